From an optimization exercise on the open Yosys and OpenROAD flow, aimed at small area, a short achievable clock period and few clock cycles; shortcuts taken in it are not production practice. In this exercise RTL edits were held to simulation tests only and were not proved equivalent to the original. Runs are listed by start time; runs that overlapped did not see each other's results, and the first one shown may already differ from the original design. The series may have gaps, and a smaller design here may also do less where the tests do not look. Power figures rest on the tool's default switching activity, not on a simulated workload.

--- config.mk ---
export PLATFORM = sky130hd
export DESIGN_NAME = sc_core
export DESIGN_NICKNAME = sc_core
export VERILOG_FILES = /design/flow/design.v
export SDC_FILE = /design/flow/constraint.sdc
export NUM_CORES = 4
export LEC_CHECK = 0
export CAP_MARGIN = 20
export CORE_MARGIN = 2
export CORE_UTILIZATION = 40
export PLACE_DENSITY = 0.6
export SETUP_SLACK_MARGIN = 0.2
export SLEW_MARGIN = 20
--- constraint.sdc ---
create_clock -name core_clock -period 16.0 [get_ports {clk}]
set_input_delay 3.2000 -clock core_clock [delete_from_list [all_inputs] [get_ports {clk}]]
set_output_delay 3.2000 -clock core_clock [all_outputs]
set_load 0.01 [all_outputs]
--- design.v ---
typedef enum {OP, OPIMM, BRANCH, LUI, JAL, JALR, LOAD, STORE, AUIPC, NOP} IType;  
typedef enum {Add, Sub, And, Or, Xor, Slt, Sltu, Sll, Srl, Sra, NoAlu} AluFunc;  
typedef enum {Eq, Neq, Lt, Ltu, Ge, Geu, Dbr} BrFunc;  
`timescale 1ns / 1ps
`default_nettype none
module decode 
  (
    input wire [31:0] instruction_in,
    output logic [3:0] iType_out,
    output logic [3:0] aluFunc_out,
    output logic [2:0] brFunc_out,
    output logic signed [31:0] imm_out,
    output logic signed [4:0] rs1_out,
    output logic signed [4:0] rs2_out,
    output logic [4:0] rd_out
  );
  logic [6:0] opcode;
  logic [2:0] funct3;
  logic [6:0] funct7;
  logic [4:0] rs1;
  logic [4:0] rs2;
  logic [4:0] rd;
  logic signed [31:0] imm;  
  typedef enum {R, I, S, B, U, J, N} inst_types;
  inst_types inst_type;
  assign opcode = instruction_in[6:0];
  always_comb begin
    aluFunc_out = NoAlu;
    iType_out = NOP;
    if (opcode == 7'b0110011) begin  
      inst_type = R;
    end else if (opcode == 7'b0010011) begin  
      inst_type = I;
    end else if (opcode == 7'b0000011) begin  
      inst_type = I;
    end else if (opcode == 7'b0100011) begin  
      inst_type = S;
    end else if (opcode == 7'b1100011) begin  
      inst_type = B;
    end else if (opcode == 7'b1101111) begin  
      inst_type = J;
    end else if (opcode == 7'b1100111) begin  
      inst_type = I;
    end else if (opcode == 7'b0110111) begin  
      inst_type = U;
    end else if (opcode == 7'b0010111) begin  
      inst_type = U;
    end else if (opcode == 7'b1110011) begin  
      inst_type = I;
    end else begin
      inst_type = N;
    end
    if (inst_type == R) begin
     funct3 = instruction_in[14:12];
     funct7 = instruction_in[31:25];
     rs1 = instruction_in[19:15];
     rs2 = instruction_in[24:20];
     rd = instruction_in[11:7];
     imm = 0;
    end else if (inst_type == I) begin
     funct3 = instruction_in[14:12];
     funct7 = 0;
     rs1 = instruction_in[19:15];
     rs2 = 0;
     rd = instruction_in[11:7];
     imm = {20'b0, instruction_in[31:20]};
    end else if (inst_type == S) begin
     funct3 = instruction_in[14:12];
     funct7 = 0;
     rs1 = instruction_in[19:15];
     rs2 = instruction_in[24:20];
     rd = 0;
     imm = {20'b0, instruction_in[31:25], instruction_in[11:7]};
    end else if (inst_type == B) begin
     funct3 = instruction_in[14:12];
     funct7 = 0;
     rs1 = instruction_in[19:15];
     rs2 = instruction_in[24:20];
     rd = 0;
     imm = {19'b0, instruction_in[31], instruction_in[30:25], instruction_in[7], instruction_in[11:8], 1'b0};
    end else if (inst_type == U) begin
     funct3 = 0;
     funct7 = 0;
     rs1 = 0;
     rs2 = 0;
     rd = instruction_in[11:7];
     imm = {instruction_in[31:12], 12'b0};
    end else if (inst_type == J) begin
     funct3 = 0;
     funct7 = 0;
     rs1 = 0;
     rs2 = 0;
     rd = instruction_in[11:7];
     imm = instruction_in[31] == 1'b1 ? {11'b111_1111_1111, instruction_in[31], instruction_in[19:12], instruction_in[20], instruction_in[30:21], 1'b0} : {11'b000_0000_0000, instruction_in[31], instruction_in[19:12], instruction_in[20], instruction_in[30:21], 1'b0};
    end else begin  
      funct3 = 0;
      funct7 = 0;
      rs1 = 0;
      rs2 = 0;
      rd = 0;
      imm = 0;
    end
    imm_out = imm;
    rs1_out = rs1;
    rs2_out = rs2;
    rd_out = rd;
    if (inst_type == R) begin
      iType_out = OP;
      if (funct3 == 4'h0 && funct7 == 8'h00) begin
        aluFunc_out = Add;
      end else if (funct3 == 4'h0 && funct7 == 8'h20) begin
        aluFunc_out = Sub;
      end else if (funct3 == 4'h4 && funct7 == 8'h00) begin
        aluFunc_out = Xor;
      end else if (funct3 == 4'h6 && funct7 == 8'h00) begin
        aluFunc_out = Or;
      end else if (funct3 == 4'h7 && funct7 == 8'h00) begin
        aluFunc_out = And;
      end else if (funct3 == 4'h1 && funct7 == 8'h00) begin
        aluFunc_out = Sll;
      end else if (funct3 == 4'h5 && funct7 == 8'h00) begin
        aluFunc_out = Srl;
      end else if (funct3 == 4'h5 && funct7 == 8'h20) begin
        aluFunc_out = Sra;
      end else if (funct3 == 4'h2 && funct7 == 8'h00) begin
        aluFunc_out = Slt;
      end else if (funct3 == 4'h3 && funct7 == 8'h00) begin
        aluFunc_out = Sltu;
      end
    end else if (inst_type == I) begin
      iType_out = OPIMM;
      if (funct3 == 4'h0) begin
        aluFunc_out = Add;
      end else if (funct3 == 4'h4) begin
        aluFunc_out = Xor;
      end else if (funct3 == 4'h6) begin
        aluFunc_out = Or;
      end else if (funct3 == 4'h7) begin
        aluFunc_out = And;
      end else if (funct3 == 4'h1 && imm[11:5] == 8'h00) begin
        aluFunc_out = Sll;
      end else if (funct3 == 4'h5 && imm[11:5] == 8'h00) begin
        aluFunc_out = Srl;
      end else if (funct3 == 4'h5 && imm[11:5] == 8'h04) begin 
        aluFunc_out = Sra;
      end else if (funct3 == 4'h2) begin
        aluFunc_out = Slt;
      end else if (funct3 == 4'h3) begin
        aluFunc_out = Sltu;
      end
    end else begin
      aluFunc_out = NoAlu;
    end
    if (inst_type == B) begin
      iType_out = BRANCH;
      if (funct3 == 4'h0) begin
        brFunc_out = Eq;
      end else if (funct3 == 4'h1) begin
        brFunc_out = Neq;
      end else if (funct3 == 4'h4) begin
        brFunc_out = Lt;
      end else if (funct3 == 4'h5) begin
        brFunc_out = Ge;
      end else if (funct3 == 4'h6) begin
        brFunc_out = Ltu;
      end else if (funct3 == 4'h7) begin
        brFunc_out = Geu;
      end else begin
        brFunc_out = Dbr;  
      end
    end else begin
      brFunc_out = Dbr;
    end
    if (inst_type == U && opcode == 7'b0110111) begin
      iType_out = LUI;
    end else if (inst_type == J) begin
      iType_out = JAL;
    end else if (inst_type == I && opcode == 7'b1100111) begin
      iType_out = JALR;
    end else if (inst_type == I && opcode == 7'b0000011) begin
      iType_out = LOAD;
    end else if (inst_type == S) begin
      iType_out = STORE;
    end else if (inst_type == U && opcode == 7'b0010111) begin
      iType_out = AUIPC;
    end else if ((inst_type != R) && (inst_type != I) && (inst_type != B)) begin
      iType_out = NOP;
    end
  end
endmodule
`default_nettype wire
`timescale 1ns / 1ps
`default_nettype none
module alu(
    input wire signed [31:0] rval1_in,
    input wire signed [31:0] rval2_in,
    input wire [3:0] aluFunc_in,
    output logic signed [31:0] data_out
);
    logic [31:0] rval1_u, rval2_u;
    assign rval1_u = rval1_in;
    assign rval2_u = rval2_in;
    always_comb begin
        case (aluFunc_in)
            Add : data_out = rval1_in + rval2_in;
            Sub : data_out = rval1_in - rval2_in;
            And : data_out = rval1_in & rval2_in;
            Or  : data_out = rval1_in | rval2_in;
            Xor : data_out = rval1_in ^ rval2_in;
            Slt : data_out = (rval1_in < rval2_in) ? 1 : 0;  
            Sltu : data_out = (rval1_u < rval2_u) ? 1 : 0;
            Sll : data_out = (rval1_in << rval2_in);
            Srl : data_out = (rval1_in >>> rval2_in);  
            Sra : data_out = (rval1_in >> rval2_in);  
            default : data_out = 0;
        endcase
    end
endmodule  
`default_nettype wire
`timescale 1ns / 1ps
`default_nettype none
module branchAlu(
    input wire signed [31:0] rval1_in,
    input wire signed [31:0] rval2_in,
    input wire [2:0] brFunc_in,
    output logic bool_out
);
    logic [31:0] rval1_u, rval2_u;
    assign rval1_u = rval1_in;
    assign rval2_u = rval2_in;
    always_comb begin
        case (brFunc_in)
            Eq: bool_out = (rval1_in == rval2_in);
            Neq: bool_out = (rval1_in != rval2_in);
            Lt:  bool_out = (rval1_in < rval2_in);  
            Ltu: bool_out = (rval1_u < rval2_u);
            Ge:  bool_out = (rval1_in >= rval2_in);  
            Geu: bool_out = (rval1_u >= rval2_u);
            default: bool_out = 0;
        endcase
    end
endmodule  
`default_nettype wire
`timescale 1ns / 1ps
`default_nettype none
module execute(
        input wire [3:0] iType_in,
        input wire [3:0] aluFunc_in,
        input wire [2:0] brFunc_in,
        input wire signed [31:0] imm_in,
        input wire signed [31:0] pc_in,
        input wire signed [31:0] rval1_in,
        input wire signed [31:0] rval2_in,
        output logic signed [31:0] data_out,
        output logic signed [31:0] addr_out,
        output logic signed [31:0] nextPc_out
    );
    logic signed [31:0] alu_rval1, alu_rval2, alu_result;
    logic [31:0] nextPc_default;
    assign nextPc_default = pc_in + 4;
    assign alu_rval1 = rval1_in;
    assign alu_rval2 = (iType_in == OPIMM) ? imm_in : rval2_in;
    logic branch_res;
    always_comb begin
        if (iType_in == OP || iType_in == OPIMM) begin
            data_out = alu_result;
            nextPc_out = nextPc_default;
        end else if (iType_in == BRANCH) begin
            data_out = 0;
            nextPc_out = (branch_res) ? pc_in + imm_in : nextPc_default;
        end else if (iType_in == LUI) begin
            data_out = imm_in;
            nextPc_out = nextPc_default;
        end else if (iType_in == JAL) begin
            data_out = pc_in + 4;
            nextPc_out = pc_in + imm_in;
        end else if (iType_in == JALR) begin
            data_out = pc_in + 4;
            nextPc_out = (rval1_in + imm_in) & ~32'b1;
        end else if (iType_in == STORE) begin
            data_out = rval2_in;
            nextPc_out = nextPc_default;
        end else if (iType_in == AUIPC) begin
            data_out = pc_in + imm_in;
            nextPc_out = nextPc_default;
        end else begin
            data_out = 0;
            nextPc_out = nextPc_default;
        end
    end
    alu my_alu(
        .rval1_in(alu_rval1),
        .rval2_in(alu_rval2),
        .aluFunc_in(aluFunc_in),
        .data_out(alu_result)
    );
    branchAlu my_branchAlu(
    .rval1_in(alu_rval1),
    .rval2_in(alu_rval2),
    .brFunc_in(brFunc_in),
    .bool_out(branch_res)
    );
    assign addr_out = rval1_in + imm_in;
endmodule  
`default_nettype wire
`timescale 1ns / 1ps
`default_nettype none
module register_file
  (
    input wire clk_in,
    input wire pulse_in,
    input wire rst_in,
    input wire [4:0] rs1_in,
    input wire [4:0] rs2_in,
    input wire [4:0] wa_in,  
    input wire we_in,  
    input wire [31:0] wd_in,  
    output logic [31:0] rd1_out,
    output logic [31:0] rd2_out
  );
  logic [31:0] registers [31:0];  
  logic [31:0] a1;
  assign a1 = registers[11];
  always_ff @(posedge clk_in) begin
    if (rst_in) begin
      for(integer i=0; i<32; i=i+1) begin
        registers[i] <= 0;  
      end
    end else if (we_in) begin
      if (pulse_in) begin
        registers[wa_in] <= wd_in;
      end
    end
  end
always_comb begin
  rd1_out = registers[rs1_in];
  rd2_out = registers[rs2_in];
end
endmodule
`default_nettype wire
`timescale 1ns / 1ps
`default_nettype none
module sc_core(
  input wire clk,
  input wire rst,
  output logic [15:0] imem_addr,
  input wire [31:0] imem_rdata,
  output logic [6:0] dmem_addr,
  output logic dmem_we,
  output logic [31:0] dmem_wdata,
  input wire [31:0] dmem_rdata,
  output logic halted
);
  logic sys_rst;
  assign sys_rst = rst;
  logic signed [31:0] pc;
  logic [15:0] effective_pc;
  assign effective_pc = pc[17:2];  
  logic [31:0] inst_fetched;
  assign imem_addr = effective_pc;
  assign inst_fetched = imem_rdata;
  localparam PULSE_PERIOD = 5;
  logic [5:0] counter;
  logic single_cycle_pulse;
  always_ff @(posedge clk) begin
    if (sys_rst) begin
      pc <= 32'h0000_0000;
      counter <= 0;
      single_cycle_pulse <= 0;
    end else begin
      if (inst_fetched != 32'h00000000) begin
        if (counter == PULSE_PERIOD-1) begin
          single_cycle_pulse <= 1;
          counter <= 0;
        end else begin
          single_cycle_pulse <= 0;
          counter <= counter + 1;
        end
        if (single_cycle_pulse) begin
          pc <= nextPc;
        end
      end
    end
  end
  assign halted = (inst_fetched == 32'h00000000) && (pc > 0);
  logic[3:0] iType;
  logic[3:0] aluFunc;
  logic[2:0] brFunc;
  logic signed [31:0] imm;
  logic [4:0] rs1;
  logic [4:0] rs2;
  logic [4:0] rd;
  decode decoder(
    .instruction_in(inst_fetched),
    .iType_out(iType),
    .aluFunc_out(aluFunc),
    .brFunc_out(brFunc),
    .imm_out(imm),
    .rs1_out(rs1),
    .rs2_out(rs2),
    .rd_out(rd)
  );
  logic signed [31:0] rval1, rval2, wd;
  logic [4:0] wa;
  logic we;
  register_file registers(
    .clk_in(clk),
    .pulse_in(single_cycle_pulse),
    .rst_in(sys_rst),
    .rs1_in(rs1),
    .rs2_in(rs2),
    .wa_in(wa),
    .we_in(we),
    .wd_in(wd),
    .rd1_out(rval1),
    .rd2_out(rval2)
  );
  logic signed [31:0] result;
  logic signed [31:0] addr, nextPc;
  execute execute_module(
    .iType_in(iType),
    .aluFunc_in(aluFunc),
    .brFunc_in(brFunc),
    .imm_in(imm),
    .pc_in(pc),
    .rval1_in(rval1),
    .rval2_in(rval2),
    .data_out(result),
    .addr_out(addr),
    .nextPc_out(nextPc)
  );
  logic[31:0] mem_addr;
  logic[15:0] effective_mem_addr;
  logic signed [31:0] mem_output;
  logic writing;
  assign mem_addr = rval1 + imm;
  assign effective_mem_addr = mem_addr[13:2];
  assign writing = (iType == STORE && counter == 3) ? 1 : 0;
  assign dmem_addr = effective_mem_addr[6:0];
  assign dmem_we = writing;
  assign dmem_wdata = result;
  assign mem_output = dmem_rdata;
  assign wd = (iType == LOAD) ? mem_output : result;
  assign wa = rd;
  assign we = (iType != BRANCH) && (iType != STORE) && (rd != 0);
endmodule
`default_nettype wire
--- run.sh ---
#!/bin/bash
# synth_recipe.tcl (not shown) runs the flow's synth.tcl, then flattens the netlist and writes it again
# the make line also repeats each setting of config.mk as NAME=value (left out here)
make -C /OpenROAD-flow-scripts/flow DESIGN_CONFIG=/design/flow/config.mk WORK_HOME=/design/flow/orfs CLKGATE_MAP_FILE= SYNTH_SCRIPT=/design/flow/synth_recipe.tcl finish
==> impl_metrics.tcl, run 1 <==
set metrics [dict create \
    first_pass_iters 12 \
    syn_area_per_cell_um2 9.26 \
    finalHoldViolations 0 \
    rr_endpoint "registers.registers[10][31]$_SDFFCE_PN0P_" \
    final_cell_mix "1,413 x nor2_1, 1,024 x edfxtp_1, 520 x nand2_1" \
    vdd_ir_drop_max_mv 0.0973 \
    grt_antenna_before_repair 45 \
    antenna_left 0 \
    grt_max_degree 122 \
    endpoint "dmem_wdata[31]" \
    fillers 17767 \
    ys_seq_elements 1063 \
    synth-edff-count 1024 \
    drive_above_1_share 0.139 \
    cp.required_ps 12800 \
    port_buffers 122 \
    synthFlopType "edfxtp_1" \
    grt-ovfl-total 0 \
    crit_arrival_ps 12550 \
    fin_tns_setup_ps 0 \
    critical_path_class "in2out" \
    rrSetupSlack_ps 7690 \
    synthDistinctLibCells 117 \
    timing.fmax_mhz 63.5 \
    die_h_um 435 \
    yosysWarnings 6 \
    wl_met1_mm 156 \
    setup_viol 0 \
    leakagePower_uw 0.0287 \
    finalPower_uw 7630 \
    end_kind "output port" \
    reg2reg_depth 26 \
    first_iter_violations 16317 \
    postSynthCellCount 8015 \
    fin_area_um2 83500 \
    finClkSkew_ps 83.0 \
    worst_pin_slew_ps 1350 \
    io_pins 123 \
    grt_usage 0.473 \
    maxCapViolCount 0 \
    fin_crit_sh 0.985 \
    worstSkewPairLatency_ps 840 \
    core_area_um2 185000 \
    cts_buffers 117 \
    rsz0062_at_grt "no" \
    cts_max_path_buffers 3 \
    placed_cell_area_um2 79500 \
    cp-start-kind "primary input" \
    num-nets-final 8199 \
    routed_wl_mm 468 \
    synth_area_um2 74200 \
    power.density_nw_per_um2 91.4 \
    via_per_inst 7.49 \
    cts_max_level 3 \
    initial_core_util 0.402 \
    final_common_cell "nor2_1" \
    grt_pass1_vias 72443 \
    cp_max_fo 18 \
    hp-class "reg2reg" \
    die_area_um2 189000 \
    crit_start "imem_rdata[2]" \
    grt_first_pass_wirelength_mm 621 \
    areaGrowthSynthToFinish_pct 12.5 \
    async_flop_share 0 \
    clkTransAtPathRegs_ps 50 \
    drv_slew 0 \
    holdBufCountCts 0 \
    via_count 79274 \
    gp_congestion 1.06 \
    cts_tree "yes" \
    max_slew_margin 0.0973 \
    dr_wl_met3_mm 72.1 \
    post-dp-hpwl_mm 313 \
    dieWidth_um 435 \
    synth_seq_area_share 0.425 \
    run_status "finished clean" \
    multi_input_area_um2 39300 \
    period_minus_slack_ps 15750 \
    cts.sinks 1063 \
    reg2reg_from "registers.registers[9][5]$_SDFFCE_PN0P_" \
    final-seq-area_um2 31500 \
    dr_wl_met2_mm 188 \
    drc 0 \
    routed.top_layer "met5" \
    wire_per_inst_um 44.2 \
    num_rows 158 \
    root_buffer "clkbuf_16" \
]
-- worst max-delay path, cell delays in order --
cell and delay, ps:
clkdlybuf4s50_1 730, nand4bb_4 690, buf_4 380, or3_2 810
buf_4 330, buf_4 220, o21ai_0 90, nand2_1 150
nor3_1 480, o41a_1 510, ha_1 360, nand2_1 220
nor3b_1 240, o41ai_1 150, a31oi_1 330, o2111ai_1 270
a2111oi_0 790, buf_4 240, nor3_1 70, o211ai_1 280
a311o_1 270, nor4_1 60, o21a_1 210, o41a_1 570
or2_2 360, clkdlybuf4s50_1 490
-- sequential cells by signal (all words and copies together), names as in the netlist --
name,count
pc,32
single_cycle_pulse,1
counter,6
registers.registers,1024
-- power by group --
part	total, µW	leakage (µW)	internal, µW	switching (µW)
logic	1600	0.0160	439	1160
registers	3210	0.0109	3140	71.1
clock network	2810	0.00185	1530	1280
-- metrics by stage --
stage          setup slack (ps)  std cells  hold slack (ps)  utilization
2_1_floorplan              3150       8046              474            -
3_3_place_gp                580      10320              491        0.430
3_5_place_dp                702      10322              503        0.430
4_1_cts                     662      10544              512        0.451
5_1_grt                     228      10557              526        0.451
6_report                    248      10590              510        0.452
-- synthesized netlist by cell type, types with 63 or more instances --
library cell	instances	area, µm²
nand3_1	164	821
ha_1	161	2010
inv_1	186	698
buf_2	220	1100
mux4_2	68	1530
nand2_1	581	2180
edfxtp_1	1024	30700
a221oi_1	219	1920
o211ai_1	108	811
o221ai_1	120	1050
nand2b_1	67	419
mux2_2	116	1310
mux2i_1	295	2950
a21oi_1	424	2120
o22ai_1	157	982
buf_4	63	473
o21ai_0	345	1730
a211oi_1	117	878
clkbuf_1	422	1580
nor2_1	1421	5330
a21o_1	66	495
nor3_1	255	1280
a31oi_1	72	450
-- cells by family after synthesis --
| group | count (synthesis) | synth area share |
|---|---|---|
| AOI/OAI and AO/OA | 2286 | 0.220 |
| xor gates and xnor gates | 102 | 0.0120 |
| adders and majority gates | 165 | 0.0282 |
| buffers and inverters | 977 | 0.0583 |
| DFF | 1063 | 0.425 |
| muxes | 482 | 0.0788 |
| other | 1 | 0.0000505 |
| and+or+nand+nor | 2939 | 0.177 |
-- worst min-delay path by stage --
| stage | depth (start not counted) | startpoint | end |
|---|---|---|---|
| 5_1_grt | 2 | counter[0]$_SDFFE_PP0N_ | counter[0]$_SDFFE_PP0N_ |
| 2_1_floorplan | 2 | counter[0]$_SDFFE_PP0N_ | counter[0]$_SDFFE_PP0N_ |
| 3_3_place_gp | 2 | counter[0]$_SDFFE_PP0N_ | counter[0]$_SDFFE_PP0N_ |
| 4_1_cts | 2 | counter[0]$_SDFFE_PP0N_ | counter[0]$_SDFFE_PP0N_ |
| 3_5_place_dp | 2 | counter[0]$_SDFFE_PP0N_ | counter[0]$_SDFFE_PP0N_ |
| 6_report | 2 | counter[0]$_SDFFE_PP0N_ | counter[0]$_SDFFE_PP0N_ |
-- routing by layer --
metal	vias up	GRT usage
met3	2506	0.181
met5	-	0.0108
met1	38277	0.559
met4	26	0.417
li1	30211	-
met2	8254	0.666
-- cell type report --
cell class | instances | area share
clock buffer | 143 | 0.0362
antenna | 39 | 0.00117
tap | 2480 | 0.0372
multi-input combinational | 6007 | 0.471
inverter | 198 | 0.00895
timing repair buffer | 581 | 0.0580
sequential | 1063 | 0.378
clock inverter | 79 | 0.00968
-- repair_timing --
item	4_1_cts	5_1_grt
buffers inserted	0	6
endpoints found under the setup margin	0	1
gates resized for setup	0	1
Testbench counts, summed over its fixed seeds: cycles 652,835.
==> inputs of run 2 (changes only) <==
==> design.v (replaced) <==
`timescale 1ns / 1ps
`default_nettype none
module register_file
  (
    input wire clk_in,
    input wire rst_in,
    input wire [4:0] rs1_in,
    input wire [4:0] rs2_in,
    input wire [4:0] wa_in,
    input wire we_in,
    input wire [31:0] wd_in,
    output logic [31:0] rd1_out,
    output logic [31:0] rd2_out
  );
  logic [31:0] registers [31:0];
  always_ff @(posedge clk_in) begin
    if (rst_in) begin
      for (integer i = 1; i < 32; i = i + 1) begin
        registers[i] <= 0;
      end
    end else if (we_in && wa_in != 0) begin
      registers[wa_in] <= wd_in;
    end
  end
  always_comb begin
    rd1_out = (rs1_in == 0) ? 32'b0 : registers[rs1_in];
    rd2_out = (rs2_in == 0) ? 32'b0 : registers[rs2_in];
  end
endmodule
`default_nettype wire
`timescale 1ns / 1ps
`default_nettype none
module sc_core(
  input wire clk,
  input wire rst,
  output logic [15:0] imem_addr,
  input wire [31:0] imem_rdata,
  output logic [6:0] dmem_addr,
  output logic dmem_we,
  output logic [31:0] dmem_wdata,
  input wire [31:0] dmem_rdata,
  output logic halted
);
  localparam int NB = 4;    
  localparam int TW = 10;   
  logic [15:0] fa;                        
  logic        s1_v, s2_v;                
  logic [15:0] s1_np, s2_np;              
  logic        s1_bt, s2_bt;              
  logic [1:0]  s1_bi, s2_bi;              
  logic        q0_v, q1_v;
  logic [31:0] q0_w, q1_w;
  logic [15:0] q0_np, q1_np;
  logic        q0_bt, q1_bt;
  logic [1:0]  q0_bi, q1_bi;
  logic [31:0] pc_d;                      
  logic [NB-1:0] btb_v;
  logic [TW-1:0] btb_tag [NB];
  logic [TW-1:0] btb_tgt [NB];
  logic [1:0]    btb_rr;
  logic        x_v;
  logic [31:0] x_a, x_b, x_alt;
  logic        x_fa, x_fb;                
  logic        x_add, x_sub, x_and, x_or, x_xor, x_slt, x_sltu;
  logic        x_sll, x_sra, x_srl, x_selalt;
  logic        x_br, x_jalrg, x_pred;
  logic [2:0]  x_f3;
  logic        x_wr;                      
  logic [4:0]  x_rd;
  logic [TW-1:0] x_tag;
  logic [1:0]  x_bi;
  logic        l0_v, l1_v, l2_v;
  logic [4:0]  l0_rd, l1_rd, l2_rd;
  logic        wb_v;
  logic [4:0]  wb_rd;
  logic [31:0] wb_val;
  logic          f_hit;
  logic [1:0]    f_bi;
  logic [TW-1:0] f_tgt;
  logic [15:0]   f_pred;
  always_comb begin
    f_hit = 1'b0;
    f_bi = 2'd0;
    f_tgt = '0;
    for (int i = 0; i < NB; i++) begin
      if (btb_v[i] && btb_tag[i] == fa[TW-1:0]) begin
        f_hit = 1'b1;
        f_bi = f_bi | 2'(i);
        f_tgt = f_tgt | btb_tgt[i];
      end
    end
    f_pred = f_hit ? {fa[15:TW], f_tgt} : fa + 16'd1;
  end
  assign imem_addr = fa;
  logic [31:0] ir;
  assign ir = q0_w;
  logic [6:0] opc;
  logic [2:0] f3;
  logic [6:0] f7;
  logic [4:0] rs1, rs2, rdf;
  assign opc = ir[6:0];
  assign f3  = ir[14:12];
  assign f7  = ir[31:25];
  assign rs1 = ir[19:15];
  assign rs2 = ir[24:20];
  assign rdf = ir[11:7];
  logic is_op, is_opi, is_ld, is_st, is_br, is_jal, is_jalr, is_lui, is_auipc;
  assign is_op    = opc == 7'b0110011;
  assign is_opi   = opc == 7'b0010011 || opc == 7'b1110011;
  assign is_ld    = opc == 7'b0000011;
  assign is_st    = opc == 7'b0100011;
  assign is_br    = opc == 7'b1100011;
  assign is_jal   = opc == 7'b1101111;
  assign is_jalr  = opc == 7'b1100111;
  assign is_lui   = opc == 7'b0110111;
  assign is_auipc = opc == 7'b0010111;
  logic is_zero;
  assign is_zero = ir == 32'b0;
  logic jalr0, jalrg;                     
  assign jalr0 = is_jalr && rs1 == 5'd0;
  assign jalrg = is_jalr && rs1 != 5'd0;
  logic [31:0] imm_i, imm_s, imm_b, imm_u, imm_j;
  assign imm_i = {20'b0, ir[31:20]};
  assign imm_s = {20'b0, ir[31:25], ir[11:7]};
  assign imm_b = {19'b0, ir[31], ir[30:25], ir[7], ir[11:8], 1'b0};
  assign imm_u = {ir[31:12], 12'b0};
  assign imm_j = {{11{ir[31]}}, ir[31], ir[19:12], ir[20], ir[30:21], 1'b0};
  logic d_wr, d_alu_wr;                   
  assign d_wr = (is_op || is_opi || is_ld || is_jal || is_jalr || is_lui || is_auipc) && rdf != 5'd0;
  assign d_alu_wr = d_wr && !is_ld;
  logic a_add, a_sub, a_and, a_or, a_xor, a_slt, a_sltu, a_sll, a_sra, a_srl;
  always_comb begin
    a_add = 0; a_sub = 0; a_and = 0; a_or = 0; a_xor = 0;
    a_slt = 0; a_sltu = 0; a_sll = 0; a_sra = 0; a_srl = 0;
    if (is_op) begin
      if (f7 == 7'h00) begin
        case (f3)
          3'd0: a_add = 1;
          3'd1: a_sll = 1;
          3'd2: a_slt = 1;
          3'd3: a_sltu = 1;
          3'd4: a_xor = 1;
          3'd5: a_sra = 1;                
          3'd6: a_or = 1;
          3'd7: a_and = 1;
        endcase
      end else if (f7 == 7'h20) begin
        if (f3 == 3'd0) a_sub = 1;
        if (f3 == 3'd5) a_srl = 1;        
      end
    end else if (is_opi) begin
      case (f3)
        3'd0: a_add = 1;
        3'd1: a_sll = ir[31:25] == 7'h00;
        3'd2: a_slt = 1;
        3'd3: a_sltu = 1;
        3'd4: a_xor = 1;
        3'd5: begin
          a_sra = ir[31:25] == 7'h00;
          a_srl = ir[31:25] == 7'h04;
        end
        3'd6: a_or = 1;
        3'd7: a_and = 1;
      endcase
    end else if (is_lui || is_auipc || jalrg) begin
      a_add = 1;
    end
  end
  logic [31:0] rf1, rf2, v1, v2;
  register_file registers(
    .clk_in(clk),
    .rst_in(rst),
    .rs1_in(rs1),
    .rs2_in(rs2),
    .wa_in(wb_rd),
    .we_in(wb_v),
    .wd_in(wb_val),
    .rd1_out(rf1),
    .rd2_out(rf2)
  );
  assign v1 = (wb_v && wb_rd == rs1) ? wb_val : rf1;
  assign v2 = (wb_v && wb_rd == rs2) ? wb_val : rf2;
  logic need_x1, need_x2, need_d1, need_d2;
  assign need_x1 = rs1 != 5'd0 && (is_op || is_opi || is_br || jalrg);
  assign need_x2 = rs2 != 5'd0 && (is_op || is_br);
  assign need_d1 = rs1 != 5'd0 && (is_ld || is_st);
  assign need_d2 = rs2 != 5'd0 && is_st;
  logic xw1, xw2, l01, l02, l11, l12, l21, l22;
  assign xw1 = x_v && x_wr && x_rd == rs1;
  assign xw2 = x_v && x_wr && x_rd == rs2;
  assign l01 = l0_v && l0_rd == rs1;
  assign l02 = l0_v && l0_rd == rs2;
  assign l11 = l1_v && l1_rd == rs1;
  assign l12 = l1_v && l1_rd == rs2;
  assign l21 = l2_v && l2_rd == rs1;
  assign l22 = l2_v && l2_rd == rs2;
  logic stall;
  assign stall = is_zero
              || (need_x1 && (l01 || l11))
              || (need_x2 && (l02 || l12))
              || (need_d1 && (xw1 || l01 || l11 || l21))
              || (need_d2 && (xw2 || l02 || l12 || l22))
              || (d_alu_wr && l1_v)
              || (d_alu_wr && l0_v && l0_rd == rdf);
  logic [31:0] pc4, tgt, npc;
  logic [31:0] imm_pc;
  assign imm_pc = is_jal ? imm_j : is_br ? imm_b : imm_u;
  assign pc4 = pc_d + 32'd4;
  assign tgt = pc_d + imm_pc;
  always_comb begin
    if (is_jal) npc = tgt;
    else if (jalr0) npc = {imm_i[31:1], 1'b0};
    else if (is_br && q0_bt) npc = tgt;
    else npc = pc4;
  end
  logic [31:0] xa, xb;
  assign xa = x_fa ? wb_val : x_a;
  assign xb = x_fb ? wb_val : x_b;
  logic [31:0] sum;
  assign sum = xa + (x_sub ? ~xb : xb) + {31'b0, x_sub};
  logic signed [31:0] sxa, sxb;
  assign sxa = xa;
  assign sxb = xb;
  logic eq, lts, ltu;
  assign eq  = xa == xb;
  assign lts = sxa < sxb;
  assign ltu = xa < xb;
  logic big;
  assign big = |xb[31:5];
  logic [31:0] shl, shr_l, shr_a;
  assign shl   = big ? 32'b0 : (xa << xb[4:0]);
  assign shr_l = big ? 32'b0 : (xa >> xb[4:0]);
  logic signed [31:0] sra_v;
  assign sra_v = sxa >>> xb[4:0];
  assign shr_a = big ? {32{xa[31]}} : sra_v;
  logic [31:0] alu;
  always_comb begin
    alu = ({32{x_add | x_sub}} & sum)
        | ({32{x_and}} & (xa & xb))
        | ({32{x_or}}  & (xa | xb))
        | ({32{x_xor}} & (xa ^ xb))
        | ({32{x_sll}} & shl)
        | ({32{x_sra}} & shr_a)
        | ({32{x_srl}} & shr_l)
        | {31'b0, (x_slt & lts) | (x_sltu & ltu)};
  end
  logic [31:0] x_res;
  assign x_res = x_selalt ? x_alt : alu;
  logic taken;
  always_comb begin
    case (x_f3)
      3'd0: taken = eq;
      3'd1: taken = !eq;
      3'd4: taken = lts;
      3'd5: taken = !lts;
      3'd6: taken = ltu;
      3'd7: taken = !ltu;
      default: taken = 1'b0;
    endcase
  end
  logic xr;                               
  logic [31:0] xr_pc;
  assign xr = x_v && ((x_br && taken != x_pred) || x_jalrg);
  assign xr_pc = x_jalrg ? {sum[31:1], 1'b0} : x_alt;
  logic issue, dr, drop;
  assign issue = q0_v && !stall && !xr;
  assign dr = q0_v && !xr && !is_zero && !jalrg && (npc[17:2] != q0_np);
  assign drop = s2_v && q0_v && !issue && q1_v && !xr && !dr;
  logic [15:0] fa_n;
  always_comb begin
    if (xr) fa_n = xr_pc[17:2];
    else if (dr) fa_n = npc[17:2];
    else if (drop) fa_n = q1_np;
    else fa_n = f_pred;
  end
  logic fl;                               
  assign fl = xr || dr || drop;
  always_ff @(posedge clk) begin
    if (rst) begin
      fa <= 16'd0;
      s1_v <= 1'b0;
      s2_v <= 1'b0;
    end else begin
      fa <= fa_n;
      s1_v <= !fl;
      s2_v <= s1_v && !fl;
    end
    s1_np <= f_pred;
    s1_bt <= f_hit;
    s1_bi <= f_bi;
    s2_np <= s1_np;
    s2_bt <= s1_bt;
    s2_bi <= s1_bi;
  end
  always_ff @(posedge clk) begin
    if (rst) begin
      q0_v <= 1'b0;
      q1_v <= 1'b0;
    end else if (xr) begin
      q0_v <= 1'b0;
      q1_v <= 1'b0;
    end else if (dr) begin
      q1_v <= 1'b0;
      if (issue) q0_v <= 1'b0;
      else q0_np <= npc[17:2];
    end else if (q0_v && !issue) begin
      if (!q1_v && s2_v) begin
        q1_v <= 1'b1;
        q1_w <= imem_rdata;
        q1_np <= s2_np;
        q1_bt <= s2_bt;
        q1_bi <= s2_bi;
      end
    end else if (q1_v) begin
      q0_v <= 1'b1;
      q0_w <= q1_w;
      q0_np <= q1_np;
      q0_bt <= q1_bt;
      q0_bi <= q1_bi;
      q1_v <= s2_v;
      q1_w <= imem_rdata;
      q1_np <= s2_np;
      q1_bt <= s2_bt;
      q1_bi <= s2_bi;
    end else begin
      q0_v <= s2_v;
      q0_w <= imem_rdata;
      q0_np <= s2_np;
      q0_bt <= s2_bt;
      q0_bi <= s2_bi;
    end
  end
  always_ff @(posedge clk) begin
    if (rst) pc_d <= 32'd0;
    else if (xr) pc_d <= xr_pc;
    else if (issue) pc_d <= npc;
  end
  logic [8:0] maddr;
  assign maddr = v1[8:0] + (is_st ? imm_s[8:0] : imm_i[8:0]);
  always_ff @(posedge clk) begin
    if (rst) begin
      x_v <= 1'b0;
      l0_v <= 1'b0;
      l1_v <= 1'b0;
      l2_v <= 1'b0;
      wb_v <= 1'b0;
      dmem_we <= 1'b0;
      halted <= 1'b0;
    end else begin
      x_v <= issue;
      l0_v <= issue && is_ld && rdf != 5'd0;
      l1_v <= l0_v;
      l2_v <= l1_v;
      wb_v <= (x_v && x_wr) || l2_v;
      dmem_we <= issue && is_st;
      if (q0_v && is_zero && !xr && !pc_d[31] && pc_d != 32'd0) halted <= 1'b1;
    end
    l0_rd <= rdf;
    l1_rd <= l0_rd;
    l2_rd <= l1_rd;
    wb_rd <= l2_v ? l2_rd : x_rd;
    wb_val <= l2_v ? dmem_rdata : x_res;
    dmem_addr <= maddr[8:2];
    dmem_wdata <= v2;
    x_a <= is_lui ? imm_u : is_auipc ? tgt : v1;
    x_b <= (is_opi || is_jalr) ? imm_i : (is_op || is_br) ? v2 : 32'b0;
    x_fa <= need_x1 && (xw1 || l21);
    x_fb <= need_x2 && (xw2 || l22);
    x_add <= a_add;
    x_sub <= a_sub;
    x_and <= a_and;
    x_or <= a_or;
    x_xor <= a_xor;
    x_slt <= a_slt;
    x_sltu <= a_sltu;
    x_sll <= a_sll;
    x_sra <= a_sra;
    x_srl <= a_srl;
    x_selalt <= is_jal || is_jalr;
    x_br <= is_br;
    x_jalrg <= jalrg;
    x_pred <= q0_bt;
    x_f3 <= f3;
    x_wr <= d_alu_wr;
    x_rd <= rdf;
    x_alt <= (is_br && !q0_bt) ? tgt : pc4;
    x_tag <= pc_d[TW+1:2];
    x_bi <= q0_bi;
  end
  logic          bw_en, bw_v, bw_alloc;
  logic [1:0]    bw_i;
  logic [TW-1:0] bw_tag, bw_tgt;
  always_comb begin
    bw_en = 1'b0; bw_v = 1'b0; bw_alloc = 1'b0;
    bw_i = btb_rr; bw_tag = x_tag; bw_tgt = x_alt[TW+1:2];
    if (x_v && x_br && taken != x_pred) begin
      bw_en = 1'b1;
      if (taken) begin
        bw_v = 1'b1; bw_alloc = 1'b1; bw_i = btb_rr;
      end else begin
        bw_v = 1'b0; bw_i = x_bi;
      end
    end else if (dr) begin
      bw_en = 1'b1;
      bw_tag = pc_d[TW+1:2];
      bw_tgt = npc[TW+1:2];
      if (is_jal || jalr0 || is_br) begin
        bw_v = 1'b1;
        bw_alloc = !q0_bt;
        bw_i = q0_bt ? q0_bi : btb_rr;
      end else begin
        bw_v = 1'b0;
        bw_i = q0_bi;
      end
    end
  end
  always_ff @(posedge clk) begin
    if (rst) begin
      btb_v <= '0;
      btb_rr <= 2'd0;
    end else if (bw_en) begin
      btb_v[bw_i] <= bw_v;
      if (bw_alloc) btb_rr <= btb_rr + 2'd1;
    end
    if (bw_en) begin
      btb_tag[bw_i] <= bw_tag;
      btb_tgt[bw_i] <= bw_tgt;
    end
  end
endmodule
`default_nettype wire
==> impl_metrics.tcl, run 2 <==
set metrics [dict create \
    wire_per_inst_um 32.5 \
    synth_mux_area_frac 0.203 \
    timing.fmax_mhz 128 \
    fin_tns_setup_ps 0 \
    worst_hold_slack_ps 326 \
    largest_register "registers.registers" \
    cts_setup_buffers 0 \
    synth.largest_area_cell "edfxtp_1" \
    synth_area_um2 85800 \
    synth_top_area_frac 0.422 \
    cpMaxStageDelayCell "nor4bb_1" \
    antenna_left 0 \
    leakagePower_uw 0.0346 \
    holdBufCountCts 0 \
    gp_congestion 0.999 \
    critical_path_class "reg2reg" \
    largest_reg_flops 1024 \
    placed_cell_area_um2 90400 \
    cp-start-kind "register" \
    setup_viol 0 \
    period_minus_slack_ps 7830 \
    syn_area_per_cell_um2 12.6 \
    crit_arrival_ps 8280 \
    drc 0 \
    synth-xor-area-share 0.0232 \
    die_area_um2 218000 \
    synth_most_common_cell "edfxtp_1" \
    grt-ovfl-total 0 \
    die_h_um 467 \
    via_count 59906 \
    drive_above_1_share 0.196 \
    grt_max_degree 136 \
    run_status "finished clean" \
    grt_first_pass_wirelength_mm 445 \
    cts_max_level 4 \
    synth_top_family_by_area "multiplexers" \
    areaGrowthSynthToFinish_pct 12.0 \
    ys_seq_elements 1546 \
    core_area_um2 213000 \
    async_flop_share 0 \
    power.density_nw_per_um2 116 \
    port_buffers 122 \
    cp.required_ps 16450 \
    synth-edff-count 1206 \
    cts_buffers 167 \
    synthTopCellsByCount "1,206 x edfxtp_1, 1,008 x and2_1, 640 x mux4_2" \
    synthFlopType "edfxtp_1" \
    first_iter_violations 7405 \
    yosys-top-cells-area "edfxtp_1 42%, mux4_2 17%, dfxtp_1 7.9%, and2_1 7.4%, ha_1 2.5%" \
    cp_max_fo 28 \
    grt_pass1_vias 59502 \
    initial_core_util 0.404 \
    io_pins 123 \
    routed_wl_mm 315 \
    final_common_cell "edfxtp_1" \
    dieWidth_um 467 \
    post-dp-hpwl_mm 206 \
    yosys.area_share.simple 0.135 \
    first_pass_iters 6 \
    postSynthCellCount 6826 \
    drv_slew 0 \
    grt_usage 0.286 \
    clkTransAtPathRegs_ps 60 \
    maxCapViolCount 0 \
    yosysWarnings 2 \
    num_rows 169 \
    rsz0062_at_grt "no" \
    via_per_inst 6.17 \
    num-nets-final 6980 \
    fin_crit_sh 0.489 \
    worst_pin_slew_ps 1220 \
    finalHoldViolations 0 \
    synthDistinctLibCells 100 \
    post-route-util 0.452 \
    synth_seq_area_share 0.502 \
    grt_antenna_before_repair 13 \
    root_buffer "clkbuf_16" \
    cts-resized-gates 0 \
    worstSkewPairLatency_ps 860 \
    synthAdderAreaFrac 0.0253 \
    cp_slowest_stage_delay_ps 770 \
    end_kind "register" \
    max_slew_margin 0.179 \
    reg_top3 "registers.registers x1024, btb_tag x40, btb_tgt x40" \
    cp_cell_sequence "nor4bb_1, nand2_1, inv_1, a22o_1, ha_1, a21oi_2, o21ai_1, o221a_2, or3_1, a32oi_1, xor2_1, nand3_1, nor4_2, a21bo_1, buf_4, or3_1, o311a_4, ha_1, nor2b_4" \
    vdd_ir_drop_max_mv 0.100 \
    cts_max_path_buffers 3 \
    finClkSkew_ps 63.1 \
    hp-class "reg2reg" \
    final_cell_mix "1,206 x edfxtp_1, 1,008 x and2_1, 640 x mux4_2" \
    cts.sinks 1546 \
    fin_area_um2 96100 \
    synth-compound-area-share 0.0790 \
    cts_tree "yes" \
]
==> run 2: cell type report <==
cell class              instances  area (µm²)
flip-flops and latches       1546       43100
diodes                         10        25.0
well taps                    2821        3530
repair buffers                315        2760
clock buffers                 210        4510
multi-input cells            4577       40600
inverters                     135         520
clock inverters                99        1060
fillers                     18980      116000
==> run 2: critical path: cells and delay by family, from the launching register on <==
family | cells | cell delay [ps]
simple gates | 7 | 3040
fa+ha+maj | 2 | 480
compound gates | 7 | 2100
xor+xnor | 1 | 190
buf+inv | 2 | 1130
flops | 1 | 470
==> run 2: path summary, 6_finish.rpt <==
path	start	to	slack [ps]	cells after the start
worst max-delay path	q0_w[3]$_DFFE_PN_	btb_tag[3][0]$_DFFE_PP_	8170	19
worst min-delay path	s1_np[13]$_DFF_P_	s2_np[13]$_DFF_P_	330	0
worst max register to register	q0_w[3]$_DFFE_PN_	btb_tag[3][0]$_DFFE_PP_	8170	19
worst min register to register	s1_np[13]$_DFF_P_	s2_np[13]$_DFF_P_	330	0
==> run 2: cells by family (layout without fill, tap and decap cells) <==
kind of cell / Yosys count / after routing
xor+xnor: 227 / 227
simple gates: 2156 / 2156
compound gates: 1065 / 1065
flops: 1546 / 1546
buf+inv: 734 / 759
mux: 925 / 925
fa+ha+maj: 172 / 172
other cells: 1 / 42
==> run 2: report_power, final <==
group	internal [µW]	switching (µW)	leakage (µW)
sequential	4540	200	0.0151
combinational	962	1460	0.0168
clock	2250	1720	0.00273
==> run 2: stage by stage <==
stage | total power, µW | instances | setup slack (ps)
after floorplan | 6190 | 6857 | 7720
after global placement | 7180 | 9393 | 8060
after detailed placement | 7200 | 9393 | 7860
after CTS | 11100 | 9702 | 7770
after global routing | 11400 | 9704 | 7590
final | 11100 | 9713 | 8170
==> run 2: metal layers <==
metal / GRT usage / part of all wire
met5: 0 / 0.00014
met4: 0.156 / 0.062
met3: 0.0465 / 0.077
met2: 0.467 / 0.48
met1: 0.363 / 0.38
Testbench counts for the RTL of run 2, summed over its fixed seeds: cycles 158,961.
==> inputs of run 3 (changes only) <==
--- a/design.v
+++ b/design.v
@@ -12,19 +12,27 @@
     output logic [31:0] rd1_out,
     output logic [31:0] rd2_out
   );
-  logic [31:0] registers [31:0];
+  logic [31:0] registers [31:1];
+  logic [31:1] valid;
+  always_ff @(posedge clk_in) begin
+    if (we_in && wa_in != 0) begin
+      registers[wa_in] <= wd_in;
+    end
+  end
   always_ff @(posedge clk_in) begin
     if (rst_in) begin
-      for (integer i = 1; i < 32; i = i + 1) begin
-        registers[i] <= 0;
-      end
+      valid <= '0;
     end else if (we_in && wa_in != 0) begin
-      registers[wa_in] <= wd_in;
+      valid[wa_in] <= 1'b1;
     end
   end
   always_comb begin
-    rd1_out = (rs1_in == 0) ? 32'b0 : registers[rs1_in];
-    rd2_out = (rs2_in == 0) ? 32'b0 : registers[rs2_in];
+    rd1_out = 32'b0;
+    rd2_out = 32'b0;
+    for (integer i = 1; i < 32; i = i + 1) begin
+      rd1_out = rd1_out | ({32{rs1_in == i && valid[i]}} & registers[i]);
+      rd2_out = rd2_out | ({32{rs2_in == i && valid[i]}} & registers[i]);
+    end
   end
 endmodule
 `default_nettype wire
@@ -62,7 +70,7 @@
   logic [31:0] x_a, x_b, x_alt;
   logic        x_fa, x_fb;                
   logic        x_add, x_sub, x_and, x_or, x_xor, x_slt, x_sltu;
-  logic        x_sll, x_sra, x_srl, x_selalt;
+  logic        x_sll, x_sra, x_sh, x_selalt;
   logic        x_br, x_jalrg, x_pred;
   logic [2:0]  x_f3;
   logic        x_wr;                      
@@ -213,35 +221,57 @@
     else if (is_br && q0_bt) npc = tgt;
     else npc = pc4;
   end
+  logic [17:0] ck_b;
+  logic [15:0] ck_a, ck_bb, ck_c, ck_k;
+  always_comb begin
+    if (is_jal) ck_b = imm_j[17:0];
+    else if (is_br && q0_bt) ck_b = imm_b[17:0];
+    else ck_b = 18'd4;
+  end
+  assign ck_a = pc_d[17:2];
+  assign ck_bb = ck_b[17:2];
+  assign ck_c = q0_np;
+  assign ck_k = {(ck_a[14:0] & ck_bb[14:0]) | ((ck_a[14:0] | ck_bb[14:0]) & ~ck_c[14:0]),
+                 pc_d[1] & ck_b[1]};
+  logic np_ok;
+  assign np_ok = jalr0 ? (q0_np == imm_i[17:2]) : ((ck_a ^ ck_bb ^ ck_c) == ck_k);
   logic [31:0] xa, xb;
   assign xa = x_fa ? wb_val : x_a;
   assign xb = x_fb ? wb_val : x_b;
+  logic [32:0] sum33;
   logic [31:0] sum;
-  assign sum = xa + (x_sub ? ~xb : xb) + {31'b0, x_sub};
-  logic signed [31:0] sxa, sxb;
-  assign sxa = xa;
-  assign sxb = xb;
+  assign sum33 = {1'b0, xa} + {1'b0, x_sub ? ~xb : xb} + {32'b0, x_sub};
+  assign sum = sum33[31:0];
   logic eq, lts, ltu;
   assign eq  = xa == xb;
-  assign lts = sxa < sxb;
-  assign ltu = xa < xb;
+  assign ltu = !sum33[32];
+  assign lts = (xa[31] != xb[31]) ? xa[31] : ltu;
   logic big;
   assign big = |xb[31:5];
-  logic [31:0] shl, shr_l, shr_a;
-  assign shl   = big ? 32'b0 : (xa << xb[4:0]);
-  assign shr_l = big ? 32'b0 : (xa >> xb[4:0]);
-  logic signed [31:0] sra_v;
-  assign sra_v = sxa >>> xb[4:0];
-  assign shr_a = big ? {32{xa[31]}} : sra_v;
+  logic [31:0] sh_in, sh_r, sh_out, shl;
+  logic fill;
+  always_comb begin
+    for (int i = 0; i < 32; i++) sh_in[i] = x_sll ? xa[31 - i] : xa[i];
+  end
+  assign fill = x_sra && xa[31];
+  always_comb begin
+    sh_r = sh_in;
+    for (int k = 0; k < 5; k++) begin
+      if (xb[k]) sh_r = (sh_r >> (1 << k)) | ({32{fill}} << (32 - (1 << k)));
+    end
+    if (big) sh_r = {32{fill}};
+  end
+  always_comb begin
+    for (int i = 0; i < 32; i++) shl[i] = sh_r[31 - i];
+  end
+  assign sh_out = x_sll ? shl : sh_r;
   logic [31:0] alu;
   always_comb begin
-    alu = ({32{x_add | x_sub}} & sum)
+    alu = ({32{x_add}} & sum)
         | ({32{x_and}} & (xa & xb))
         | ({32{x_or}}  & (xa | xb))
         | ({32{x_xor}} & (xa ^ xb))
-        | ({32{x_sll}} & shl)
-        | ({32{x_sra}} & shr_a)
-        | ({32{x_srl}} & shr_l)
+        | ({32{x_sh}}  & sh_out)
         | {31'b0, (x_slt & lts) | (x_sltu & ltu)};
   end
   logic [31:0] x_res;
@@ -264,7 +294,7 @@
   assign xr_pc = x_jalrg ? {sum[31:1], 1'b0} : x_alt;
   logic issue, dr, drop;
   assign issue = q0_v && !stall && !xr;
-  assign dr = q0_v && !xr && !is_zero && !jalrg && (npc[17:2] != q0_np);
+  assign dr = q0_v && !xr && !is_zero && !jalrg && !np_ok;
   assign drop = s2_v && q0_v && !issue && q1_v && !xr && !dr;
   logic [15:0] fa_n;
   always_comb begin
@@ -366,8 +396,8 @@
     x_b <= (is_opi || is_jalr) ? imm_i : (is_op || is_br) ? v2 : 32'b0;
     x_fa <= need_x1 && (xw1 || l21);
     x_fb <= need_x2 && (xw2 || l22);
-    x_add <= a_add;
-    x_sub <= a_sub;
+    x_add <= a_add || a_sub;
+    x_sub <= a_sub || a_slt || a_sltu || is_br;
     x_and <= a_and;
     x_or <= a_or;
     x_xor <= a_xor;
@@ -375,7 +405,7 @@
     x_sltu <= a_sltu;
     x_sll <= a_sll;
     x_sra <= a_sra;
-    x_srl <= a_srl;
+    x_sh <= a_sll || a_sra || a_srl;
     x_selalt <= is_jal || is_jalr;
     x_br <= is_br;
     x_jalrg <= jalrg;
@@ -414,17 +444,31 @@
       end
     end
   end
+  logic          bq_en, bq_v;
+  logic [1:0]    bq_i;
+  logic [TW-1:0] bq_tag, bq_tgt;
   always_ff @(posedge clk) begin
     if (rst) begin
-      btb_v <= '0;
+      bq_en <= 1'b0;
       btb_rr <= 2'd0;
-    end else if (bw_en) begin
-      btb_v[bw_i] <= bw_v;
-      if (bw_alloc) btb_rr <= btb_rr + 2'd1;
-    end
-    if (bw_en) begin
-      btb_tag[bw_i] <= bw_tag;
-      btb_tgt[bw_i] <= bw_tgt;
+    end else begin
+      bq_en <= bw_en;
+      if (bw_en && bw_alloc) btb_rr <= btb_rr + 2'd1;
+    end
+    bq_v <= bw_v;
+    bq_i <= bw_i;
+    bq_tag <= bw_tag;
+    bq_tgt <= bw_tgt;
+  end
+  always_ff @(posedge clk) begin
+    if (rst) begin
+      btb_v <= '0;
+    end else if (bq_en) begin
+      btb_v[bq_i] <= bq_v;
+    end
+    if (bq_en) begin
+      btb_tag[bq_i] <= bq_tag;
+      btb_tgt[bq_i] <= bq_tgt;
     end
   end
 endmodule
==> flow/run.sh (new file) <==
#!/bin/bash
set -euo pipefail
bash standard.sh SETUP_SLACK_MARGIN=11 finish > standard_flow.log 2>&1
==> standard.sh (new file) <==
#!/bin/bash
# synth_recipe.tcl (not shown) runs the flow's synth.tcl, then flattens the netlist and writes it again
# the make line also repeats each setting of config.mk as NAME=value (left out here)
make -C /OpenROAD-flow-scripts/flow DESIGN_CONFIG=/design/flow/config.mk WORK_HOME=/design/flow/orfs CLKGATE_MAP_FILE= SYNTH_SCRIPT=/design/flow/synth_recipe.tcl "${@:-finish}"
--- a/config.mk
+++ b/config.mk
@@ -9,5 +9,4 @@
 export CORE_MARGIN = 2
 export CORE_UTILIZATION = 40
 export PLACE_DENSITY = 0.6
-export SETUP_SLACK_MARGIN = 0.2
 export SLEW_MARGIN = 20
removed: run.sh
==> impl_metrics.tcl, run 3 <==
set metrics [dict create \
    run_status "finished clean" \
    die_h_um 435 \
    cts_max_level 4 \
    worst_pin_slew_ps 1360 \
    synth_top_area_frac 0.473 \
    setup_viol 0 \
    first_pass_iters 13 \
    hp-class "reg2reg" \
    core_area_um2 185000 \
    finClkSkew_ps 102 \
    synthDistinctLibCells 95 \
    grt_usage 0.362 \
    cts_max_path_buffers 3 \
    synth-edff-count 1174 \
    synth_most_common_cell "edfxtp_1" \
    vdd_ir_drop_max_mv 0.120 \
    synthTopCellsByCount "1,174 x edfxtp_1, 503 x a22oi_1, 385 x dfxtp_1" \
    wire_per_inst_um 40.0 \
    via_count 64083 \
    final_cell_mix "1,174 x edfxtp_1, 503 x a22oi_1, 358 x dfxtp_1" \
    areaGrowthSynthToFinish_pct 15.7 \
    grt_max_degree 72 \
    die_area_um2 190000 \
    maxCapViolCount 0 \
    fillers 16688 \
    timing.fmax_mhz 197 \
    grt_pass1_vias 60010 \
    routed_wl_mm 357 \
    cts.sinks 1559 \
    largest_reg_flops 992 \
    cts_tree "yes" \
    num_rows 158 \
    fin_tns_setup_ps 0 \
    worstSkewPairLatency_ps 870 \
    critical_path_class "reg2reg" \
    antenna_left 0 \
    cp.required_ps 16680 \
    via_per_inst 7.19 \
    max_slew_margin 0.0853 \
    grt_antenna_before_repair 20 \
    yosysWarnings 2 \
    drc 0 \
    post-dp-hpwl_mm 212 \
    synth.largest_area_cell "edfxtp_1" \
    dieWidth_um 435 \
    largest_register "registers.registers" \
    final_common_cell "edfxtp_1" \
    layout.cells.non_filler 8918 \
    finalHoldViolations 0 \
    port_buffers 122 \
    first_iter_violations 14786 \
    fin_area_um2 86100 \
    cts_buffers 163 \
    yosys-top-cells-area "edfxtp_1 47%, dfxtp_1 10%, a22oi_1 5.1%, a221oi_1 2.9%, a22o_1 2.8%" \
    end_kind "register" \
    initial_core_util 0.402 \
    clkTransAtPathRegs_ps 60 \
    dp_cells 8545 \
    synthFlopType "edfxtp_1" \
    async_flop_share 0 \
    cp-start-kind "register" \
    root_buffer "clkbuf_16" \
    num-nets-final 6532 \
    gp_congestion 1.03 \
    grt-ovfl-total 0 \
    drive_above_1_share 0.137 \
    period_minus_slack_ps 5080 \
    syn_area_per_cell_um2 12.0 \
    synth_area_um2 74500 \
    fin_crit_sh 0.318 \
    crit_arrival_ps 5770 \
    grt_first_pass_wirelength_mm 482 \
    synth_seq_area_share 0.577 \
    placed_cell_area_um2 79000 \
    postSynthCellCount 6200 \
    reg_top3 "registers.registers x992, btb_tag x40, btb_tgt x40" \
    drv_slew 0 \
    cp_max_fo 29 \
    ys_seq_elements 1559 \
    io_pins 123 \
    leakagePower_uw 0.0291 \
    rsz0062_at_grt "yes" \
    power.density_nw_per_um2 103 \
]
-- run 3: changes by cell type in the layout (fill, tap and decap cells not counted), sizes merged, moves of 125 or more --
cell and delta:
o21ai -125, nand3 +172, a221oi +206, a22oi +490, a22o +196, mux4 -608, and2 -949
-- run 3: critical path, stage by stage, from the launching register on --
cell and delay (ps):
dfxtp_4 400, buf_16 260, mux2i_4 350, inv_1 170
ha_2 420, nor2_1 50, o31ai_1 310, a31o_2 230
nand4_1 250, o21a_4 320, mux2_4 330, nor3_1 1050
o21ai_0 440, xnor2_1 240, nor2_1 60
-- run 3: layout make-up --
| type | count | area (µm²) | share of cell area |
|---|---|---|---|
| inverters | 160 | 633 | 0.00735 |
| diodes | 6 | 15.0 | 0.000174 |
| well taps | 2480 | 3100 | 0.0360 |
| flip-flops and latches | 1559 | 43000 | 0.500 |
| clock inverters | 94 | 1180 | 0.0137 |
| multi-input cells | 4030 | 30200 | 0.350 |
| clock buffers | 207 | 4450 | 0.0517 |
| repair buffers | 380 | 3530 | 0.0410 |
| repair inverters | 2 | 16.3 | 0.000189 |
-- run 3: metrics by stage --
| stage | power, µW | setup slack, ps | hold slack (ps) | utilization |
|---|---|---|---|---|
| floorplan | 4730 | 10510 | 310 | - |
| global placement | 4910 | 8840 | 310 | 0.426 |
| detailed placement | 4920 | 8810 | 313 | 0.426 |
| CTS | 8860 | 11000 | 317 | 0.461 |
| global route | 9070 | 10950 | 323 | 0.465 |
| finish | 8900 | 10920 | 319 | 0.465 |
-- run 3: final timing paths --
kind | start | to | slack [ps] | depth (start not counted)
max reg2reg | x_fa$_DFF_P_ | btb_rr[0]$_SDFFE_PP0P_ | 10920 | 14
max | x_fa$_DFF_P_ | btb_rr[0]$_SDFFE_PP0P_ | 10920 | 14
min | s1_np[3]$_DFF_P_ | s2_np[3]$_DFF_P_ | 320 | 0
min reg2reg | s1_np[3]$_DFF_P_ | s2_np[3]$_DFF_P_ | 320 | 0
-- run 3: report_power, final --
part	internal (µW)	switching, µW	total (µW)
registers	4360	58.2	4420
clock network	2300	1720	4020
logic	157	307	464
-- run 3: per-layer routing --
metal / track usage / wire length [µm]
met3: 0.153 / 61400
met4: 0.244 / 30200
met5: 0.00176 / 128
met2: 0.480 / 137000
met1: 0.473 / 128000
-- run 3: cell families (layout without fill, tap and decap cells) --
| logic type | after synthesis | after routing | share of synthesized area |
|---|---|---|---|
| buffers and inverters | 613 | 843 | 0.0320 |
| other | 0 | 6 | 0 |
| adders and majority gates | 170 | 170 | 0.0303 |
| xor gates and xnor gates | 261 | 261 | 0.0307 |
| muxes | 313 | 313 | 0.0491 |
| AOI/OAI and AO/OA | 1811 | 1812 | 0.181 |
| and+or+nand+nor | 1473 | 1474 | 0.100 |
| DFF | 1559 | 1559 | 0.577 |
-- run 3: what timing repair did --
action | 4_1_cts | 5_1_grt
buffers inserted | 37 | 18
hold buffers | 0 | 0
endpoints found under the setup margin | 266 | 168
gates cloned | 10 | 1
pin swaps | 9 | 23
gates resized for setup | 122 | 106
Testbench counts for the RTL of run 3, summed over its fixed seeds: cycles 158,294.
==> inputs of run 4 (changes only) <==
--- a/design.v
+++ b/design.v
@@ -444,31 +444,17 @@
       end
     end
   end
-  logic          bq_en, bq_v;
-  logic [1:0]    bq_i;
-  logic [TW-1:0] bq_tag, bq_tgt;
   always_ff @(posedge clk) begin
     if (rst) begin
-      bq_en <= 1'b0;
       btb_rr <= 2'd0;
-    end else begin
-      bq_en <= bw_en;
-      if (bw_en && bw_alloc) btb_rr <= btb_rr + 2'd1;
-    end
-    bq_v <= bw_v;
-    bq_i <= bw_i;
-    bq_tag <= bw_tag;
-    bq_tgt <= bw_tgt;
-  end
-  always_ff @(posedge clk) begin
-    if (rst) begin
       btb_v <= '0;
-    end else if (bq_en) begin
-      btb_v[bq_i] <= bq_v;
+    end else if (bw_en) begin
+      if (bw_alloc) btb_rr <= btb_rr + 2'd1;
+      btb_v[bw_i] <= bw_v;
     end
-    if (bq_en) begin
-      btb_tag[bq_i] <= bq_tag;
-      btb_tgt[bq_i] <= bq_tgt;
+    if (bw_en) begin
+      btb_tag[bw_i] <= bw_tag;
+      btb_tgt[bw_i] <= bw_tgt;
     end
   end
 endmodule
--- a/config.mk
+++ b/config.mk
@@ -8,5 +8,7 @@
 export CAP_MARGIN = 20
 export CORE_MARGIN = 2
 export CORE_UTILIZATION = 40
+export CTS_CLUSTER_DIAMETER = 80
+export CTS_CLUSTER_SIZE = 24
 export PLACE_DENSITY = 0.6
 export SLEW_MARGIN = 20
==> impl_metrics.tcl, run 4 <==
set metrics [dict create \
    cts_max_level 3 \
    post-route-util 0.459 \
    power.density_nw_per_um2 91.0 \
    routed_wl_mm 362 \
    num_rows 157 \
    p_seq_frac 0.566 \
    io_pins 123 \
    grt_antenna_before_repair 16 \
    grt_usage 0.369 \
    rrSetupSlack_ps 10790 \
    clkTransAtPathRegs_ps 90 \
    hp-class "reg2reg" \
    post-dp-hpwl_mm 211 \
    synth_top_family_by_area "compound AO/OA/AOI/OAI gates" \
    worst_pin_slew_ps 1260 \
    reg2reg_from "x_fb$_DFF_P_" \
    finClkSkew_ps 62.0 \
    finalHoldViolations 0 \
    grt_max_degree 69 \
    max_slew_margin 0.155 \
    cp_max_fo 19 \
    cp-start-kind "register" \
    synth_seq_area_share 0.574 \
    gp_congestion 1.00 \
    dieWidth_um 434 \
    synth.largest_area_cell "edfxtp_1" \
    core_area_um2 183000 \
    period_minus_slack_ps 5210 \
    final_cell_mix "1,174 x edfxtp_1, 390 x a22oi_1, 326 x dfxtp_1" \
    yosys.area_share.simple 0.100 \
    largest_register "registers.registers" \
    setup_ws_ps 10790 \
    switchingPower_uw 1920 \
    final_common_cell "edfxtp_1" \
    synth-edff-count 1174 \
    dp_slack_ps 8740 \
    leakagePower_uw 0.0307 \
    p_comb_frac 0.057 \
    fin_tns_setup_ps 0 \
    initial_core_util 0.403 \
    cts.sinks 1535 \
    die_area_um2 189000 \
    run_status "finished clean" \
    via_per_inst 7.34 \
    synthAdderAreaFrac 0.0303 \
    holdBufCountCts 0 \
    via_count 64555 \
    worstSkewPairLatency_ps 820 \
    crit_start "x_fb$_DFF_P_" \
    cp.required_ps 16700 \
    cts_tree "yes" \
    grt_pass1_vias 58478 \
    first_pass_iters 12 \
    endpoint "btb_v[1]$_SDFFE_PP0N_" \
    rsz0062_at_grt "yes" \
    synthTopCellsByCount "1,174 x edfxtp_1, 390 x a22oi_1, 362 x clkbuf_1" \
    synth_mux_area_frac 0.0473 \
    timing.fmax_mhz 192 \
    synthFlopType "edfxtp_1" \
    synth-xor-area-share 0.0297 \
    power.share.switching 0.251 \
    yosys-top-cells-area "edfxtp_1 48%, dfxtp_1 9.8%, a22oi_1 4.0%, a221oi_1 3.6%, a22o_1 3.5%" \
    first_iter_violations 15646 \
    drc 0 \
    vdd_ir_drop_max_mv 0.102 \
    syn_area_per_cell_um2 12.0 \
    grt-ovfl-total 0 \
    crit_arrival_ps 5920 \
    cts_max_path_buffers 3 \
    grt_first_pass_wirelength_mm 482 \
    async_flop_share 0 \
    synth_area_um2 74000 \
    wire_per_inst_um 41.2 \
    end_kind "register" \
    rr_endpoint "btb_v[1]$_SDFFE_PP0N_" \
    synth-compound-area-share 0.186 \
    num-nets-final 6464 \
    port_buffers 122 \
    ys_seq_elements 1535 \
    synthDistinctLibCells 97 \
    root_buffer "clkbuf_16" \
    fin_crit_sh 0.326 \
    drive_above_1_share 0.136 \
    antenna_left 0 \
    postSynthCellCount 6175 \
    areaGrowthSynthToFinish_pct 13.8 \
    reg2reg_depth 22 \
    maxCapViolCount 0 \
    cts_buffers 95 \
    synth_top_area_frac 0.476 \
    reg_top3 "registers.registers x992, btb_tag x40, btb_tgt x40" \
    setup_viol 0 \
    largest_reg_flops 992 \
    p_int_uw 5750 \
    drv_slew 0 \
    clkPwrFrac 0.377 \
    yosysWarnings 2 \
    die_h_um 434 \
    synth_most_common_cell "edfxtp_1" \
    critical_path_class "reg2reg" \
]
==> run 4: worst max-delay path: stages, from the launching register on <==
cell and delay [ps]:
dfxtp_4 420, buf_12 130, buf_12 100, buf_16 220, mux2i_1 360, ha_1 320
nor4_2 310, nand4_1 250, or3_1 420, a211o_1 310, o211ai_1 110, or3b_4 300
buf_6 140, nor2_4 30, buf_6 120, nor3_4 250, buf_12 140, nand2_4 60
o21a_4 220, ha_4 280, nand2_2 70, or3_4 430, o32ai_2 130
==> run 4: worst min path at each step <==
stage | startpoint | to | slack (ps) | cells past startpoint
3_5_place_dp | s1_np[15]$_DFF_P_ | s2_np[15]$_DFF_P_ | 310 | 0
5_1_grt | s1_bi[0]$_SDFF_PP1_ | s2_bi[0]$_DFF_P_ | 340 | 0
2_1_floorplan | s1_bi[0]$_SDFF_PP1_ | s2_bi[0]$_DFF_P_ | 310 | 0
6_report | s1_np[2]$_DFF_P_ | s2_np[2]$_DFF_P_ | 340 | 0
4_1_cts | s1_np[15]$_DFF_P_ | s2_np[15]$_DFF_P_ | 340 | 0
3_3_place_gp | s1_np[14]$_DFF_P_ | s2_np[14]$_DFF_P_ | 310 | 0
==> run 4: kinds of logic (layout without fill, tap and decap cells) <==
logic type               after synthesis  after routing
AO/OA/AOI/OAI                       1826           1826
flip-flops                          1535           1535
AND/OR/NAND/NOR                     1468           1477
buffers and inverters                629            755
multiplexers                         297            299
XOR/XNOR                             251            251
adder cells (fa/ha/maj)              169            169
other                                  0             20
==> run 4: power groups by stage <==
stage / registers [µW] / logic, µW / clock network, µW
floorplan: 4410 / 222 / 0
global placement: 4430 / 360 / 0
detailed placement: 4430 / 363 / 0
CTS: 4340 / 395 / 2870
global route: 4340 / 453 / 3010
finish: 4340 / 434 / 2890
==> run 4: layout make-up <==
| type | count | area [µm²] |
|---|---|---|
| timing repair inverter | 2 | 13.8 |
| clock inverter | 63 | 783 |
| sequential | 1535 | 42600 |
| fill | 16683 | 99200 |
| timing repair buffer | 404 | 3940 |
| antenna | 20 | 50.0 |
| multi-input combinational | 4022 | 30500 |
| inverter | 170 | 653 |
| tap | 2464 | 3080 |
| clock buffer | 116 | 2640 |
==> run 4: repair_timing <==
action,in CTS,in global routing
endpoints found under the setup margin,393,261
pin swaps,24,30
gates resized for setup,169,98
buffers inserted,49,41
gates cloned,15,15
==> run 4: per-layer routing <==
metal | up-vias | share of wire | global-route usage | routed length (µm)
met4 | 8 | 0.077 | 0.209 | 27700
met5 | - | 0.00014 | 0.00130 | 51
met2 | 6883 | 0.39 | 0.496 | 139000
li1 | 24592 | - | - | -
met1 | 31457 | 0.37 | 0.497 | 132000
met3 | 1615 | 0.17 | 0.151 | 62400
==> run 4: per-stage QoR <==
stage,instances,total power [µW],area [µm²],hold WS (ps)
6_report,8796,7670,84200,335
5_1_grt,8777,7800,84200,341
4_1_cts,8719,7600,83200,335
3_5_place_dp,8476,4800,78400,313
3_3_place_gp,8476,4790,78400,311
2_1_floorplan,6175,4630,74400,310
Testbench counts for the RTL of run 4, summed over its fixed seeds: cycles 158,961.
==> inputs of run 5 (changes only) <==
--- a/design.v
+++ b/design.v
@@ -444,17 +444,30 @@
       end
     end
   end
+  logic          bq_en, bq_v, bq_alloc;
+  logic [1:0]    bq_i, bq_w;
+  logic [TW-1:0] bq_tag, bq_tgt;
+  always_ff @(posedge clk) begin
+    if (rst) bq_en <= 1'b0;
+    else bq_en <= bw_en;
+    bq_v <= bw_v;
+    bq_alloc <= bw_alloc;
+    bq_i <= bw_i;
+    bq_tag <= bw_tag;
+    bq_tgt <= bw_tgt;
+  end
+  assign bq_w = bq_alloc ? btb_rr : bq_i;
   always_ff @(posedge clk) begin
     if (rst) begin
       btb_rr <= 2'd0;
       btb_v <= '0;
-    end else if (bw_en) begin
-      if (bw_alloc) btb_rr <= btb_rr + 2'd1;
-      btb_v[bw_i] <= bw_v;
+    end else if (bq_en) begin
+      if (bq_alloc) btb_rr <= btb_rr + 2'd1;
+      btb_v[bq_w] <= bq_v;
     end
-    if (bw_en) begin
-      btb_tag[bw_i] <= bw_tag;
-      btb_tgt[bw_i] <= bw_tgt;
+    if (bq_en) begin
+      btb_tag[bq_w] <= bq_tag;
+      btb_tgt[bq_w] <= bq_tgt;
     end
   end
 endmodule
==> flow/run.sh (replaced) <==
#!/bin/bash
set -euo pipefail
bash standard.sh SETUP_SLACK_MARGIN=11.4 finish > standard_flow.log 2>&1
==> impl_metrics.tcl, run 5 <==
set metrics [dict create \
    setup_ws_ps 11150 \
    cts.sinks 1560 \
    root_buffer "clkbuf_16" \
    rsz0062_at_grt "yes" \
    synth-edff-count 1174 \
    worst_hold_slack_ps 328 \
    grt_pass1_vias 59784 \
    core_area_um2 186000 \
    via_per_inst 7.25 \
    yosysWarnings 2 \
    setup_viol 0 \
    cp.required_ps 16650 \
    cts_max_level 3 \
    finClkSkew_ps 108 \
    first_pass_iters 10 \
    postSynthCellCount 6262 \
    die_area_um2 191000 \
    end_kind "register" \
    cts_max_path_buffers 3 \
    multi_input_area_um2 31200 \
    gp_congestion 1.00 \
    holdBufCountCts 0 \
    final_cell_mix "1,174 x edfxtp_1, 395 x a22oi_1, 351 x dfxtp_1" \
    die_h_um 436 \
    reg_top3 "registers.registers x992, btb_tag x40, btb_tgt x40" \
    synthFlopType "edfxtp_1" \
    synth_seq_area_share 0.574 \
    final-seq-area_um2 43100 \
    cts_buffers 96 \
    initial_core_util 0.403 \
    drv_slew 0 \
    drive_above_1_share 0.155 \
    fin_area_um2 85900 \
    wire_per_inst_um 40.6 \
    dp_slack_ps 8630 \
    drc 0 \
    dieWidth_um 436 \
    port_buffers 122 \
    synth_area_um2 74800 \
    timing.fmax_mhz 206 \
    yosys-top-cells-area "edfxtp_1 47%, dfxtp_1 10%, a22oi_1 4.0%, a22o_1 3.5%, a221oi_1 3.4%" \
    clkTransAtPathRegs_ps 90 \
    largest_reg_flops 992 \
    grt_antenna_before_repair 15 \
    grt_max_degree 67 \
    finalPower_uw 7790 \
    areaGrowthSynthToFinish_pct 14.8 \
    cp_max_fo 19 \
    largest_register "registers.registers" \
    via_count 64864 \
    synth_most_common_cell "edfxtp_1" \
    synth.largest_area_cell "edfxtp_1" \
    first_iter_violations 15081 \
    grt_usage 0.365 \
    fin_crit_sh 0.303 \
    run_status "finished clean" \
    hp-class "reg2reg" \
    critical_path_class "reg2reg" \
    crit_arrival_ps 5500 \
    synthDistinctLibCells 100 \
    num_rows 158 \
    synth_top_area_frac 0.471 \
    placed_cell_area_um2 79300 \
    antenna_left 0 \
    vdd_ir_drop_max_mv 0.110 \
    finalHoldViolations 0 \
    grt_first_pass_wirelength_mm 488 \
    final_common_cell "edfxtp_1" \
    cp-start-kind "register" \
    routed_wl_mm 363 \
    power.density_nw_per_um2 90.6 \
    leakagePower_uw 0.0289 \
    ys_seq_elements 1560 \
    num-nets-final 6606 \
    fillers 16709 \
    cts_tree "yes" \
    maxCapViolCount 0 \
    fin_tns_setup_ps 0 \
    worstSkewPairLatency_ps 830 \
    synthTopCellsByCount "1,174 x edfxtp_1, 395 x a22oi_1, 386 x dfxtp_1" \
    grt-ovfl-total 0 \
    max_slew_margin 0.0804 \
    syn_area_per_cell_um2 11.9 \
    worst_pin_slew_ps 1380 \
    io_pins 123 \
    period_minus_slack_ps 4850 \
    async_flop_share 0 \
    post-dp-hpwl_mm 215 \
]
==> run 5: cell types whose count changed after synthesis, sizes merged, moves of 13 or more <==
cell | previous run | this run
a211oi | 50 | 67
buf | 97 | 111
o31ai | 21 | 6
nand2 | 310 | 325
nand3 | 163 | 193
nor2 | 350 | 373
a21o | 30 | 43
dfxtp | 361 | 386
inv | 168 | 139
and3 | 101 | 118
==> run 5: final timing paths <==
kind	from	end	slack (ps)	cells past startpoint
setup reg to reg	q0_w[17]$_DFFE_PP_	dmem_addr[5]$_DFF_P_	11150	15
setup / recovery	q0_w[17]$_DFFE_PP_	dmem_addr[5]$_DFF_P_	11150	15
hold / removal	s1_bi[0]$_SDFF_PP1_	s2_bi[0]$_DFF_P_	330	0
hold reg to reg	s1_bi[0]$_SDFF_PP1_	s2_bi[0]$_DFF_P_	330	0
==> run 5: per-stage QoR <==
stage,utilization,instances
6_report,0.463,8946
3_3_place_gp,0.427,8593
5_1_grt,0.462,8933
3_5_place_dp,0.427,8593
2_1_floorplan,-,6262
4_1_cts,0.454,8846
==> run 5: report_power, final <==
part           internal, µW  switching [µW]
logic                   171             307
registers              4360            62.1
clock network          1300            1590
total                  5830            1960
==> run 5: metal layers <==
| layer | GRT usage | up-vias | routed length [µm] |
|---|---|---|---|
| met1 | 0.491 | 31545 | 134000 |
| li1 | - | 24989 | - |
| met3 | 0.149 | 1576 | 60300 |
| met4 | 0.213 | 14 | 28400 |
| met2 | 0.489 | 6740 | 140000 |
| met5 | 0 | - | 172 |
==> run 5: layout make-up <==
| type | instances | share of cell area |
|---|---|---|
| clock inverters | 61 | 0.0101 |
| multi-input cells | 4087 | 0.363 |
| flip-flops and latches | 1560 | 0.502 |
| well taps | 2480 | 0.0361 |
| repair inverters | 1 | 0.0000728 |
| clock buffers | 117 | 0.0296 |
| inverters | 142 | 0.00640 |
| repair buffers | 482 | 0.0523 |
| diodes | 16 | 0.000466 |
==> run 5: cells by family after synthesis <==
family                   share of synthesized area
AO/OA/AOI/OAI                                0.186
flip-flops                                   0.574
AND/OR/NAND/NOR                              0.101
buffers and inverters                       0.0323
multiplexers                                0.0459
XOR/XNOR                                    0.0302
adder cells (fa/ha/maj)                     0.0301
==> run 5: worst max-delay path, cell delays in order, from the launching register on <==
cell	delay [ps]
edfxtp_1	580
buf_4	250
nor2_4	410
and3_2	270
buf_4	430
buf_4	490
a22oi_1	190
nand4_1	170
nor3_1	90
a21oi_4	460
ha_1	390
nand4_1	130
o311a_4	270
nand2b_4	80
a21oi_2	200
xnor2_2	220
==> run 5: repair_timing <==
item	in CTS	in global routing
resized for setup	348	168
gates cloned	9	14
buffers inserted	66	69
pin swaps	21	59
setup endpoints to repair	362	236
Testbench counts for the RTL of run 5, summed over its fixed seeds: cycles 158,294.
==> inputs of run 6 (changes only) <==
--- a/design.v
+++ b/design.v
@@ -50,7 +50,7 @@
   output logic halted
 );
   localparam int NB = 4;    
-  localparam int TW = 10;   
+  localparam int TW = 8;    
   logic [15:0] fa;                        
   logic        s1_v, s2_v;                
   logic [15:0] s1_np, s2_np;              
@@ -100,6 +100,7 @@
     f_pred = f_hit ? {fa[15:TW], f_tgt} : fa + 16'd1;
   end
   assign imem_addr = fa;
+  assign dmem_wdata = x_b;                
   logic [31:0] ir;
   assign ir = q0_w;
   logic [6:0] opc;
@@ -391,9 +392,8 @@
     wb_rd <= l2_v ? l2_rd : x_rd;
     wb_val <= l2_v ? dmem_rdata : x_res;
     dmem_addr <= maddr[8:2];
-    dmem_wdata <= v2;
     x_a <= is_lui ? imm_u : is_auipc ? tgt : v1;
-    x_b <= (is_opi || is_jalr) ? imm_i : (is_op || is_br) ? v2 : 32'b0;
+    x_b <= (is_opi || is_jalr) ? imm_i : (is_op || is_br || is_st) ? v2 : 32'b0;
     x_fa <= need_x1 && (xw1 || l21);
     x_fb <= need_x2 && (xw2 || l22);
     x_add <= a_add || a_sub;
--- a/config.mk
+++ b/config.mk
@@ -7,8 +7,8 @@
 export LEC_CHECK = 0
 export CAP_MARGIN = 20
 export CORE_MARGIN = 2
-export CORE_UTILIZATION = 40
+export CORE_UTILIZATION = 50
 export CTS_CLUSTER_DIAMETER = 80
 export CTS_CLUSTER_SIZE = 24
-export PLACE_DENSITY = 0.6
+export PLACE_DENSITY = 0.65
 export SLEW_MARGIN = 20
==> impl_metrics.tcl, run 6 <==
set metrics [dict create \
    period_minus_slack_ps 4730 \
    drive_above_1_share 0.162 \
    first_iter_violations 15241 \
    synthFlopType "edfxtp_1" \
    post-dp-hpwl_mm 201 \
    via_count 64397 \
    cts_buffers 88 \
    maxCapViolCount 0 \
    worstSkewPairLatency_ps 790 \
    clkTransAtPathRegs_ps 100 \
    worst_hold_slack_ps 329 \
    synth_top_family_by_area "compound AO/OA/AOI/OAI gates" \
    grt_max_degree 75 \
    crit_arrival_ps 5400 \
    critical_path_class "reg2reg" \
    cts.sinks 1506 \
    grt_antenna_before_repair 24 \
    timing.fmax_mhz 212 \
    grt_usage 0.451 \
    gp_congestion 1.04 \
    io_pins 123 \
    cts_max_path_buffers 3 \
    crit_family "simple AND/OR/NAND/NOR gates" \
    cp_slowest_stage_delay_ps 440 \
    drv_slew 0 \
    syn_area_per_cell_um2 11.9 \
    cts_tree "yes" \
    num-nets-final 6451 \
    fin_area_um2 83100 \
    synth-edff-count 1158 \
    rsz0062_at_grt "yes" \
    async_flop_share 0 \
    synth.largest_area_cell "edfxtp_1" \
    core_area_um2 144000 \
    synthTopCellsByCount "1,158 x edfxtp_1, 386 x a22oi_1, 359 x clkbuf_1" \
    power.density_nw_per_um2 88.7 \
    finClkSkew_ps 58.7 \
    synthAdderAreaFrac 0.0311 \
    rrSetupSlack_ps 11270 \
    synth_mux_area_frac 0.0449 \
    postSynthCellCount 6090 \
    cp.required_ps 16680 \
    cp_max_fo 6 \
    cp-start-kind "register" \
    grt-ovfl-total 0 \
    synth_area_um2 72800 \
    placed_cell_area_um2 76500 \
    end_kind "register" \
    via_per_inst 7.85 \
    hp-class "reg2reg" \
    synth_most_common_cell "edfxtp_1" \
    first_pass_iters 13 \
    setup_viol 0 \
    root_buffer "clkbuf_16" \
    fin_tns_setup_ps 0 \
    final_cell_mix "1,158 x edfxtp_1, 386 x a22oi_1, 300 x a221oi_1" \
    synth-xor-area-share 0.0307 \
    worst_pin_slew_ps 1190 \
    holdBufCountCts 0 \
    ys_seq_elements 1506 \
    synth_top_area_frac 0.478 \
    die_h_um 386 \
    finalHoldViolations 0 \
    path_buf_inv 12 \
    initial_core_util 0.505 \
    fin_crit_sh 0.295 \
    vdd_ir_drop_max_mv 0.103 \
    fillers 11732 \
    yosys-top-cells-area "edfxtp_1 48%, dfxtp_1 9.6%, a22oi_1 4.0%, a221oi_1 3.6%, a22o_1 3.4%" \
    synth_seq_area_share 0.574 \
    antenna_left 0 \
    grt_pass1_vias 59164 \
    run_status "finished clean" \
    post-route-util 0.577 \
    cts_max_level 3 \
    areaGrowthSynthToFinish_pct 14.2 \
    grt_first_pass_wirelength_mm 466 \
    crit_top_cell "buf_6" \
    die_area_um2 149000 \
    yosysWarnings 2 \
    synth-compound-area-share 0.190 \
    final_common_cell "edfxtp_1" \
    largest_reg_flops 992 \
    leakagePower_uw 0.0304 \
    max_slew_margin 0.208 \
    port_buffers 122 \
    cpMaxStageDelayCell "fa_1" \
    dieWidth_um 386 \
    yosys.area_share.simple 0.0962 \
    drc 0 \
    largest_register "registers.registers" \
    routed_wl_mm 348 \
    num_rows 139 \
    wire_per_inst_um 42.5 \
    synthDistinctLibCells 98 \
]
## run 6: per-layer routing
| layer | up-vias | global-route usage | share of wire |
|---|---|---|---|
| li1 | 24357 | - | - |
| met1 | 30589 | 0.539 | 0.32 |
| met2 | 7127 | 0.637 | 0.40 |
| met3 | 2298 | 0.194 | 0.17 |
| met4 | 26 | 0.348 | 0.11 |
| met5 | - | 0.0169 | 0.0014 |
## run 6: final timing paths
path,from,endpoint,depth (start not counted)
setup reg to reg,q0_w[2]$_DFFE_PP_,fa[0]$_SDFF_PP0_,25
setup / recovery,q0_w[2]$_DFFE_PP_,fa[0]$_SDFF_PP0_,25
hold / removal,s1_np[12]$_DFF_P_,s2_np[12]$_DFF_P_,0
hold reg to reg,s1_np[12]$_DFF_P_,s2_np[12]$_DFF_P_,0
## run 6: where the power goes
part | switching (µW) | leakage (µW) | internal [µW]
Clock | 1460 | 0.00140 | 1130
Sequential | 63.5 | 0.0148 | 4210
Combinational | 310 | 0.0142 | 190
Total | 1830 | 0.0304 | 5540
## run 6: what timing repair did
item,CTS,global route
gates cloned,15,15
resized for setup,389,240
endpoints found under the setup margin,344,270
buffers inserted,101,62
pin swaps,26,63
## run 6: area by class of cell
type                    instances  area [µm²]  share of cell area
clock buffers                 119        2400              0.0289
diodes                         19        47.5            0.000572
flip-flops and latches       1506       41900               0.505
clock inverters                40         513             0.00617
inverters                     176         668             0.00804
well taps                    1903        2380              0.0287
repair buffers                487        4760              0.0573
multi-input cells            3956       30400               0.366
## run 6: kinds of logic after synthesis
kind of cell    Yosys count
xor+xnor                255
simple gates           1377
buf+inv                 632
flops                  1506
compound gates         1869
mux                     280
fa+ha+maj               171
## run 6: stage by stage
stage | setup slack [ps] | instances | total power, µW
after floorplan | 11150 | 6090 | 4580
after detailed placement | 9520 | 7834 | 4760
final | 11270 | 8206 | 7370
after CTS | 11190 | 8109 | 7270
after global placement | 9580 | 7834 | 4760
after global routing | 11100 | 8191 | 7490
Testbench counts for the RTL of run 6, summed over its fixed seeds: cycles 158,294.
==> inputs of run 7 (changes only) <==
--- a/design.v
+++ b/design.v
@@ -100,7 +100,6 @@
     f_pred = f_hit ? {fa[15:TW], f_tgt} : fa + 16'd1;
   end
   assign imem_addr = fa;
-  assign dmem_wdata = x_b;                
   logic [31:0] ir;
   assign ir = q0_w;
   logic [6:0] opc;
@@ -392,8 +391,9 @@
     wb_rd <= l2_v ? l2_rd : x_rd;
     wb_val <= l2_v ? dmem_rdata : x_res;
     dmem_addr <= maddr[8:2];
+    dmem_wdata <= v2;
     x_a <= is_lui ? imm_u : is_auipc ? tgt : v1;
-    x_b <= (is_opi || is_jalr) ? imm_i : (is_op || is_br || is_st) ? v2 : 32'b0;
+    x_b <= (is_opi || is_jalr) ? imm_i : (is_op || is_br) ? v2 : 32'b0;
     x_fa <= need_x1 && (xw1 || l21);
     x_fb <= need_x2 && (xw2 || l22);
     x_add <= a_add || a_sub;
==> impl_metrics.tcl, run 7 <==
set metrics [dict create \
    yosysWarnings 2 \
    synth_most_common_cell "edfxtp_1" \
    hp-class "reg2reg" \
    num-nets-final 6493 \
    die_area_um2 151000 \
    areaGrowthSynthToFinish_pct 13.8 \
    vdd_ir_drop_max_mv 0.0855 \
    via_per_inst 7.77 \
    largest_reg_flops 992 \
    cp_slowest_stage_delay_ps 430 \
    setup_viol 0 \
    cts_max_level 3 \
    die_h_um 389 \
    via_count 64180 \
    routed_wl_mm 346 \
    gp_congestion 1.01 \
    drc 0 \
    crit_top_cell "buf_12" \
    first_pass_iters 12 \
    path_buf_inv 10 \
    clkPwrFrac 0.348 \
    yosys-top-cells-area "edfxtp_1 47%, dfxtp_1 10%, a22oi_1 4.1%, a221oi_1 3.5%, a22o_1 3.3%" \
    first_iter_violations 14854 \
    synth-edff-count 1158 \
    final_common_cell "edfxtp_1" \
    async_flop_share 0 \
    p_comb_frac 0.069 \
    cp_cell_sequence "buf_12, buf_16, buf_12, buf_6, mux2i_4, buf_4, ha_4, nor4_4, nand4_1, or3_1, a21oi_2, xnor2_1, nor2_2, a2111oi_4, buf_4, a21oi_4, buf_12, a2111oi_4, buf_6, a31o_4, buf_12, buf_12" \
    grt_pass1_vias 59573 \
    synthFlopType "edfxtp_1" \
    period_minus_slack_ps 4770 \
    use_met3 0.185 \
    finalHoldViolations 0 \
    max_slew_margin 0.180 \
    finClkSkew_ps 44.6 \
    synthDistinctLibCells 106 \
    clkTransAtPathRegs_ps 100 \
    synth_area_um2 74000 \
    holdBufCountCts 0 \
    post-dp-hpwl_mm 202 \
    grtUsageMet2 0.590 \
    timing.fmax_mhz 210 \
    top_usage_layer "met1" \
    wire_per_inst_um 41.9 \
    core_area_um2 147000 \
    initial_core_util 0.503 \
    cts_buffers 88 \
    port_buffers 122 \
    cp_max_fo 6 \
    syn_area_per_cell_um2 12.1 \
    synth_seq_area_share 0.572 \
    finalPower_uw 7510 \
    worstSkewPairLatency_ps 760 \
    drive_above_1_share 0.159 \
    grt_usage 0.442 \
    crit_family "buffers and inverters" \
    worst_pin_slew_ps 1220 \
    p_seq_frac 0.583 \
    cts_max_path_buffers 3 \
    num_rows 141 \
    cp.required_ps 16490 \
    fin_crit_sh 0.298 \
    critical_path_class "reg2reg" \
    synth.largest_area_cell "edfxtp_1" \
    leakagePower_uw 0.0303 \
    grt_max_degree 65 \
    dp_slack_ps 9630 \
    run_status "finished clean" \
    synth_top_area_frac 0.470 \
    power.share.switching 0.248 \
    ys_seq_elements 1538 \
    maxCapViolCount 0 \
    final_cell_mix "1,158 x edfxtp_1, 404 x a22oi_1, 343 x dfxtp_1" \
    p_int_uw 5650 \
    met1_usage 0.594 \
    fin_tns_setup_ps 0 \
    cts.sinks 1538 \
    dieWidth_um 389 \
    end_kind "register" \
    drv_slew 0 \
    cpMaxStageDelayCell "or3_1" \
    largest_register "registers.registers" \
    antenna_left 0 \
    grt_antenna_before_repair 20 \
    switchingPower_uw 1860 \
    root_buffer "clkbuf_16" \
    cp-start-kind "register" \
    io_pins 123 \
    crit_arrival_ps 5260 \
    postSynthCellCount 6140 \
    grt_first_pass_wirelength_mm 467 \
    rsz0062_at_grt "yes" \
    setup_ws_ps 11230 \
    synthTopCellsByCount "1,158 x edfxtp_1, 404 x a22oi_1, 380 x dfxtp_1" \
    grt-ovfl-total 0 \
    post-route-util 0.572 \
    power.density_nw_per_um2 89.1 \
    cts_tree "yes" \
]
-- run 7: cell families after synthesis --
kind of cell	Yosys count	synth area share
simple gates	1402	0.0968
compound gates	1845	0.188
xor+xnor	252	0.0298
fa+ha+maj	170	0.0304
flops	1538	0.572
mux	314	0.0499
buf+inv	619	0.0332
-- run 7: worst paths after layout --
path	start	to	slack, ps	depth (start not counted)
max reg2reg	x_fb$_DFF_P_	q1_w[23]$_DFFE_PP_	11230	22
max	x_fb$_DFF_P_	q1_w[23]$_DFFE_PP_	11230	22
min	s1_bt$_DFF_P_	s2_bt$_DFF_P_	330	0
min reg2reg	s1_bt$_DFF_P_	s2_bt$_DFF_P_	330	0
-- run 7: what timing repair did --
item                                    CTS  global route
cloned                                   20             8
endpoints found under the setup margin  348           244
pin swaps                                33            46
resized for setup                       322           168
setup buffers                           106            53
-- run 7: cell type report --
class                           count  area, µm²
Antenna cell                        8       20.0
Multi-Input combinational cell   3992      31100
Fill cell                       12027      63100
Clock buffer                      109       2330
Timing Repair Buffer              482       4690
Sequential cell                  1538      42500
Tap cell                         1930       2410
Inverter                          155        582
Clock inverter                     42        596
-- run 7: metal layers --
layer	wire length (µm)	vias to the layer above	part of all wire
met5	205	-	0.00059
met4	29100	24	0.084
met3	62300	1765	0.18
met2	133000	6945	0.38
met1	122000	30847	0.35
li1	-	24599	-
-- run 7: power groups by stage --
stage	clock [µW]	combinational [µW]	sequential, µW
after floorplan	0	281	4430
after global placement	0	420	4470
after detailed placement	0	425	4470
after CTS	2600	480	4370
after global routing	2730	546	4370
final	2610	521	4370
-- run 7: through the flow --
stage          instance area (µm²)  hold slack, ps  std cells
2_1_floorplan                74300             310       6140
3_3_place_gp                 77700             310       7909
3_5_place_dp                 77700             313       7909
4_1_cts                      83000             334       8186
5_1_grt                      84200             338       8248
6_report                     84300             333       8256
Testbench counts for the RTL of run 7, summed over its fixed seeds: cycles 158,294.
==> inputs of run 8 (changes only) <==
--- a/design.v
+++ b/design.v
@@ -208,8 +208,7 @@
               || (need_x2 && (l02 || l12))
               || (need_d1 && (xw1 || l01 || l11 || l21))
               || (need_d2 && (xw2 || l02 || l12 || l22))
-              || (d_alu_wr && l1_v)
-              || (d_alu_wr && l0_v && l0_rd == rdf);
+              || (d_alu_wr && l1_v);
   logic [31:0] pc4, tgt, npc;
   logic [31:0] imm_pc;
   assign imm_pc = is_jal ? imm_j : is_br ? imm_b : imm_u;
@@ -322,42 +321,31 @@
     s2_bt <= s1_bt;
     s2_bi <= s1_bi;
   end
+  logic q0_take;                          
+  assign q0_take = !q0_v || !stall;
   always_ff @(posedge clk) begin
-    if (rst) begin
-      q0_v <= 1'b0;
-      q1_v <= 1'b0;
-    end else if (xr) begin
+    if (q0_take) begin
+      if (q1_v) {q0_w, q0_np, q0_bt, q0_bi} <= {q1_w, q1_np, q1_bt, q1_bi};
+      else {q0_w, q0_np, q0_bt, q0_bi} <= {imem_rdata, s2_np, s2_bt, s2_bi};
+    end else if (dr) begin
+      q0_np <= npc[17:2];
+    end
+    if (!q1_v || q0_take) {q1_w, q1_np, q1_bt, q1_bi} <= {imem_rdata, s2_np, s2_bt, s2_bi};
+  end
+  always_ff @(posedge clk) begin
+    if (rst || xr) begin
       q0_v <= 1'b0;
       q1_v <= 1'b0;
     end else if (dr) begin
       q1_v <= 1'b0;
       if (issue) q0_v <= 1'b0;
-      else q0_np <= npc[17:2];
-    end else if (q0_v && !issue) begin
-      if (!q1_v && s2_v) begin
-        q1_v <= 1'b1;
-        q1_w <= imem_rdata;
-        q1_np <= s2_np;
-        q1_bt <= s2_bt;
-        q1_bi <= s2_bi;
-      end
+    end else if (!q0_take) begin
+      if (!q1_v) q1_v <= s2_v;
     end else if (q1_v) begin
       q0_v <= 1'b1;
-      q0_w <= q1_w;
-      q0_np <= q1_np;
-      q0_bt <= q1_bt;
-      q0_bi <= q1_bi;
       q1_v <= s2_v;
-      q1_w <= imem_rdata;
-      q1_np <= s2_np;
-      q1_bt <= s2_bt;
-      q1_bi <= s2_bi;
     end else begin
       q0_v <= s2_v;
-      q0_w <= imem_rdata;
-      q0_np <= s2_np;
-      q0_bt <= s2_bt;
-      q0_bi <= s2_bi;
     end
   end
   always_ff @(posedge clk) begin
@@ -379,7 +367,7 @@
     end else begin
       x_v <= issue;
       l0_v <= issue && is_ld && rdf != 5'd0;
-      l1_v <= l0_v;
+      l1_v <= l0_v && !(issue && d_alu_wr && rdf == l0_rd);
       l2_v <= l1_v;
       wb_v <= (x_v && x_wr) || l2_v;
       dmem_we <= issue && is_st;
==> impl_metrics.tcl, run 8 <==
set metrics [dict create \
    root_buffer "clkbuf_16" \
    fillers 12133 \
    io_pins 123 \
    fin_tns_setup_ps 0 \
    gp_congestion 1.02 \
    crit_arrival_ps 5610 \
    dieWidth_um 388 \
    vdd_ir_drop_max_mv 0.0824 \
    via_per_inst 7.80 \
    cts_max_level 3 \
    synth.largest_area_cell "edfxtp_1" \
    synthTopCellsByCount "1,158 x edfxtp_1, 409 x a22oi_1, 386 x clkbuf_1" \
    reg2reg_depth 16 \
    grt_usage 0.432 \
    die_area_um2 151000 \
    drc 0 \
    drive_above_1_share 0.132 \
    syn_area_per_cell_um2 12.0 \
    run_status "finished clean" \
    first_pass_iters 11 \
    antenna_left 0 \
    wl_met1_mm 122 \
    synth_most_common_cell "edfxtp_1" \
    routed_wl_mm 340 \
    cp-start-kind "register" \
    max_slew_margin 0.0817 \
    yosysWarnings 2 \
    post-route-util 0.559 \
    fin_crit_sh 0.308 \
    cp.required_ps 16680 \
    cts_max_path_buffers 3 \
    synth_area_um2 73900 \
    clkTransAtPathRegs_ps 100 \
    leakagePower_uw 0.0281 \
    period_minus_slack_ps 4920 \
    worst_pin_slew_ps 1370 \
    num-nets-final 6414 \
    grt_antenna_before_repair 18 \
    die_h_um 388 \
    maxCapViolCount 0 \
    initial_core_util 0.502 \
    cts_tree "yes" \
    finClkSkew_ps 47.8 \
    reg2reg_from "q0_w[17]$_DFFE_PN_" \
    core_area_um2 147000 \
    synthDistinctLibCells 89 \
    dr_wl_met2_mm 129 \
    grt_max_degree 76 \
    final_common_cell "edfxtp_1" \
    rrSetupSlack_ps 11080 \
    via_count 63794 \
    cts_buffers 88 \
    end_kind "register" \
    post-dp-hpwl_mm 203 \
    timing.fmax_mhz 203 \
    fin_area_um2 82400 \
    port_buffers 122 \
    placed_cell_area_um2 77600 \
    worstSkewPairLatency_ps 800 \
    num_rows 141 \
    drv_slew 0 \
    ys_seq_elements 1538 \
    async_flop_share 0 \
    synth_top_area_frac 0.471 \
    finalPower_uw 7290 \
    cts.sinks 1538 \
    postSynthCellCount 6166 \
    routed.top_layer "met5" \
    wire_per_inst_um 41.5 \
    grt_pass1_vias 58264 \
    power.density_nw_per_um2 88.5 \
    setup_viol 0 \
    hp-class "reg2reg" \
    dr_wl_met3_mm 62.6 \
    finalHoldViolations 0 \
    endpoint "dmem_addr[5]$_DFF_P_" \
    rsz0062_at_grt "yes" \
    synth_seq_area_share 0.573 \
    grt_first_pass_wirelength_mm 457 \
    areaGrowthSynthToFinish_pct 11.4 \
    yosys-top-cells-area "edfxtp_1 47%, dfxtp_1 10%, a22oi_1 4.2%, a221oi_1 3.4%, a22o_1 3.4%" \
    largest_reg_flops 992 \
    cp_max_fo 30 \
    largest_register "registers.registers" \
    synthFlopType "edfxtp_1" \
    rr_endpoint "dmem_addr[5]$_DFF_P_" \
    grt-ovfl-total 0 \
    holdBufCountCts 0 \
    critical_path_class "reg2reg" \
    first_iter_violations 15015 \
    final_cell_mix "1,158 x edfxtp_1, 409 x a22oi_1, 345 x dfxtp_1" \
    synth-edff-count 1158 \
    crit_start "q0_w[17]$_DFFE_PN_" \
]
## run 8: cell count changes after synthesis, sizes merged, moves of 15 or more
cell | before | now
nand2 | 280 | 313
clkbuf | 344 | 386
a21oi | 242 | 218
o22ai | 15 | 30
nand3 | 191 | 174
buf | 120 | 77
nor2 | 302 | 341
inv | 154 | 134
a211oi | 51 | 67
nand4 | 114 | 141
or3 | 32 | 10
## run 8: stage by stage
stage | hold WS (ps) | std cells | setup slack [ps]
after global placement | 311 | 7935 | 10450
after floorplan | 310 | 6166 | 11400
after CTS | 326 | 8142 | 11400
final | 319 | 8176 | 11080
after detailed placement | 312 | 7935 | 10320
after global routing | 337 | 8168 | 11180
## run 8: what timing repair did
action	4_1_cts	5_1_grt
gates cloned	9	3
resized for setup	260	125
pin swaps	8	21
setup endpoints to repair	284	187
buffers inserted	48	23
## run 8: where the power goes
| group | internal (µW) | total [µW] | switching [µW] |
|---|---|---|---|
| clock network | 1200 | 2670 | 1470 |
| logic | 112 | 298 | 186 |
| registers | 4280 | 4320 | 42.9 |
## run 8: final cells by class
class                           instances  area, µm²  share of cell area
Sequential cell                      1538      42500               0.516
Multi-Input combinational cell       4030      30300               0.368
Timing Repair Buffer                  384       3540              0.0430
Tap cell                             1930       2410              0.0293
Clock buffer                          104       2310              0.0281
Clock inverter                         46        733             0.00890
Inverter                              135        510             0.00620
Antenna cell                            8       20.0            0.000243
Timing Repair inverter                  1       7.51           0.0000912
## run 8: how the worst min path moves through the flow
stage               slack (ps)                 to           startpoint  cells after the start
detailed placement         310  s2_np[15]$_DFF_P_    s1_np[15]$_DFF_P_                      0
floorplan                  310   s2_bi[0]$_DFF_P_  s1_bi[0]$_SDFF_PP1_                      0
global route               340   s2_np[2]$_DFF_P_     s1_np[2]$_DFF_P_                      0
finish                     320   s2_np[4]$_DFF_P_     s1_np[4]$_DFF_P_                      0
global placement           310  s2_np[10]$_DFF_P_    s1_np[10]$_DFF_P_                      0
CTS                        330   s2_np[4]$_DFF_P_     s1_np[4]$_DFF_P_                      0
## run 8: cell families after synthesis
kind of cell             Yosys count  synth area share
AND/OR/NAND/NOR                 1459            0.0994
multiplexers                     303            0.0481
buffers and inverters            598            0.0309
AO/OA/AOI/OAI                   1843             0.187
flip-flops                      1538             0.573
adder cells (fa/ha/maj)          170            0.0305
XOR/XNOR                         255            0.0302
## run 8: critical path, stage by stage (launching register included)
cell and delay (ps):
edfxtp_1 530, buf_4 200, buf_4 140, nor2b_1 190
and3_2 210, buf_4 380, a22o_1 340, a221oi_1 210
nand3_1 140, nor3_2 780, a21oi_1 350, ha_1 430
nand2_1 80, or3_1 330, and3b_1 200, o21ai_1 140
xor2_1 160
## run 8: layer usage
metal,vias up,global-route usage
met5,-,0.00351
met3,1587,0.193
met1,30965,0.587
met2,6818,0.570
li1,24416,-
met4,8,0.240
Testbench counts for the RTL of run 8, summed over its fixed seeds: cycles 157,190.
==> inputs of run 9 (changes only) <==
--- a/design.v
+++ b/design.v
@@ -353,8 +353,11 @@
     else if (xr) pc_d <= xr_pc;
     else if (issue) pc_d <= npc;
   end
-  logic [8:0] maddr;
-  assign maddr = v1[8:0] + (is_st ? imm_s[8:0] : imm_i[8:0]);
+  logic [8:0] mimm, maddr_rf, maddr_wb, maddr;
+  assign mimm = is_st ? imm_s[8:0] : imm_i[8:0];
+  assign maddr_rf = rf1[8:0] + mimm;
+  assign maddr_wb = wb_val[8:0] + mimm;
+  assign maddr = (wb_v && wb_rd == rs1) ? maddr_wb : maddr_rf;
   always_ff @(posedge clk) begin
     if (rst) begin
       x_v <= 1'b0;
==> impl_metrics.tcl, run 9 <==
set metrics [dict create \
    root_buffer "clkbuf_16" \
    cp-start-kind "register" \
    synth-edff-count 1158 \
    cp_cell_sequence "buf_4, and3b_1, and3_2, buf_4, a22o_1, a221oi_1, nand4_1, nor3_4, a21oi_1, ha_1, nor3_1, o31ai_1, a31o_2, a21oi_1, xnor2_1" \
    antenna_left 0 \
    cts_max_level 3 \
    max_slew_margin 0.0962 \
    final_cell_mix "1,158 x edfxtp_1, 413 x a22oi_1, 349 x dfxtp_1" \
    fin_crit_sh 0.296 \
    path_buf_inv 2 \
    die_area_um2 150000 \
    syn_area_per_cell_um2 12.1 \
    cpMaxStageDelayCell "nor3_4" \
    cts.sinks 1538 \
    largest_register "registers.registers" \
    grt_pass1_vias 58094 \
    synth_seq_area_share 0.575 \
    synthFlopType "edfxtp_1" \
    cts_max_path_buffers 3 \
    run_status "finished clean" \
    yosys-top-cells-area "edfxtp_1 47%, dfxtp_1 10%, a22oi_1 4.2%, a221oi_1 3.5%, a22o_1 3.3%" \
    grt_max_degree 69 \
    io_pins 123 \
    clkTransAtPathRegs_ps 100 \
    cp_max_fo 30 \
    maxCapViolCount 0 \
    cp.required_ps 16700 \
    grt_antenna_before_repair 20 \
    setup_viol 0 \
    cp_slowest_stage_delay_ps 550 \
    holdBufCountCts 0 \
    finalHoldViolations 0 \
    areaGrowthSynthToFinish_pct 11.5 \
    die_h_um 388 \
    end_kind "register" \
    grt_first_pass_wirelength_mm 460 \
    worstSkewPairLatency_ps 790 \
    power.density_nw_per_um2 87.4 \
    postSynthCellCount 6082 \
    synth_most_common_cell "edfxtp_1" \
    synth.largest_area_cell "edfxtp_1" \
    leakagePower_uw 0.0279 \
    finClkSkew_ps 43.9 \
    core_area_um2 146000 \
    cts_buffers 86 \
    ys_seq_elements 1538 \
    first_iter_violations 15512 \
    grt_usage 0.437 \
    dieWidth_um 388 \
    timing.fmax_mhz 211 \
    initial_core_util 0.505 \
    fin_tns_setup_ps 0 \
    gp_congestion 1.01 \
    period_minus_slack_ps 4740 \
    drive_above_1_share 0.137 \
    via_count 63547 \
    via_per_inst 7.83 \
    synthTopCellsByCount "1,158 x edfxtp_1, 413 x a22oi_1, 380 x dfxtp_1" \
    worst_pin_slew_ps 1350 \
    crit_arrival_ps 5450 \
    num_rows 140 \
    rsz0062_at_grt "yes" \
    num-nets-final 6370 \
    yosysWarnings 2 \
    wire_per_inst_um 42.2 \
    critical_path_class "reg2reg" \
    largest_reg_flops 992 \
    crit_family "compound AO/OA/AOI/OAI gates" \
    drc 0 \
    worst_hold_slack_ps 322 \
    synth_top_area_frac 0.472 \
    vdd_ir_drop_max_mv 0.0969 \
    hp-class "reg2reg" \
    grt-ovfl-total 0 \
    final_common_cell "edfxtp_1" \
    synth_area_um2 73700 \
    finalPower_uw 7180 \
    drv_slew 0 \
    post-dp-hpwl_mm 203 \
    async_flop_share 0 \
    synthDistinctLibCells 101 \
    first_pass_iters 12 \
    port_buffers 122 \
    cts_tree "yes" \
    routed_wl_mm 342 \
]
[run 9: changes by cell type after synthesis, moves of 13 or more]
cell,delta
xnor2_1,-20
o21ai_1,+43
nand4_1,-29
o21ai_0,-103
xor2_1,+14
nand2_1,-74
inv_1,+24
nand3_1,+32
clkbuf_1,-33
o221ai_1,+13
a22o_1,-16
a21oi_1,+17
[run 9: per-layer routing]
| layer | wire (µm) | part of all wire | global-route usage |
|---|---|---|---|
| met5 | 185 | 0.00054 | 0.000957 |
| met4 | 27500 | 0.080 | 0.255 |
| met3 | 62300 | 0.18 | 0.196 |
| met2 | 132000 | 0.38 | 0.581 |
| met1 | 121000 | 0.35 | 0.582 |
[run 9: cell type report]
cell class / instances / area (µm²)
inverter: 162 / 608
sequential: 1538 / 42500
tap: 1917 / 2400
clock inverter: 39 / 597
timing repair buffer: 404 / 3640
clock buffer: 106 / 2250
fill: 12000 / 63800
multi-input combinational: 3942 / 30100
antenna: 13 / 32.5
[run 9: kinds of logic after synthesis]
group,Yosys count,share of synthesized area
AO/OA/AOI/OAI,1796,0.185
multiplexers,331,0.0524
flip-flops,1538,0.575
XOR/XNOR,249,0.0296
buffers and inverters,606,0.0318
AND/OR/NAND/NOR,1392,0.0959
adder cells (fa/ha/maj),170,0.0306
[run 9: final timing paths]
check             slack [ps]  cells after the start                    to                from
setup / recovery       11260                     15  dmem_addr[6]$_DFF_P_  q0_w[17]$_DFFE_PN_
hold / removal           320                      0     s2_np[11]$_DFF_P_   s1_np[11]$_DFF_P_
setup reg to reg       11260                     15  dmem_addr[6]$_DFF_P_  q0_w[17]$_DFFE_PN_
hold reg to reg          320                      0     s2_np[11]$_DFF_P_   s1_np[11]$_DFF_P_
[run 9: what timing repair did]
action,in CTS,in global routing
cloned,8,6
pin swaps,10,28
buffers inserted,39,50
resized for setup,212,142
hold endpoints to repair,0,0
setup endpoints to repair,219,190
[run 9: metrics by stage]
stage	cell area, µm²	std cells	util	worst slack (ps)
after floorplan	73800	6082	-	11410
after global placement	77400	7860	0.530	9700
after detailed placement	77400	7860	0.530	9510
after CTS	81000	8052	0.555	11370
after global routing	82100	8111	0.563	11270
final	82100	8121	0.563	11260
[run 9: power breakdown]
group          leakage (µW)  switching (µW)  internal (µW)
sequential           0.0124            35.5           4270
clock               0.00138            1470           1110
combinational        0.0141             191            108
total                0.0279            1690           5490
Testbench counts for the RTL of run 9, summed over its fixed seeds: cycles 157,190.
==> inputs of run 10 (changes only) <==
--- a/design.v
+++ b/design.v
@@ -62,6 +62,19 @@
   logic        q0_bt, q1_bt;
   logic [1:0]  q0_bi, q1_bi;
   logic [31:0] pc_d;                      
+  logic [9:0] q0_c;
+  function automatic logic [9:0] classify(input logic [31:0] w);
+    classify = {w == 32'b0,
+                w[6:0] == 7'b0010111,
+                w[6:0] == 7'b0110111,
+                w[6:0] == 7'b1100111,
+                w[6:0] == 7'b1101111,
+                w[6:0] == 7'b1100011,
+                w[6:0] == 7'b0100011,
+                w[6:0] == 7'b0000011,
+                w[6:0] == 7'b0010011 || w[6:0] == 7'b1110011,
+                w[6:0] == 7'b0110011};
+  endfunction
   logic [NB-1:0] btb_v;
   logic [TW-1:0] btb_tag [NB];
   logic [TW-1:0] btb_tgt [NB];
@@ -113,17 +126,17 @@
   assign rs2 = ir[24:20];
   assign rdf = ir[11:7];
   logic is_op, is_opi, is_ld, is_st, is_br, is_jal, is_jalr, is_lui, is_auipc;
-  assign is_op    = opc == 7'b0110011;
-  assign is_opi   = opc == 7'b0010011 || opc == 7'b1110011;
-  assign is_ld    = opc == 7'b0000011;
-  assign is_st    = opc == 7'b0100011;
-  assign is_br    = opc == 7'b1100011;
-  assign is_jal   = opc == 7'b1101111;
-  assign is_jalr  = opc == 7'b1100111;
-  assign is_lui   = opc == 7'b0110111;
-  assign is_auipc = opc == 7'b0010111;
+  assign is_op    = q0_c[0];
+  assign is_opi   = q0_c[1];
+  assign is_ld    = q0_c[2];
+  assign is_st    = q0_c[3];
+  assign is_br    = q0_c[4];
+  assign is_jal   = q0_c[5];
+  assign is_jalr  = q0_c[6];
+  assign is_lui   = q0_c[7];
+  assign is_auipc = q0_c[8];
   logic is_zero;
-  assign is_zero = ir == 32'b0;
+  assign is_zero = q0_c[9];
   logic jalr0, jalrg;                     
   assign jalr0 = is_jalr && rs1 == 5'd0;
   assign jalrg = is_jalr && rs1 != 5'd0;
@@ -325,8 +338,8 @@
   assign q0_take = !q0_v || !stall;
   always_ff @(posedge clk) begin
     if (q0_take) begin
-      if (q1_v) {q0_w, q0_np, q0_bt, q0_bi} <= {q1_w, q1_np, q1_bt, q1_bi};
-      else {q0_w, q0_np, q0_bt, q0_bi} <= {imem_rdata, s2_np, s2_bt, s2_bi};
+      if (q1_v) {q0_w, q0_c, q0_np, q0_bt, q0_bi} <= {q1_w, classify(q1_w), q1_np, q1_bt, q1_bi};
+      else {q0_w, q0_c, q0_np, q0_bt, q0_bi} <= {imem_rdata, classify(imem_rdata), s2_np, s2_bt, s2_bi};
     end else if (dr) begin
       q0_np <= npc[17:2];
     end
==> flow/run.sh (replaced) <==
#!/bin/bash
set -euo pipefail
bash standard.sh SETUP_SLACK_MARGIN=11.6 finish > standard_flow.log 2>&1
==> impl_metrics.tcl, run 10 <==
set metrics [dict create \
    yosys-top-cells-area "edfxtp_1 47%, dfxtp_1 10%, a221oi_1 3.7%, a22oi_1 3.6%, a22o_1 3.4%" \
    routed_wl_mm 346 \
    synthFlopType "edfxtp_1" \
    cts_max_level 3 \
    ys_seq_elements 1541 \
    synth_top_area_frac 0.468 \
    post-dp-hpwl_mm 209 \
    synth_seq_area_share 0.570 \
    largest_reg_flops 992 \
    synthTopCellsByCount "1,161 x edfxtp_1, 395 x nor2_1, 380 x dfxtp_1" \
    synth_area_um2 74500 \
    whs_path_depth 0 \
    grt_first_pass_wirelength_mm 469 \
    dieWidth_um 390 \
    final_cell_mix "1,161 x edfxtp_1, 361 x nor2_1, 357 x a22oi_1" \
    synth.largest_area_cell "edfxtp_1" \
    worst_pin_slew_ps 1330 \
    yosysWarnings 2 \
    areaGrowthSynthToFinish_pct 12.1 \
    clkPwrFrac 0.366 \
    gp_congestion 1.04 \
    grt-ovfl-total 0 \
    core_area_um2 148000 \
    clkTransAtPathRegs_ps 90 \
    via_per_inst 7.78 \
    wire_per_inst_um 41.8 \
    cts_buffers 89 \
    cp_max_fo 20 \
    cp-start-kind "register" \
    drive_above_1_share 0.148 \
    hp-class "reg2reg" \
    largest_register "registers.registers" \
    setup_viol 0 \
    synthDistinctLibCells 107 \
    whs_endpoint "s2_np[0]$_DFF_P_" \
    antenna_left 0 \
    setup_ws_ps 11430 \
    num_rows 141 \
    cts.sinks 1541 \
    p_seq_frac 0.591 \
    initial_core_util 0.504 \
    worstSkewPairLatency_ps 810 \
    die_area_um2 152000 \
    end_kind "register" \
    first_iter_violations 15142 \
    timing.fmax_mhz 219 \
    critical_path_class "reg2reg" \
    drv_slew 0 \
    cp.required_ps 16640 \
    final_common_cell "edfxtp_1" \
    vdd_ir_drop_max_mv 0.0943 \
    maxCapViolCount 0 \
    drc 0 \
    crit_arrival_ps 5210 \
    min_from "s1_np[0]$_DFF_P_" \
    p_comb_frac 0.043 \
    rsz0062_at_grt "yes" \
    grt_antenna_before_repair 15 \
    rrSetupSlack_ps 11430 \
    finalHoldViolations 0 \
    p_int_uw 5570 \
    grt_max_degree 65 \
    fin_crit_sh 0.286 \
    fin_tns_setup_ps 0 \
    reg2reg_from "q0_w[20]$_DFFE_PN_" \
    io_pins 123 \
    synth-edff-count 1161 \
    num-nets-final 6505 \
    port_buffers 122 \
    run_status "finished clean" \
    cts_tree "yes" \
    dp_slack_ps 10090 \
    cts_max_path_buffers 3 \
    first_pass_iters 11 \
    die_h_um 390 \
    power.density_nw_per_um2 87.6 \
    syn_area_per_cell_um2 12.0 \
    async_flop_share 0 \
    synth_most_common_cell "edfxtp_1" \
    grt_pass1_vias 59176 \
    postSynthCellCount 6225 \
    root_buffer "clkbuf_16" \
    rr_endpoint "x_b[4]$_DFF_P_" \
    max_slew_margin 0.105 \
    power.share.switching 0.239 \
    period_minus_slack_ps 4570 \
    reg2reg_depth 9 \
    grt_usage 0.440 \
    switchingPower_uw 1740 \
    via_count 64359 \
    finClkSkew_ps 75.9 \
    leakagePower_uw 0.0294 \
]
[run 10: logic make-up (layout without fill, tap and decap cells)]
family	Yosys count	after routing	share of synthesized area
AO/OA/AOI/OAI	1848	1848	0.186
flip-flops	1541	1541	0.570
AND/OR/NAND/NOR	1511	1512	0.103
buffers and inverters	607	714	0.0333
multiplexers	294	294	0.0470
XOR/XNOR	252	252	0.0297
adder cells (fa/ha/maj)	172	172	0.0306
other	0	14	0
[run 10: area by class of cell]
type,count,area [µm²]
antenna,14,35.0
clock buffer,106,2370
clock inverter,50,692
fill,12229,64400
inverter,148,556
multi-input combinational,4078,30800
sequential,1541,42600
tap,1930,2410
timing repair buffer,410,3950
[run 10: metrics by stage]
step	hold WS (ps)	total power, µW	util	instances	instance area, µm²
final	330	7310	0.564	8277	83500
after global routing	337	7440	0.564	8263	83400
after CTS	331	7260	0.556	8222	82100
after detailed placement	312	4690	0.528	8012	78000
after global placement	310	4680	0.528	8009	78000
after floorplan	310	4560	-	6225	74500
[run 10: how the worst max path moves through the flow]
stage	start	slack (ps)	endpoint
2_1_floorplan	x_fb$_DFF_P_	11600	q0_np[0]$_DFFE_PP_
3_3_place_gp	x_fb$_DFF_P_	10240	q0_np[10]$_DFFE_PP_
3_5_place_dp	x_fb$_DFF_P_	10090	q0_np[10]$_DFFE_PP_
4_1_cts	fa[8]$_SDFF_PP0_	11480	imem_addr[8]
5_1_grt	fa[8]$_SDFF_PP0_	11480	imem_addr[8]
6_report	q0_w[20]$_DFFE_PN_	11430	x_b[4]$_DFF_P_
[run 10: metal layers]
metal  track usage  wire length, µm  part of all wire  vias up
met5      0.000319               77           0.00022        -
met4         0.249            27600             0.080       10
met3         0.198            62900              0.18     1693
met2         0.586           133000              0.38     6940
met1         0.589           123000              0.36    31015
li1              -                -                 -    24701
[run 10: critical path, cell delays in order (launching register included)]
cell,delay (ps)
edfxtp_1,390
buf_4,240
and2_0,340
and3_2,580
buf_4,460
a221oi_1,400
nand4_1,150
nor3_1,1080
a21oi_1,480
a22o_1,330
[run 10: what timing repair did]
action,4_1_cts,5_1_grt
gates cloned,4,5
setup buffers,50,35
hold buffers,0,0
hold endpoints to repair,0,0
pin swaps,9,24
setup endpoints to repair,221,203
gates resized for setup,425,176
[run 10: power groups by stage]
stage / Combinational [µW] / Clock, µW / Sequential, µW
2_1_floorplan: 163 / 0 / 4400
3_3_place_gp: 267 / 0 / 4420
3_5_place_dp: 271 / 0 / 4420
4_1_cts: 288 / 2660 / 4320
5_1_grt: 326 / 2790 / 4320
6_report: 313 / 2670 / 4320
Testbench counts for the RTL of run 10, summed over its fixed seeds: cycles 157,190.
==> inputs of run 11 (changes only) <==
--- a/design.v
+++ b/design.v
@@ -113,6 +113,7 @@
     f_pred = f_hit ? {fa[15:TW], f_tgt} : fa + 16'd1;
   end
   assign imem_addr = fa;
+  assign dmem_wdata = x_b;                
   logic [31:0] ir;
   assign ir = q0_w;
   logic [6:0] opc;
@@ -395,9 +396,8 @@
     wb_rd <= l2_v ? l2_rd : x_rd;
     wb_val <= l2_v ? dmem_rdata : x_res;
     dmem_addr <= maddr[8:2];
-    dmem_wdata <= v2;
     x_a <= is_lui ? imm_u : is_auipc ? tgt : v1;
-    x_b <= (is_opi || is_jalr) ? imm_i : (is_op || is_br) ? v2 : 32'b0;
+    x_b <= (is_opi || is_jalr) ? imm_i : (is_op || is_br || is_st) ? v2 : 32'b0;
     x_fa <= need_x1 && (xw1 || l21);
     x_fb <= need_x2 && (xw2 || l22);
     x_add <= a_add || a_sub;
==> impl_metrics.tcl, run 11 <==
set metrics [dict create \
    root_buffer "clkbuf_16" \
    routed_wl_mm 348 \
    via_count 64140 \
    switchingPower_uw 1670 \
    period_minus_slack_ps 4840 \
    fin_tns_setup_ps 0 \
    cts_buffers 85 \
    yosys.area_share.simple 0.101 \
    grt_first_pass_wirelength_mm 465 \
    yosysWarnings 2 \
    setup_viol 0 \
    finClkSkew_ps 88.3 \
    port_buffers 122 \
    via_per_inst 7.77 \
    cpMaxStageDelayCell "a211oi_1" \
    endpoint "x_a[27]$_DFF_P_" \
    cp_slowest_stage_delay_ps 790 \
    synth_seq_area_share 0.572 \
    dp_cells 7929 \
    p_comb_frac 0.045 \
    core_area_um2 145000 \
    cts_tree "yes" \
    cp_cell_sequence "buf_12, buf_4, nor2_4, and3_2, buf_4, buf_4, a222oi_1, nand3_1, nor3_1, a211oi_1, a21oi_1, o21ai_0" \
    synth-edff-count 1161 \
    antenna_left 0 \
    routed.top_layer "met5" \
    end_kind "register" \
    crit_start "q0_w[15]$_DFFE_PN_" \
    dr_wl_met3_mm 56.7 \
    die_h_um 386 \
    max_slew_margin 0.0532 \
    num_rows 140 \
    power.share.switching 0.235 \
    die_area_um2 149000 \
    synth.largest_area_cell "edfxtp_1" \
    final_cell_mix "1,161 x edfxtp_1, 395 x a22oi_1, 329 x nor2_1" \
    num-nets-final 6490 \
    wire_per_inst_um 42.2 \
    cts_max_path_buffers 3 \
    synth_top_family_by_area "compound AO/OA/AOI/OAI gates" \
    leakagePower_uw 0.0290 \
    crit_top_cell "buf_4" \
    post-dp-hpwl_mm 211 \
    synthAdderAreaFrac 0.0310 \
    synthDistinctLibCells 104 \
    rrSetupSlack_ps 11160 \
    maxCapViolCount 0 \
    first_pass_iters 14 \
    async_flop_share 0 \
    layout.cells.non_filler 8251 \
    largest_reg_flops 992 \
    synthTopCellsByCount "1,161 x edfxtp_1, 396 x a22oi_1, 366 x clkbuf_1" \
    dieWidth_um 386 \
    yosys-top-cells-area "edfxtp_1 48%, dfxtp_1 9.5%, a22oi_1 4.1%, a221oi_1 3.7%, a22o_1 3.3%" \
    critical_path_class "reg2reg" \
    rsz0062_at_grt "yes" \
    synth-xor-area-share 0.0308 \
    grt_antenna_before_repair 34 \
    cp-start-kind "register" \
    grt_pass1_vias 58810 \
    synth_most_common_cell "edfxtp_1" \
    wl_met1_mm 113 \
    gp_congestion 1.00 \
    drive_above_1_share 0.161 \
    drc 0 \
    areaGrowthSynthToFinish_pct 13.1 \
    synthFlopType "edfxtp_1" \
    p_seq_frac 0.597 \
    crit_arrival_ps 5440 \
    cts_max_level 3 \
    initial_core_util 0.503 \
    cp_max_fo 20 \
    synth-compound-area-share 0.189 \
    synth_area_um2 73100 \
    reg2reg_depth 12 \
    largest_register "registers.registers" \
    hp-class "reg2reg" \
    grt-ovfl-total 0 \
    final_common_cell "edfxtp_1" \
    p_int_uw 5440 \
    synth_mux_area_frac 0.0436 \
    grt_max_degree 80 \
    cts.sinks 1509 \
    rr_endpoint "x_a[27]$_DFF_P_" \
    postSynthCellCount 6150 \
    drv_slew 0 \
    fin_crit_sh 0.303 \
    power.density_nw_per_um2 85.9 \
    vdd_ir_drop_max_mv 0.117 \
    synth_top_area_frac 0.477 \
    syn_area_per_cell_um2 11.9 \
    dr_wl_met2_mm 141 \
    clkTransAtPathRegs_ps 100 \
    grt_usage 0.444 \
    first_iter_violations 14330 \
    holdBufCountCts 0 \
    ys_seq_elements 1509 \
    reg2reg_from "q0_w[15]$_DFFE_PN_" \
    io_pins 123 \
    clkPwrFrac 0.358 \
    worst_pin_slew_ps 1410 \
    cp.required_ps 16590 \
    run_status "finished clean" \
    finalHoldViolations 0 \
    timing.fmax_mhz 206 \
    worstSkewPairLatency_ps 800 \
]
==> run 11: changes by cell type in the layout (fill, tap and decap cells not counted), sizes merged, moves of 23 or more <==
cell,before,now
nand2,302,333
o21ai,172,226
dfxtp,380,348
a21oi,289,254
xor2,69,92
buf,336,403
nand4,152,129
nor2,397,364
a22oi,358,396
==> run 11: cell type report <==
type | instances | area [µm²]
diodes | 21 | 52.6
clock buffers | 105 | 2220
clock inverters | 42 | 616
fillers | 11998 | 62700
inverters | 158 | 597
multi-input cells | 4025 | 30400
flip-flops and latches | 1509 | 42100
well taps | 1917 | 2400
repair buffers | 474 | 4430
==> run 11: metal layers <==
layer  vias up  track usage
met5         -      0.00942
met3      2154        0.181
met2      6752        0.629
li1      24525            -
met1     30689        0.537
met4        20        0.346
==> run 11: cells by family after synthesis <==
group,Yosys count
buffers and inverters,620
AND/OR/NAND/NOR,1469
multiplexers,272
AO/OA/AOI/OAI,1852
flip-flops,1509
XOR/XNOR,257
adder cells (fa/ha/maj),171
==> run 11: stage by stage <==
stage	power (µW)	setup WS [ps]	util	hold WS, ps	instance area, µm²
after floorplan	4490	11630	-	310	73200
after global placement	4620	9400	0.529	311	76900
after detailed placement	4620	9290	0.529	312	76900
after CTS	7060	11420	0.558	335	81200
after global routing	7230	11410	0.569	337	82700
final	7110	11160	0.569	330	82700
==> run 11: how the worst min path moves through the flow <==
stage | startpoint | end | slack [ps] | cells past startpoint
final | s1_np[11]$_DFF_P_ | s2_np[11]$_DFF_P_ | 330 | 0
after global routing | s1_np[1]$_DFF_P_ | s2_np[1]$_DFF_P_ | 340 | 0
after CTS | s1_np[1]$_DFF_P_ | s2_np[1]$_DFF_P_ | 330 | 0
after detailed placement | s1_np[14]$_DFF_P_ | s2_np[14]$_DFF_P_ | 310 | 0
after global placement | s1_np[12]$_DFF_P_ | s2_np[12]$_DFF_P_ | 310 | 0
after floorplan | s1_bi[0]$_SDFF_PP1_ | s2_bi[0]$_DFF_P_ | 310 | 0
==> run 11: power by group through the flow <==
| stage | clock, µW | combinational (µW) | sequential, µW |
|---|---|---|---|
| 2_1_floorplan | 0 | 166 | 4320 |
| 3_3_place_gp | 0 | 273 | 4350 |
| 3_5_place_dp | 0 | 275 | 4350 |
| 4_1_cts | 2520 | 299 | 4240 |
| 5_1_grt | 2650 | 336 | 4250 |
| 6_report | 2540 | 322 | 4240 |
==> run 11: critical path, delay by kind of cell (launching register included) <==
family / cells / cell delay (ps)
and+or+nand+nor: 4 / 1090
buffers and inverters: 4 / 1400
AOI/OAI and AO/OA: 4 / 1700
DFF: 1 / 440
==> run 11: timing repair <==
| action | 4_1_cts | 5_1_grt |
|---|---|---|
| cloned | 5 | 8 |
| gates resized for setup | 498 | 170 |
| hold endpoints to repair | 0 | 0 |
| buffers inserted | 79 | 60 |
| endpoints found under the setup margin | 285 | 267 |
| pin swaps | 11 | 33 |
Testbench counts for the RTL of run 11, summed over its fixed seeds: cycles 157,190.
==> inputs of run 12 (changes only) <==
--- a/config.mk
+++ b/config.mk
@@ -7,8 +7,8 @@
 export LEC_CHECK = 0
 export CAP_MARGIN = 20
 export CORE_MARGIN = 2
-export CORE_UTILIZATION = 50
+export CORE_UTILIZATION = 55
 export CTS_CLUSTER_DIAMETER = 80
 export CTS_CLUSTER_SIZE = 24
-export PLACE_DENSITY = 0.65
+export PLACE_DENSITY = 0.68
 export SLEW_MARGIN = 20
==> impl_metrics.tcl, run 12 <==
set metrics [dict create \
    setup_viol 0 \
    worst_pin_slew_ps 1340 \
    worst_hold_slack_ps 329 \
    cp_max_fo 2 \
    cts.sinks 1509 \
    worstSkewPairLatency_ps 790 \
    synth_top_area_frac 0.477 \
    path_buf_inv 1 \
    leakagePower_uw 0.0286 \
    postSynthCellCount 6150 \
    grt_antenna_before_repair 19 \
    dieWidth_um 369 \
    num-nets-final 6439 \
    power.density_nw_per_um2 85.7 \
    fin_crit_sh 0.286 \
    holdBufCountCts 0 \
    via_per_inst 7.97 \
    yosysWarnings 2 \
    die_h_um 369 \
    core_area_um2 132000 \
    run_status "finished clean" \
    areaGrowthSynthToFinish_pct 11.8 \
    grt-ovfl-total 0 \
    dp_slack_ps 9780 \
    drive_above_1_share 0.146 \
    synth_most_common_cell "edfxtp_1" \
    grt_usage 0.481 \
    cts_max_level 3 \
    ys_seq_elements 1509 \
    cp_slowest_stage_delay_ps 460 \
    post-dp-hpwl_mm 200 \
    grt_first_pass_wirelength_mm 456 \
    final_common_cell "edfxtp_1" \
    routed_wl_mm 341 \
    cts_max_path_buffers 3 \
    synth_area_um2 73100 \
    hp-class "reg2reg" \
    wire_per_inst_um 42.4 \
    yosys-top-cells-area "edfxtp_1 48%, dfxtp_1 9.5%, a22oi_1 4.1%, a221oi_1 3.7%, a22o_1 3.3%" \
    crit_arrival_ps 1370 \
    first_iter_violations 15377 \
    clkTransAtPathRegs_ps 100 \
    async_flop_share 0 \
    setup_ws_ps 11430 \
    end_kind "output port" \
    synthFlopType "edfxtp_1" \
    root_buffer "clkbuf_16" \
    synthTopCellsByCount "1,161 x edfxtp_1, 396 x a22oi_1, 366 x clkbuf_1" \
    grt_pass1_vias 58417 \
    initial_core_util 0.555 \
    drv_slew 0 \
    finalHoldViolations 0 \
    synth_seq_area_share 0.572 \
    largest_reg_flops 992 \
    drc 0 \
    cts_buffers 83 \
    synthDistinctLibCells 104 \
    crit_family "flip-flops" \
    timing.fmax_mhz 219 \
    syn_area_per_cell_um2 11.9 \
    period_minus_slack_ps 4570 \
    cp-start-kind "register" \
    maxCapViolCount 0 \
    synth.largest_area_cell "edfxtp_1" \
    final_cell_mix "1,161 x edfxtp_1, 395 x a22oi_1, 328 x nor2_1, 328 x nand2_1, 309 x a221oi_1" \
    vdd_ir_drop_max_mv 0.114 \
    rsz0062_at_grt "yes" \
    via_count 63982 \
    cts_tree "yes" \
    rrSetupSlack_ps 11450 \
    critical_path_class "reg2out" \
    cp.required_ps 12800 \
    fin_tns_setup_ps 0 \
    port_buffers 122 \
    die_area_um2 136000 \
    first_pass_iters 14 \
    cpMaxStageDelayCell "dfxtp_4" \
    grt_max_degree 70 \
    largest_register "registers.registers" \
    antenna_left 0 \
    gp_congestion 1.01 \
    io_pins 123 \
    finClkSkew_ps 76.3 \
    synth-edff-count 1161 \
    cp_cell_sequence "buf_6" \
    post-route-util 0.620 \
    num_rows 133 \
    max_slew_margin 0.100 \
]
-- run 12: changes by cell type in the layout (fill, tap and decap cells not counted), sizes merged --
cell,change
bufbuf,+1
diode,-9
and3,+1
nor2b,-1
nand2,+1
buf,-52
bufinv,-5
clkinvlp,+1
clkbuf,+16
inv,-3
clkinv,-8
-- run 12: area by class of cell --
type | instances | area [µm²]
clock buffers | 120 | 2240
multi-input cells | 4026 | 30200
diodes | 12 | 30.0
clock inverters | 27 | 399
well taps | 1755 | 2200
inverters | 158 | 606
flip-flops and latches | 1509 | 42000
repair buffers | 424 | 4050
fillers | 10298 | 50000
-- run 12: per-stage QoR --
stage / cell area [µm²] / power [µW] / instances
4_1_cts: 80600 / 6950 / 7969
3_5_place_dp: 76400 / 4620 / 7733
5_1_grt: 81700 / 7130 / 8022
2_1_floorplan: 73200 / 4490 / 6150
6_report: 81800 / 7010 / 8031
3_3_place_gp: 76400 / 4610 / 7733
-- run 12: path summary, 6_finish.rpt --
path                                          from           endpoint  depth (start not counted)
worst min register to register   s1_np[11]$_DFF_P_  s2_np[11]$_DFF_P_                          0
worst max register to register  q0_w[18]$_DFFE_PN_    x_a[15]$_DFF_P_                         11
worst max-delay path            x_b[19]$_SDFF_PP0_     dmem_wdata[19]                          1
worst min-delay path             s1_np[11]$_DFF_P_  s2_np[11]$_DFF_P_                          0
-- run 12: what timing repair did --
action	in CTS	in global routing
endpoints found under the setup margin	282	254
gates cloned	7	7
pin swaps	13	32
resized for setup	492	147
setup buffers	82	42
-- run 12: power by group --
part / leakage [µW] / switching (µW) / internal (µW)
clock network: 0.00126 / 1410 / 1030
registers: 0.0138 / 44.1 / 4200
logic: 0.0135 / 197 / 121
-- run 12: logic make-up after synthesis --
family / share of synthesized area
flip-flops: 0.572
XOR/XNOR: 0.0308
AO/OA/AOI/OAI: 0.189
AND/OR/NAND/NOR: 0.101
adder cells (fa/ha/maj): 0.0310
buffers and inverters: 0.0330
multiplexers: 0.0436
-- run 12: worst register-to-register path: cells and delay by family (launching register included) --
family | cells | cell delay (ps)
compound gates | 5 | 1640
flops | 1 | 470
buf+inv | 2 | 970
simple gates | 4 | 1290
-- run 12: layer usage --
metal | track usage | vias up | wire length [µm]
li1 | - | 24386 | -
met2 | 0.684 | 6933 | 138000
met1 | 0.574 | 30315 | 110000
met4 | 0.365 | 24 | 36400
met5 | 0.0107 | - | 346
met3 | 0.208 | 2324 | 56400

[re-timing with driven ports]
In the flow no input, the clock included, has a driving cell. The finished layouts below were timed again as built, in two steps.
Step 1 assumes that a clkbuf_16 drives the clock port and a buf_2 every other input.
Step 2 moves the port delays by t, midway between the first and last clock arrival at a register: inputs arrive t later, outputs are due t later. That takes back most of the time a late clock gives input paths.
Three values: ideal, step 1, step 2; two values: the first two.
| run | t, ns | setup slack, ns | pins driven straight from the clock port |
|---|---|---|---|
| run 1 | 0.885 | 0.248 / 0.221 / 0.221 | 1 |
| run 2 | 0.919 | 8.169 / 8.169 / 8.169 | 1 |
| run 3 | 0.903 | 10.919 / 10.919 / 10.506 | 1 |
| run 4 | 0.873 | 10.786 / 10.786 / 10.490 | 1 |
| run 5 | 0.875 | 11.146 / 11.146 / 10.969 | 1 |
| run 6 | 0.843 | 11.274 / 11.274 / 10.758 | 1 |
| run 7 | 0.833 | 11.227 / 11.227 / 10.760 | 1 |
| run 8 | 0.851 | 11.075 / 11.075 / 10.839 | 1 |
| run 9 | 0.850 | 11.257 / 11.257 / 11.048 | 1 |
| run 10 | 0.852 | 11.427 / 11.419 / 10.884 | 1 |
| run 11 | 0.833 | 11.156 / 11.156 / 11.002 | 1 |
| run 12 | 0.833 | 11.427 / 11.347 / 10.907 | 1 |
After both steps every run listed still meets setup and hold. For run 10, which loses most, drivers alone change the setup slack by -0.008 ns; drivers and shift together by -0.543 ns.
